This design comes from an exercise in tuning for small area, a short achievable clock period and few clock cycles on the open sky130 flow, not from production work. Where RTL was checked, it was by simulation tests only, not by an equivalence proof against the original. The runs stand in the order in which they began. Some may have run side by side, so a run need not build on the results above it, and the first need not be the original design. Not every run is shown, and edits may drop behaviour that the tests do not exercise. No functional check of the RTL was part of run 2. No activity file was given, so power comes from the tool's default toggle rates.

<file path="flow/design.v">
`timescale 1ns / 1ps
module myCPU (
    input  wire         cpu_rst,
    input  wire         cpu_clk,
    output wire [13:0]  inst_addr,
    input  wire [31:0]  inst,
    output wire [31:0]  Bus_addr,
    input  wire [31:0]  Bus_rdata,
    output wire         Bus_wen,
    output wire [31:0]  Bus_wdata
);
    reg  [31:0] e_pc;
    reg  [31:0] e_base;      
    reg  [31:0] e_imm;
    reg  [31:0] e_a;         
    reg  [31:0] e_b;         
    reg  [4:0]  e_rd;
    reg  [2:0]  e_f3;
    reg         e_alt;       
    reg  [1:0]  e_rsel;      
    reg         e_we;        
    reg         e_st;
    reg         e_br;
    reg         e_jmp;
    wire [31:0] agu = e_base + e_imm;
    wire [31:0] pc4 = e_pc + 32'd4;
    wire eq  = (e_a == e_b);
    wire lo  = (e_a[30:0] < e_b[30:0]);
    wire sd  = e_a[31] ^ e_b[31];
    wire ltu = sd ? e_b[31] : lo;
    wire lt  = sd ? e_a[31] : lo;
    wire cmp = e_f3[2] ? (e_f3[1] ? ltu : lt) : eq;
    wire taken = e_jmp | (e_br & (cmp ^ e_f3[0]));
    wire [31:0] npc = taken ? {agu[31:1], 1'b0} : pc4;
    wire [31:0] sum = e_alt ? (e_a - e_b) : (e_a + e_b);
    wire        sleft = ~e_f3[2];
    wire [31:0] a_rev;
    genvar gi;
    generate
        for (gi = 0; gi < 32; gi = gi + 1) begin : g_rev
            assign a_rev[gi] = e_a[31 - gi];
        end
    endgenerate
    wire [31:0] sh_in = sleft ? a_rev : e_a;
    wire signed [32:0] sh_ext = {e_alt & ~sleft & e_a[31], sh_in};
    wire signed [32:0] sh_out = sh_ext >>> e_b[4:0];
    wire [31:0] sh_r = sh_out[31:0];
    wire [31:0] sh_l;
    generate
        for (gi = 0; gi < 32; gi = gi + 1) begin : g_rev2
            assign sh_l[gi] = sh_r[31 - gi];
        end
    endgenerate
    reg [31:0] alu;
    always @(*) begin
        case (e_f3)
            3'b000: alu = sum;
            3'b001: alu = sh_l;
            3'b010: alu = {31'b0, lt};
            3'b011: alu = {31'b0, ltu};
            3'b100: alu = e_a ^ e_b;
            3'b101: alu = sh_r;
            3'b110: alu = e_a | e_b;
            default: alu = e_a & e_b;
        endcase
    end
    wire [31:0] rsh = Bus_rdata >> {agu[1:0], 3'b000};
    wire [31:0] ld = e_f3[1] ? Bus_rdata :
                     e_f3[0] ? {{16{~e_f3[2] & rsh[15]}}, rsh[15:0]} :
                               {{24{~e_f3[2] & rsh[7]}}, rsh[7:0]};
    reg [31:0] res;
    always @(*) begin
        case (e_rsel)
            2'd0: res = alu;
            2'd1: res = ld;
            2'd2: res = pc4;
            default: res = agu;
        endcase
    end
    wire [3:0] wm = e_f3[1] ? 4'b1111 :
                    e_f3[0] ? (agu[1] ? 4'b1100 : 4'b0011) :
                              (4'b0001 << agu[1:0]);
    assign inst_addr = npc[15:2];
    assign Bus_addr  = agu;
    assign Bus_wen   = e_st;
    assign Bus_wdata = {wm[3] ? e_b[31:24] : Bus_rdata[31:24],
                        wm[2] ? e_b[23:16] : Bus_rdata[23:16],
                        wm[1] ? e_b[15:8]  : Bus_rdata[15:8],
                        wm[0] ? e_b[7:0]   : Bus_rdata[7:0]};
    reg [31:0] rf [1:31];
    always @(posedge cpu_clk) begin
        if (e_we)
            rf[e_rd] <= res;
    end
    wire [4:0] op  = inst[6:2];
    wire [2:0] f3  = inst[14:12];
    wire [4:0] rs1 = inst[19:15];
    wire [4:0] rs2 = inst[24:20];
    wire [4:0] rd  = inst[11:7];
    wire is_lui   = (op == 5'b01101);
    wire is_auipc = (op == 5'b00101);
    wire is_jal   = (op == 5'b11011);
    wire is_jalr  = (op == 5'b11001);
    wire is_br    = (op == 5'b11000);
    wire is_ld    = (op == 5'b00000);
    wire is_st    = (op == 5'b01000);
    wire is_opi   = (op == 5'b00100);
    wire is_op    = (op == 5'b01100);
    wire [31:0] r1 = (rs1 == 5'd0) ? 32'd0 :
                     (e_we && e_rd == rs1) ? res : rf[rs1];
    wire [31:0] r2 = (rs2 == 5'd0) ? 32'd0 :
                     (e_we && e_rd == rs2) ? res : rf[rs2];
    wire [31:0] imm_i = {{21{inst[31]}}, inst[30:20]};
    wire [31:0] imm_s = {{21{inst[31]}}, inst[30:25], inst[11:7]};
    wire [31:0] imm_b = {{20{inst[31]}}, inst[7], inst[30:25], inst[11:8], 1'b0};
    wire [31:0] imm_u = {inst[31:12], 12'b0};
    wire [31:0] imm_j = {{12{inst[31]}}, inst[19:12], inst[20], inst[30:21], 1'b0};
    reg [31:0] imm;
    always @(*) begin
        if (is_st)
            imm = imm_s;
        else if (is_br)
            imm = imm_b;
        else if (is_lui | is_auipc)
            imm = imm_u;
        else if (is_jal)
            imm = imm_j;
        else
            imm = imm_i;
    end
    wire [31:0] st_data = f3[1] ? r2 :
                          f3[0] ? {2{r2[15:0]}} : {4{r2[7:0]}};
    always @(posedge cpu_clk) begin
        e_imm  <= imm;
        e_base <= (is_jalr | is_ld | is_st) ? r1 : (is_lui ? 32'd0 : npc);
        e_a    <= r1;
        e_b    <= is_st ? st_data : (is_opi ? imm_i : r2);
        e_rd   <= rd;
        e_f3   <= f3;
        e_alt  <= inst[30] & (is_op | f3 == 3'b101);
        e_rsel <= (is_op | is_opi) ? 2'd0 :
                  is_ld ? 2'd1 :
                  (is_jal | is_jalr) ? 2'd2 : 2'd3;
    end
    always @(posedge cpu_clk or posedge cpu_rst) begin
        if (cpu_rst) begin
            e_pc  <= 32'hFFFF_FFFC;
            e_we  <= 1'b0;
            e_st  <= 1'b0;
            e_br  <= 1'b0;
            e_jmp <= 1'b0;
        end else begin
            e_pc  <= npc;
            e_we  <= (is_lui | is_auipc | is_jal | is_jalr | is_ld | is_opi | is_op) & (rd != 5'd0);
            e_st  <= is_st;
            e_br  <= is_br;
            e_jmp <= is_jal | is_jalr;
        end
    end
endmodule
</file>
<file path="flow/config.mk">
export PLATFORM = sky130hd
export DESIGN_NAME = myCPU
export DESIGN_NICKNAME = myCPU
export VERILOG_FILES = /design/flow/design.v
export SDC_FILE = /design/flow/constraint.sdc
export NUM_CORES = 4
export LEC_CHECK = 0
export CAP_MARGIN = 20
export CORE_MARGIN = 2
export CORE_UTILIZATION = 30
export SLEW_MARGIN = 20
</file>
<file path="flow/constraint.sdc">
create_clock -name core_clock -period 10.0 [get_ports {cpu_clk}]
set_input_delay 2.0000 -clock core_clock [delete_from_list [all_inputs] [get_ports {cpu_clk}]]
set_output_delay 2.0000 -clock core_clock [all_outputs]
set_load 0.01 [all_outputs]
</file>
<file path="flow/run.sh">
#!/bin/bash
# synth_recipe.tcl (not shown) runs the flow's synth.tcl, then flattens the netlist and writes it again
# the make line also repeats each setting of config.mk as NAME=value (left out here)
make -C /OpenROAD-flow-scripts/flow DESIGN_CONFIG=/design/flow/config.mk WORK_HOME=/design/flow/orfs CLKGATE_MAP_FILE= SYNTH_SCRIPT=/design/flow/synth_recipe.tcl finish
</file>
==> impl_metrics.py, run 1 <==
metrics = {
    "status": {
        "status": "no timing/DRC/antenna violations",
    },
    "clock_network": {
        "clockRootBuffer": "clkbuf_16",
        "clkTransAtPathRegs_ps": 60,
        "clock_latency_ps": 810,
        "cts-resized-gates": 0,
        "numCtsBuffers": 132,
        "cts.sinks": 1167,
        "cts_max_level": 4,
        "cts_buffer_depth": 3,
        "cts_tree": "built",
        "cts_setup_buffers": 0,
        "ctsHoldBuffers": 0,
    },
    "setup_path": {
        "crit_arrival_ps": 6370,
        "rrSetupSlack_ps": 3390,
        "reg2reg_to": "e_base[26]$_DFF_P_",
        "cp-start-kind": "register",
        "r2r-start": "e_base[0]$_DFF_P_",
        "cp.required_ps": 8000,
        "ff2ff_path_depth": 14,
        "critPathCapture": "inst_addr[3]",
        "worstSetupPathType": "register to output port",
        "cp_max_fo": 14,
        "cp-end-kind": "output port",
        "crit_start": "e_a[1]$_DFF_P_",
    },
    "final_layout": {
        "fillCellCount": 20500,
        "finalNetCount": 4890,
        "layout-drive-gt1-share": 0.231,
        "final_cell_count_no_fill": 7638,
        "utilization": 0.345,
        "synthToLayoutAreaGrowth_pct": 14.4,
        "stdcell_area_mm2": 0.0741,
    },
    "placed_design": {
        "placed_area_mm2": 0.0697,
        "dp.cells": 7390,
        "place_congestion": 0.987,
        "hpwl_um": 166000,
        "numPortBuffers": 142,
    },
    "logic_synthesis": {
        "ys_ff_latch": 1167,
        "synth_nets": 4825,
        "avgSynthCellArea_um2": 14.0,
        "synth_edf_count": 992,
        "synth_cells": 4623,
        "post-synth-top-count-cell": "edfxtp_1",
        "synth.cells.most_frequent": "992 x edfxtp_1, 605 x mux4_2, 330 x nor2_1",
        "yosys.cell_types.count": 94,
        "synth.top_cell.area_share": 0.460,
        "yosysTopAreaCell": "edfxtp_1",
        "synthFlopType": "edfxtp_1",
        "synthArstFlopShare": 0.0308,
        "yosys_warnings": 1,
        "yosysSeqAreaShare": 0.517,
        "synth_area_leaders": "edfxtp_1 46%, mux4_2 21%, dfxtp_1 4.3%",
        "synth_area_mm2": 0.0648,
    },
    "min_path": {
        "hold_path.class": "register to register",
    },
    "drt": {
        "vias": 45900,
        "final_antenna_net_count": 0,
        "route.detailed.drc": 0,
        "wl_um": 252000,
        "dr.pass1.iters": 6,
        "wl_per_cell_um": 33.0,
        "drt_iter0_drc": 6201,
        "vias_per_cell": 6.01,
    },
    "global_routing": {
        "grt_pass1_vias": 44700,
        "grt_pass1_wl_um": 350000,
        "grt_max_degree": 116,
        "antenna_found_initial": 23,
        "grt-ovfl-total": 0,
        "track_usage": 0.225,
    },
    "timing": {
        "maxSlewHeadroom": 0.135,
        "clock_skew_ps": 57.6,
        "post-route-min-period_ps": 8370,
        "hold_viol_final": 0,
        "slew_violations": 0,
        "fin_crit_sh": 0.837,
        "worst_pin_slew_ps": 1290,
        "rsz0062_at_grt": "false",
        "fmax_mhz": 119,
        "setup_tns_ps": 0,
        "finalSetupViolCount": 0,
    },
    "power": {
        "finalPower_mw": 17.8,
        "ir_drop_mv": 0.174,
        "power.density_mw_per_mm2": 240,
        "power_leakage_nw": 24.8,
    },
    "floorplanning": {
        "die_width_um": 469,
        "start_util": 0.302,
        "core_area_mm2": 0.215,
        "ios": 145,
        "rows": 170,
        "die-area_mm2": 0.220,
        "die_h_um": 469,
    },
    "flow_run": {
        "cap_viol_max_count": 0,
    },
}
## critical path, cell delays in order (launching register included)
cell and delay, ps:
dfxtp_1 650, inv_1 160, ha_1 390, or2_2 300, a221oi_1 420, o21a_1 380, a211oi_2 180, o21ai_1 510
a21o_1 280, o31ai_4 80, xnor2_2 160, a21oi_4 580, buf_4 400, mux2i_1 440, clkdlybuf4s50_1 620
## stage by stage
stage                     hold slack, ps  setup slack, ps
after global routing                 564             1410
after global placement               511             2640
final                                531             1630
after CTS                            533             1730
after detailed placement             522             2610
after floorplan                      478             3820
## kinds of logic (layout without fill, tap and decap cells)
group	after synthesis	after routing	synth area share
multiplexers	840	840	0.248
XOR/XNOR	82	82	0.0112
AND/OR/NAND/NOR	928	928	0.0651
other	0	3	0
AO/OA/AOI/OAI	978	978	0.101
flip-flops	1167	1167	0.517
adder cells (fa/ha/maj)	136	136	0.0266
buffers and inverters	492	666	0.0317
## worst min-delay path by stage
stage | startpoint | end | slack, ps | cells after the start
5_1_grt | e_pc[1]$_DFF_PP0_ | e_pc[1]$_DFF_PP0_ | 560 | 1
2_1_floorplan | e_pc[0]$_DFF_PP0_ | e_pc[0]$_DFF_PP0_ | 480 | 1
6_report | e_pc[1]$_DFF_PP0_ | e_pc[1]$_DFF_PP0_ | 530 | 1
4_1_cts | e_pc[1]$_DFF_PP0_ | e_pc[1]$_DFF_PP0_ | 530 | 1
3_5_place_dp | e_pc[1]$_DFF_PP0_ | e_pc[1]$_DFF_PP0_ | 520 | 1
3_3_place_gp | e_pc[1]$_DFF_PP0_ | e_pc[1]$_DFF_PP0_ | 510 | 1
## final cells by class
cell class              count  area [um2]  area share
flip-flops and latches   1167       33500       0.452
multi-input cells        2964       29600       0.399
well taps                2838        3550      0.0479
clock buffers             169        3510      0.0474
repair buffers            287        2620      0.0354
clock inverters            74         853      0.0115
inverters                 136         510     0.00688
diodes                      3        7.51    0.000101
## metal layers
metal  track usage  routed length [um]
met1         0.301               99200
met4        0.0914               11500
met5             0                  56
met2         0.356              117000
met3        0.0469               24700
## cells in the final DEF, fill, tap and decap left out, types with 24 or more instances in the layout
| cell type | instances |
|---|---|
| xor2_1 | 35 |
| xnor2_1 | 46 |
| clkdlybuf4s50_1 | 132 |
| o22ai_1 | 28 |
| dfxtp_1 | 136 |
| mux2_2 | 27 |
| clkbuf_1 | 30 |
| ha_1 | 133 |
| nand3_1 | 58 |
| a21oi_1 | 251 |
| buf_4 | 137 |
| nor3_1 | 51 |
| mux4_2 | 605 |
| inv_1 | 130 |
| mux2i_1 | 195 |
| edfxtp_1 | 992 |
| clkbuf_16 | 132 |
| dfstp_2 | 30 |
| clkinv_2 | 25 |
| nand2_1 | 279 |
| o221ai_1 | 24 |
| a21o_1 | 37 |
| nor2_1 | 296 |
| o211ai_1 | 32 |
| o21ai_0 | 195 |
| and2_1 | 33 |
| o21a_1 | 31 |
| a211oi_1 | 94 |
| nor2_4 | 32 |
## where the power goes
| group | total, mW | leakage [nW] | switching (mW) | internal (mW) |
|---|---|---|---|---|
| Combinational | 5.99 | 12.2 | 4.14 | 1.85 |
| Sequential | 6.90 | 10.5 | 0.212 | 6.68 |
| Clock | 4.90 | 2.12 | 2.15 | 2.75 |
| Total | 17.8 | 24.8 | 6.50 | 11.3 |
## sequential cells by signal, summed over array words and instances, names as in the netlist
register and count:
e_b 32, rf 992, e_br 1, e_base 32, e_a 32, e_f3 3, e_rsel 2, e_jmp 1
e_rd 5, e_st 1, e_alt 1, e_imm 32, e_pc 32, e_we 1
Testbench counts, summed over its fixed seeds: cycles 176,016.
==> run 2: changes to the inputs <==
--- a/flow/design.v
+++ b/flow/design.v
@@ -10,7 +10,6 @@
     output wire [31:0]  Bus_wdata
 );
-    reg  [31:0] e_pc;
-    reg  [31:0] e_base;      
-    reg  [31:0] e_imm;
+    reg  [31:0] e_pc4;       
+    reg  [31:0] e_ag;        
     reg  [31:0] e_a;         
     reg  [31:0] e_b;         
@@ -21,16 +20,11 @@
     reg         e_we;        
     reg         e_st;
-    reg         e_br;
-    reg         e_jmp;
-    wire [31:0] agu = e_base + e_imm;
-    wire [31:0] pc4 = e_pc + 32'd4;
-    wire eq  = (e_a == e_b);
-    wire lo  = (e_a[30:0] < e_b[30:0]);
-    wire sd  = e_a[31] ^ e_b[31];
-    wire ltu = sd ? e_b[31] : lo;
-    wire lt  = sd ? e_a[31] : lo;
-    wire cmp = e_f3[2] ? (e_f3[1] ? ltu : lt) : eq;
-    wire taken = e_jmp | (e_br & (cmp ^ e_f3[0]));
-    wire [31:0] npc = taken ? {agu[31:1], 1'b0} : pc4;
+    reg         e_taken;
+    reg         e_rmw;       
+    wire [31:0] npc = e_taken ? {e_ag[31:1], 1'b0} : e_pc4;
+    wire        lo  = (e_a[30:0] < e_b[30:0]);
+    wire        sd  = e_a[31] ^ e_b[31];
+    wire        ltu = sd ? e_b[31] : lo;
+    wire        lt  = sd ? e_a[31] : lo;
     wire [31:0] sum = e_alt ? (e_a - e_b) : (e_a + e_b);
     wire        sleft = ~e_f3[2];
@@ -65,5 +59,5 @@
         endcase
     end
-    wire [31:0] rsh = Bus_rdata >> {agu[1:0], 3'b000};
+    wire [31:0] rsh = Bus_rdata >> {e_ag[1:0], 3'b000};
     wire [31:0] ld = e_f3[1] ? Bus_rdata :
                      e_f3[0] ? {{16{~e_f3[2] & rsh[15]}}, rsh[15:0]} :
@@ -74,18 +68,19 @@
             2'd0: res = alu;
             2'd1: res = ld;
-            2'd2: res = pc4;
-            default: res = agu;
+            2'd2: res = e_pc4;
+            default: res = e_ag;
         endcase
     end
     wire [3:0] wm = e_f3[1] ? 4'b1111 :
-                    e_f3[0] ? (agu[1] ? 4'b1100 : 4'b0011) :
-                              (4'b0001 << agu[1:0]);
+                    e_f3[0] ? (e_ag[1] ? 4'b1100 : 4'b0011) :
+                              (4'b0001 << e_ag[1:0]);
     assign inst_addr = npc[15:2];
-    assign Bus_addr  = agu;
+    assign Bus_addr  = e_ag;
     assign Bus_wen   = e_st;
-    assign Bus_wdata = {wm[3] ? e_b[31:24] : Bus_rdata[31:24],
-                        wm[2] ? e_b[23:16] : Bus_rdata[23:16],
-                        wm[1] ? e_b[15:8]  : Bus_rdata[15:8],
-                        wm[0] ? e_b[7:0]   : Bus_rdata[7:0]};
+    assign Bus_wdata = e_b;
+    wire [31:0] merged = {wm[3] ? e_b[31:24] : Bus_rdata[31:24],
+                          wm[2] ? e_b[23:16] : Bus_rdata[23:16],
+                          wm[1] ? e_b[15:8]  : Bus_rdata[15:8],
+                          wm[0] ? e_b[7:0]   : Bus_rdata[7:0]};
     reg [31:0] rf [1:31];
     always @(posedge cpu_clk) begin
@@ -129,11 +124,20 @@
             imm = imm_i;
     end
+    wire [31:0] base = (is_jalr | is_ld | is_st) ? r1 : (is_lui ? 32'd0 : npc);
+    wire d_lo  = (r1[30:0] < r2[30:0]);
+    wire d_sd  = r1[31] ^ r2[31];
+    wire d_ltu = d_sd ? r2[31] : d_lo;
+    wire d_lt  = d_sd ? r1[31] : d_lo;
+    wire d_eq  = (r1 == r2);
+    wire d_cmp = f3[2] ? (f3[1] ? d_ltu : d_lt) : d_eq;
+    wire d_taken = is_jal | is_jalr | (is_br & (d_cmp ^ f3[0]));
+    wire rmw1 = is_st & ~f3[1] & ~e_rmw;     
+    wire rmw2 = e_rmw;                       
     wire [31:0] st_data = f3[1] ? r2 :
                           f3[0] ? {2{r2[15:0]}} : {4{r2[7:0]}};
     always @(posedge cpu_clk) begin
-        e_imm  <= imm;
-        e_base <= (is_jalr | is_ld | is_st) ? r1 : (is_lui ? 32'd0 : npc);
+        e_ag   <= base + imm;
         e_a    <= r1;
-        e_b    <= is_st ? st_data : (is_opi ? imm_i : r2);
+        e_b    <= rmw2 ? merged : is_st ? st_data : (is_opi ? imm_i : r2);
         e_rd   <= rd;
         e_f3   <= f3;
@@ -145,15 +149,15 @@
     always @(posedge cpu_clk or posedge cpu_rst) begin
         if (cpu_rst) begin
-            e_pc  <= 32'hFFFF_FFFC;
-            e_we  <= 1'b0;
-            e_st  <= 1'b0;
-            e_br  <= 1'b0;
-            e_jmp <= 1'b0;
+            e_pc4   <= 32'd0;
+            e_we    <= 1'b0;
+            e_st    <= 1'b0;
+            e_taken <= 1'b0;
+            e_rmw   <= 1'b0;
         end else begin
-            e_pc  <= npc;
-            e_we  <= (is_lui | is_auipc | is_jal | is_jalr | is_ld | is_opi | is_op) & (rd != 5'd0);
-            e_st  <= is_st;
-            e_br  <= is_br;
-            e_jmp <= is_jal | is_jalr;
+            e_pc4   <= rmw1 ? npc : npc + 32'd4;
+            e_rmw   <= rmw1;
+            e_we    <= (is_lui | is_auipc | is_jal | is_jalr | is_ld | is_opi | is_op) & (rd != 5'd0);
+            e_st    <= is_st & ~rmw1;
+            e_taken <= d_taken;
         end
     end
--- a/flow/config.mk
+++ b/flow/config.mk
@@ -6,6 +6,8 @@
 export NUM_CORES = 4
 export LEC_CHECK = 0
+export ABC_CLOCK_PERIOD_IN_PS = 3000
 export CAP_MARGIN = 20
 export CORE_MARGIN = 2
-export CORE_UTILIZATION = 30
+export CORE_UTILIZATION = 40
+export SETUP_SLACK_MARGIN = 5
 export SLEW_MARGIN = 20
==> impl_metrics.py, run 2 <==
metrics = {
    "timing": {
        "post-route-min-period_ps": 6640,
        "worst_pin_slew_ps": 1160,
        "fin_crit_sh": 0.664,
        "slew_violations": 0,
        "setup_ws_ps": 3360,
        "fmax_mhz": 151,
        "clock_skew_ps": 51.0,
        "setup_tns_ps": 0,
        "finalSetupViolCount": 0,
        "timing.hold.ws_ps": 573,
        "maxSlewHeadroom": 0.203,
        "hold_viol_final": 0,
        "rsz0062_at_grt": "true",
    },
    "drt": {
        "wl_um": 262000,
        "final_antenna_net_count": 0,
        "vias": 47400,
        "route.detailed.drc": 0,
        "vias_per_cell": 6.58,
        "dr.pass1.iters": 6,
        "wl_per_cell_um": 36.3,
        "drt_iter0_drc": 5998,
    },
    "placed_design": {
        "pre_cts_ws_ps": 1390,
        "dp.cells": 6757,
        "place_congestion": 1.03,
        "numPortBuffers": 142,
        "hpwl_um": 163000,
    },
    "logic_synthesis": {
        "synth_area_leaders": "edfxtp_1 48%, mux4_2 20%, ha_1 3.7%",
        "synthArstFlopShare": 0.0317,
        "ys_ff_latch": 1135,
        "synth_cells": 4622,
        "synth_nets": 4879,
        "synth.cells.most_frequent": "1024 x edfxtp_1, 584 x mux4_2, 356 x nor2_1",
        "yosys.cell_types.count": 89,
        "yosys_warnings": 1,
        "yosysTopAreaCell": "edfxtp_1",
        "avgSynthCellArea_um2": 14.0,
        "synth_area_mm2": 0.0647,
        "synth.top_cell.area_share": 0.475,
        "post-synth-top-count-cell": "edfxtp_1",
        "synth_edf_count": 1024,
        "synthFlopType": "edfxtp_1",
        "yosysSeqAreaShare": 0.513,
    },
    "global_routing": {
        "track_usage": 0.312,
        "antenna_found_initial": 18,
        "grt-ovfl-total": 0,
        "grt_max_degree": 86,
        "grt_pass1_vias": 46200,
        "grt_pass1_wl_um": 360000,
    },
    "setup_path": {
        "r2r-start": "e_b[4]$_DFFE_PP_",
        "worst-path-buf-inv": 3,
        "cp.required_ps": 10660,
        "cp_max_fo": 5,
        "crit_arrival_ps": 7300,
        "ff2ff_path_depth": 32,
        "reg2reg_to": "e_taken$_DFF_PP0_",
        "cp-end-kind": "register",
        "max_stage_delay_ps": 510,
        "cp_common_cell": "nor2_4",
        "slowest_stage": "edfxtp_1",
        "worstSetupPathType": "register to register",
        "cp-start-kind": "register",
        "cp_top_family": "simple AND/OR/NAND/NOR gates",
        "rrSetupSlack_ps": 3360,
    },
    "power": {
        "pwr-share-seq": 0.384,
        "ir_drop_mv": 0.166,
        "power.density_mw_per_mm2": 211,
        "switchingPower_mw": 5.70,
        "clkPwrFrac": 0.269,
        "finalPower_mw": 16.4,
        "power_switching_share": 0.347,
        "p_int_mw": 10.7,
        "comb_power_share": 0.346,
        "power_leakage_nw": 26.9,
    },
    "final_layout": {
        "finalNetCount": 5191,
        "fillCellCount": 13800,
        "mostFrequentLayoutCell": "edfxtp_1",
        "synthToLayoutAreaGrowth_pct": 20.6,
        "final_cell_count_no_fill": 7202,
        "layout-drive-gt1-share": 0.323,
        "regMostFlops": "rf",
        "largest_reg_flops": 992,
        "final_cell_mix": "1024 x edfxtp_1, 584 x mux4_2, 291 x nor2_1",
    },
    "floorplanning": {
        "die_h_um": 406,
        "die_width_um": 406,
        "core_area_mm2": 0.161,
        "die-area_mm2": 0.165,
        "rows": 147,
        "ios": 145,
        "start_util": 0.403,
    },
    "min_path": {
        "hold_path.class": "register to register",
        "min_to": "e_pc4[0]$_DFF_PP0_",
        "min-delay-start": "e_pc4[0]$_DFF_PP0_",
        "hold_depth": 2,
    },
    "clock_network": {
        "cts_tree": "built",
        "clockRootBuffer": "clkbuf_16",
        "cts_buffer_depth": 3,
        "clock_latency_ps": 770,
        "cts_max_level": 3,
        "clkTransAtPathRegs_ps": 60,
        "cts.sinks": 1135,
        "numCtsBuffers": 120,
        "ctsHoldBuffers": 0,
    },
    "flow_run": {
        "cap_viol_max_count": 0,
    },
    "status": {
        "status": "no timing/DRC/antenna violations",
    },
}
-- run 2: layer usage --
| layer | wire, um | GRT usage |
|---|---|---|
| met2 | 121000 | 0.490 |
| met4 | 18800 | 0.191 |
| met1 | 94400 | 0.395 |
| met3 | 27300 | 0.0716 |
| met5 | 63 | 0 |
-- run 2: stage by stage --
stage	util	area (um2)
2_1_floorplan	-	65200
3_3_place_gp	0.431	69200
3_5_place_dp	0.431	69200
4_1_cts	0.475	76300
5_1_grt	0.485	77900
6_report	0.486	78000
-- run 2: area by class of cell --
type,count,area [um2],area share
clock inverters,69,637,0.00817
clock buffers,150,3200,0.0410
diodes,11,27.5,0.000353
flip-flops and latches,1135,33200,0.426
multi-input cells,3027,32100,0.412
inverters,128,548,0.00703
repair buffers,518,5550,0.0712
repair inverters,4,31.3,0.000401
well taps,2160,2700,0.0347
-- run 2: tightest hold or removal path: cells and delay by family (launching register included) --
| family | cells | cell delay, ps |
|---|---|---|
| flip-flops | 1 | 410 |
| buffers and inverters | 1 | 80 |
| AND/OR/NAND/NOR | 1 | 40 |
-- run 2: timing repair --
item | 4_1_cts | 5_1_grt
resized for setup | 431 | 235
endpoints found under the setup margin | 687 | 144
setup buffers | 116 | 64
gates cloned | 25 | 9
pin swaps | 108 | 97
-- run 2: cell families (layout without fill, tap and decap cells) --
group | after synthesis | count (layout) | share of synthesized area
flip-flops | 1135 | 1135 | 0.513
AND/OR/NAND/NOR | 910 | 912 | 0.0628
AO/OA/AOI/OAI | 951 | 956 | 0.0942
XOR/XNOR | 126 | 126 | 0.0171
other | 0 | 11 | 0
buffers and inverters | 467 | 869 | 0.0309
adder cells (fa/ha/maj) | 191 | 191 | 0.0372
multiplexers | 842 | 842 | 0.245
-- run 2: how the worst max path moves through the flow --
stage                          start                end  slack [ps]  cells after the start
global route        e_b[7]$_DFFE_PP_  e_taken$_DFF_PP0_        3210                     30
floorplan                   inst[15]   e_ag[30]$_DFF_P_        3630                     26
detailed placement  e_b[3]$_DFFE_PP_  e_taken$_DFF_PP0_        1390                     32
finish              e_b[4]$_DFFE_PP_  e_taken$_DFF_PP0_        3360                     32
CTS                 e_b[7]$_DFFE_PP_  e_taken$_DFF_PP0_        3460                     30
global placement    e_b[3]$_DFFE_PP_  e_taken$_DFF_PP0_        1330                     32
-- run 2: power groups by stage --
| stage | combinational [mW] | sequential [mW] | clock, mW |
|---|---|---|---|
| detailed placement | 4.30 | 6.40 | 0 |
| floorplan | 2.64 | 6.20 | 0 |
| global route | 5.94 | 6.31 | 4.65 |
| CTS | 5.11 | 6.30 | 4.47 |
| global placement | 4.28 | 6.39 | 0 |
| finish | 5.69 | 6.32 | 4.43 |
==> run 3: changes to the inputs <==
==> flow/design.v: back to that of run 1 <==
==> impl_metrics.py, run 3 <==
metrics = {
    "drt": {
        "vias": 46900,
        "vias_per_cell": 6.55,
        "dr.pass1.iters": 5,
        "drt_iter0_drc": 6481,
        "wl_met3_um": 24800,
        "final_antenna_net_count": 0,
        "wl_met1_um": 93400,
        "top_layer_used": "met5",
        "route.detailed.drc": 0,
        "dr_wl_met2_um": 117000,
        "wl_um": 253000,
        "wl_per_cell_um": 35.4,
    },
    "global_routing": {
        "grt_max_degree": 121,
        "antenna_found_initial": 17,
        "grt_pass1_vias": 45800,
        "grt-ovfl-total": 0,
        "grt_pass1_wl_um": 348000,
        "track_usage": 0.301,
    },
    "setup_path": {
        "cp-start-kind": "register",
        "max_stage_delay_ps": 510,
        "worst-path-buf-inv": 5,
        "crit_arrival_ps": 4220,
        "slowest_stage": "or4_4",
        "ff2ff_path_depth": 18,
        "critPathCapture": "inst_addr[10]",
        "cp_cell_sequence": "buf_12 -> inv_16 -> ha_4 -> or4_4 -> o21a_4 -> a211oi_4 -> o21ai_4 -> a21o_1 -> o31ai_4 -> xnor2_2 -> a21oi_4 -> buf_6 -> buf_16 -> mux2_4 -> buf_6",
        "cp_common_cell": "buf_6",
        "reg2reg_to": "e_a[24]$_DFF_P_",
        "worstSetupPathType": "register to output port",
        "crit_start": "e_b[3]$_DFF_P_",
        "r2r-start": "e_imm[0]$_DFF_P_",
        "cp.depth": 15,
        "cp_top_family": "compound AO/OA/AOI/OAI gates",
        "cp-end-kind": "output port",
        "cp_max_fo": 6,
        "cp.required_ps": 8000,
        "rrSetupSlack_ps": 4950,
    },
    "floorplanning": {
        "core_area_mm2": 0.161,
        "die_h_um": 407,
        "die-area_mm2": 0.165,
        "die_width_um": 407,
        "start_util": 0.403,
        "rows": 147,
        "ios": 145,
    },
    "timing": {
        "fin_crit_sh": 0.622,
        "rsz0062_at_grt": "true",
        "fmax_mhz": 161,
        "worst_pin_slew_ps": 1220,
        "slew_violations": 0,
        "maxSlewHeadroom": 0.176,
        "post-route-min-period_ps": 6220,
        "clock_skew_ps": 37.9,
        "hold_viol_final": 0,
        "finalSetupViolCount": 0,
        "setup_tns_ps": 0,
        "timing.hold.ws_ps": 542,
    },
    "min_path": {
        "hold_path.class": "register to register",
        "hold_depth": 1,
    },
    "final_layout": {
        "multi_input_area_mm2": 0.0313,
        "synthToLayoutAreaGrowth_pct": 18.6,
        "regMostFlops": "rf",
        "layout-drive-gt1-share": 0.327,
        "fillCellCount": 13900,
        "mostFrequentLayoutCell": "edfxtp_1",
        "final_cell_mix": "992 x edfxtp_1, 605 x mux4_2, 290 x nor2_1",
        "largest_reg_flops": 992,
        "final_cell_count_no_fill": 7160,
        "finalNetCount": 5094,
        "seq_area_mm2": 0.0336,
    },
    "logic_synthesis": {
        "synth.cells.most_frequent": "992 x edfxtp_1, 605 x mux4_2, 330 x nor2_1",
        "synth_area_mm2": 0.0648,
        "yosysTopAreaCell": "edfxtp_1",
        "synth_area_leaders": "edfxtp_1 46%, mux4_2 21%, dfxtp_1 4.3%",
        "yosys.cell_types.count": 94,
        "yosys_warnings": 1,
        "yosysSeqAreaShare": 0.517,
        "synth_nets": 4825,
        "post-synth-top-count-cell": "edfxtp_1",
        "synth.top_cell.area_share": 0.460,
        "synthFlopType": "edfxtp_1",
        "synth_edf_count": 992,
        "ys_ff_latch": 1167,
        "synthArstFlopShare": 0.0308,
        "synth_cells": 4623,
        "avgSynthCellArea_um2": 14.0,
    },
    "clock_network": {
        "cts_tree": "built",
        "clock_latency_ps": 770,
        "cts.sinks": 1167,
        "clockRootBuffer": "clkbuf_16",
        "numCtsBuffers": 120,
        "cts_buffer_depth": 3,
        "cts_max_level": 3,
        "clkTransAtPathRegs_ps": 60,
        "ctsHoldBuffers": 0,
    },
    "power": {
        "comb_power_share": 0.395,
        "power.density_mw_per_mm2": 246,
        "power_leakage_nw": 26.2,
        "power_switching_share": 0.365,
        "p_int_mw": 12.0,
        "pwr-share-seq": 0.365,
        "clkPwrFrac": 0.239,
        "switchingPower_mw": 6.89,
        "ir_drop_mv": 0.207,
    },
    "flow_run": {
        "cap_viol_max_count": 0,
    },
    "placed_design": {
        "place_congestion": 1.04,
        "numPortBuffers": 142,
        "hpwl_um": 167000,
        "dp.cells": 6711,
    },
    "status": {
        "status": "no timing/DRC/antenna violations",
    },
}
==> run 3: layout make-up <==
class | count | area share
inverter | 136 | 0.00765
sequential | 1167 | 0.437
timing repair inverter | 7 | 0.000700
clock buffer | 150 | 0.0408
antenna | 1 | 0.0000326
clock inverter | 79 | 0.0105
tap | 2160 | 0.0352
multi-input combinational | 2967 | 0.407
timing repair buffer | 493 | 0.0609
==> run 3: worst min-delay path by stage <==
| stage | slack, ps | start | endpoint |
|---|---|---|---|
| after floorplan | 480 | e_pc[0]$_DFF_PP0_ | e_pc[0]$_DFF_PP0_ |
| after global placement | 530 | e_pc[1]$_DFF_PP0_ | e_pc[1]$_DFF_PP0_ |
| after detailed placement | 520 | e_pc[1]$_DFF_PP0_ | e_pc[1]$_DFF_PP0_ |
| after CTS | 540 | e_pc[1]$_DFF_PP0_ | e_pc[1]$_DFF_PP0_ |
| after global routing | 570 | e_pc[1]$_DFF_PP0_ | e_pc[1]$_DFF_PP0_ |
| final | 540 | e_pc[1]$_DFF_PP0_ | e_pc[1]$_DFF_PP0_ |
==> run 3: through the flow <==
step / cell area (um2) / power (mW) / util / setup slack (ps)
after floorplan: 65000 / 10.1 / - / 4460
after global placement: 68900 / 12.7 / 0.428 / 2700
after detailed placement: 68900 / 12.8 / 0.429 / 2720
after CTS: 75900 / 18.4 / 0.472 / 3760
after global routing: 76900 / 19.4 / 0.478 / 3710
final: 76900 / 18.9 / 0.478 / 3780
==> run 3: metal layers <==
layer,GRT usage,vias to the layer above
li1,-,19200
met4,0.178,20
met5,0,-
met2,0.479,2847
met3,0.0595,712
met1,0.382,24100
==> run 3: power groups by stage <==
stage / registers (mW) / logic (mW) / clock network [mW]
2_1_floorplan: 6.90 / 3.20 / 0
3_3_place_gp: 6.98 / 5.72 / 0
3_5_place_dp: 7.00 / 5.76 / 0
4_1_cts: 6.89 / 6.92 / 4.58
5_1_grt: 6.92 / 7.73 / 4.76
6_report: 6.90 / 7.46 / 4.52
==> run 3: cell families after synthesis <==
kind of cell / synth area share
AOI/OAI and AO/OA: 0.101
xor gates and xnor gates: 0.0112
adders and majority gates: 0.0266
buffers and inverters: 0.0317
DFF: 0.517
muxes: 0.248
and+or+nand+nor: 0.0651
==> run 3: timing repair <==
item | 4_1_cts | 5_1_grt
endpoints found under the setup margin | 735 | 166
pin swaps | 72 | 51
cloned | 17 | 2
setup buffers | 145 | 54
gates resized for setup | 667 | 195
Testbench counts for the RTL of run 3, summed over its fixed seeds: cycles 176,016.
==> run 4: changes to the inputs <==
==> flow/design.v (replaced) <==
`timescale 1ns / 1ps
module myCPU (
    input  wire         cpu_rst,
    input  wire         cpu_clk,
    output wire [13:0]  inst_addr,
    input  wire [31:0]  inst,
    output wire [31:0]  Bus_addr,
    input  wire [31:0]  Bus_rdata,
    output wire         Bus_wen,
    output wire [31:0]  Bus_wdata
);
    genvar gi, gl;
    localparam WA = 4;           
    localparam NA = 32 / WA;
    localparam WC = 8;           
    localparam NC = 32 / WC;
    reg  [31:0]   e_pc4;     
    reg  [31:0]   e_tgt;     
    reg  [WA-1:0] e_s0;      
    reg  [31:WA]  e_sa;      
    reg  [31:WA]  e_sb;      
    reg  [NA-1:0] e_g;       
    reg  [NA-1:1] e_p;       
    reg  [NC-1:0] e_eq;      
    reg  [NC-1:0] e_lt;      
    reg  [31:0]   e_a;       
    reg  [31:0]   e_b;       
    reg  [4:0]    e_sh;      
    reg           e_sra;
    reg  [4:0]    e_rd;
    reg  [2:0]    e_f3;
    reg           s_add, s_slt, s_xor, s_or, s_and, s_sr, s_sl;
    reg           s_ld, s_pc4, s_tgt;
    reg           e_we;      
    reg           e_st;
    reg           e_rmw;     
    reg           e_jal;
    reg           e_jalr;
    reg           e_br;
    reg           e_beqt;    
    reg           e_binv;    
    wire [NA-1:0] cg [0:3];
    wire [NA-1:0] cp [0:3];
    assign cg[0] = e_g;
    assign cp[0] = {e_p, 1'b0};
    generate
        for (gl = 0; gl < 3; gl = gl + 1) begin : g_lvl
            for (gi = 0; gi < NA; gi = gi + 1) begin : g_el
                if (gi >= (1 << gl)) begin : g_c
                    assign cg[gl+1][gi] = cg[gl][gi] | cp[gl][gi] & cg[gl][gi - (1 << gl)];
                    assign cp[gl+1][gi] = cp[gl][gi] & cp[gl][gi - (1 << gl)];
                end else begin : g_p
                    assign cg[gl+1][gi] = cg[gl][gi];
                    assign cp[gl+1][gi] = cp[gl][gi];
                end
            end
        end
    endgenerate
    wire [NA-1:0] cin_k = {cg[3][NA-2:0], 1'b0};
    wire [31:0] ag;
    assign ag[WA-1:0] = e_s0;
    generate
        for (gi = 1; gi < NA; gi = gi + 1) begin : g_sel
            assign ag[WA*gi +: WA] = cin_k[gi] ? e_sb[WA*gi +: WA] : e_sa[WA*gi +: WA];
        end
    endgenerate
    wire c_eq = &e_eq;
    wire c_lt = e_lt[3] | e_eq[3] & (e_lt[2] | e_eq[2] & (e_lt[1] | e_eq[1] & e_lt[0]));
    wire taken = e_jal | e_br & (e_binv ^ (e_beqt ? c_eq : c_lt));
    wire [31:0] jt  = {ag[31:1], 1'b0};
    wire [31:0] npc = e_jalr ? jt : taken ? e_tgt : e_pc4;
    wire signed [32:0] sh_ext = {e_sra & e_a[31], e_a};
    wire signed [32:0] sh_out = sh_ext >>> e_sh;
    wire [31:0] sh_r = sh_out[31:0];
    wire [31:0] sh_l;
    generate
        for (gi = 0; gi < 32; gi = gi + 1) begin : g_rev2
            assign sh_l[gi] = sh_r[31 - gi];
        end
    endgenerate
    wire [31:0] rsh = Bus_rdata >> {e_s0[1:0], 3'b000};
    wire [31:0] ld = e_f3[1] ? Bus_rdata :
                     e_f3[0] ? {{16{~e_f3[2] & rsh[15]}}, rsh[15:0]} :
                               {{24{~e_f3[2] & rsh[7]}}, rsh[7:0]};
    wire [31:0] res = ({32{s_add}}  & ag) |
                      ({32{s_slt}}  & {31'b0, c_lt}) |
                      ({32{s_xor}}  & (e_a ^ e_b)) |
                      ({32{s_or}}   & (e_a | e_b)) |
                      ({32{s_and}}  & (e_a & e_b)) |
                      ({32{s_sr}}   & sh_r) |
                      ({32{s_sl}}   & sh_l) |
                      ({32{s_ld}}   & ld) |
                      ({32{s_pc4}}  & e_pc4) |
                      ({32{s_tgt}}  & e_tgt);
    wire [3:0] wm = e_f3[0] ? (e_s0[1] ? 4'b1100 : 4'b0011) :
                              (4'b0001 << e_s0[1:0]);
    wire [31:0] merged = {wm[3] ? e_b[31:24] : Bus_rdata[31:24],
                          wm[2] ? e_b[23:16] : Bus_rdata[23:16],
                          wm[1] ? e_b[15:8]  : Bus_rdata[15:8],
                          wm[0] ? e_b[7:0]   : Bus_rdata[7:0]};
    assign inst_addr = npc[15:2];
    assign Bus_addr  = ag;
    assign Bus_wen   = e_st;
    assign Bus_wdata = e_b;
    reg [31:0] rf [1:31];
    always @(posedge cpu_clk) begin
        if (e_we)
            rf[e_rd] <= res;
    end
    wire [4:0] op  = inst[6:2];
    wire [2:0] f3  = inst[14:12];
    wire [4:0] rs1 = inst[19:15];
    wire [4:0] rs2 = inst[24:20];
    wire [4:0] rd  = inst[11:7];
    wire is_lui   = (op == 5'b01101);
    wire is_auipc = (op == 5'b00101);
    wire is_jal   = (op == 5'b11011);
    wire is_jalr  = (op == 5'b11001);
    wire is_br    = (op == 5'b11000);
    wire is_ld    = (op == 5'b00000);
    wire is_st    = (op == 5'b01000);
    wire is_opi   = (op == 5'b00100);
    wire is_op    = (op == 5'b01100);
    wire is_alu   = is_op | is_opi;
    reg [31:0] rf1, rf2;
    integer ri;
    always @(*) begin
        rf1 = 32'd0;
        rf2 = 32'd0;
        for (ri = 1; ri < 32; ri = ri + 1) begin
            rf1 = rf1 | ({32{rs1 == ri[4:0]}} & rf[ri]);
            rf2 = rf2 | ({32{rs2 == ri[4:0]}} & rf[ri]);
        end
    end
    wire [31:0] r1 = (e_we && e_rd == rs1) ? res : rf1;
    wire [31:0] r2 = (e_we && e_rd == rs2) ? res : rf2;
    wire [31:0] imm_i = {{21{inst[31]}}, inst[30:20]};
    wire [31:0] imm_s = {{21{inst[31]}}, inst[30:25], inst[11:7]};
    wire [31:0] imm_b = {{20{inst[31]}}, inst[7], inst[30:25], inst[11:8], 1'b0};
    wire [31:0] imm_u = {inst[31:12], 12'b0};
    wire [31:0] imm_j = {{12{inst[31]}}, inst[19:12], inst[20], inst[30:21], 1'b0};
    wire        use_r2 = is_op | is_br;
    wire [31:0] imm_a  = is_st ? imm_s : imm_i;
    wire [31:0] opb    = use_r2 ? r2 : imm_a;
    wire        sub   = is_op & inst[30] & (f3 == 3'b000);
    wire [31:0] addb  = sub ? ~r2 : opb;
    wire [WA+1:0] d_s0c = {1'b0, r1[WA-1:0], sub} + {1'b0, addb[WA-1:0], sub};
    wire [31:WA]  d_sa, d_sb;
    wire [NA-1:1] d_g, d_p;
    generate
        for (gi = 1; gi < NA; gi = gi + 1) begin : g_add
            wire [WA:0]   t0 = {1'b0, r1[WA*gi +: WA]} + {1'b0, addb[WA*gi +: WA]};
            wire [WA+1:0] t1 = {1'b0, r1[WA*gi +: WA], 1'b1} + {1'b0, addb[WA*gi +: WA], 1'b1};
            assign d_sa[WA*gi +: WA] = t0[WA-1:0];
            assign d_g[gi]           = t0[WA];
            assign d_sb[WA*gi +: WA] = t1[WA:1];
            assign d_p[gi]           = t1[WA+1];
        end
    endgenerate
    wire sgn = is_br ? ~f3[1] : ~f3[0];
    wire [NC-1:0] d_eq, d_ltu;
    generate
        for (gi = 0; gi < NC; gi = gi + 1) begin : g_cmp
            assign d_eq[gi]  = (r1[WC*gi +: WC] == opb[WC*gi +: WC]);
            assign d_ltu[gi] = (r1[WC*gi +: WC] <  opb[WC*gi +: WC]);
        end
    endgenerate
    wire d_ltt = (sgn & (r1[31] ^ opb[31])) ? r1[31] : d_ltu[NC-1];
    wire [31:0] imm_t = is_br ? imm_b : is_jal ? imm_j : imm_u;
    wire [31:0] t_j = jt + imm_t;
    wire [31:0] t_t = e_tgt + imm_t;
    wire [31:0] t_p = e_pc4 + imm_t;
    wire [31:0] d_tgt = is_lui ? imm_u : e_jalr ? t_j : taken ? t_t : t_p;
    wire        shl = is_alu & (f3 == 3'b001);
    wire [31:0] r1_rev;
    generate
        for (gi = 0; gi < 32; gi = gi + 1) begin : g_rev
            assign r1_rev[gi] = r1[31 - gi];
        end
    endgenerate
    wire rmw1 = is_st & ~f3[1] & ~e_rmw;     
    wire rmw2 = e_rmw;                       
    wire [31:0] st_data = f3[1] ? r2 :
                          f3[0] ? {2{r2[15:0]}} : {4{r2[7:0]}};
    always @(posedge cpu_clk) begin
        e_tgt  <= d_tgt;
        e_s0   <= d_s0c[WA:1];
        e_sa   <= d_sa;
        e_sb   <= d_sb;
        e_g    <= {d_g, d_s0c[WA+1]};
        e_p    <= d_p;
        e_eq   <= d_eq;
        e_lt   <= {d_ltt, d_ltu[NC-2:0]};
        e_a    <= shl ? r1_rev : r1;
        e_b    <= rmw2 ? merged : is_st ? st_data : opb;
        e_sh   <= opb[4:0];
        e_sra  <= inst[30] & (f3 == 3'b101);
        e_rd   <= rd;
        e_f3   <= f3;
        s_add  <= is_alu & (f3 == 3'b000);
        s_slt  <= is_alu & (f3[2:1] == 2'b01);
        s_xor  <= is_alu & (f3 == 3'b100);
        s_or   <= is_alu & (f3 == 3'b110);
        s_and  <= is_alu & (f3 == 3'b111);
        s_sr   <= is_alu & (f3 == 3'b101);
        s_sl   <= shl;
        s_ld   <= is_ld;
        s_pc4  <= is_jal | is_jalr;
        s_tgt  <= is_lui | is_auipc;
        e_beqt <= ~f3[2];
        e_binv <= f3[0];
    end
    always @(posedge cpu_clk or posedge cpu_rst) begin
        if (cpu_rst) begin
            e_pc4  <= 32'd0;
            e_we   <= 1'b0;
            e_st   <= 1'b0;
            e_rmw  <= 1'b0;
            e_jal  <= 1'b0;
            e_jalr <= 1'b0;
            e_br   <= 1'b0;
        end else begin
            e_pc4  <= rmw1 ? npc : npc + 32'd4;
            e_we   <= (is_lui | is_auipc | is_jal | is_jalr | is_ld | is_alu) & (rd != 5'd0);
            e_st   <= is_st & ~rmw1;
            e_rmw  <= rmw1;
            e_jal  <= is_jal;
            e_jalr <= is_jalr;
            e_br   <= is_br;
        end
    end
endmodule
--- a/flow/config.mk
+++ b/flow/config.mk
@@ -6,8 +6,7 @@
 export NUM_CORES = 4
 export LEC_CHECK = 0
-export ABC_CLOCK_PERIOD_IN_PS = 3000
 export CAP_MARGIN = 20
 export CORE_MARGIN = 2
-export CORE_UTILIZATION = 40
+export CORE_UTILIZATION = 30
 export SETUP_SLACK_MARGIN = 5
 export SLEW_MARGIN = 20
==> impl_metrics.py, run 4 <==
metrics = {
    "drt": {
        "drt_iter0_drc": 14100,
        "route.detailed.drc": 0,
        "vias_per_cell": 6.80,
        "vias": 57600,
        "dr.pass1.iters": 14,
        "wl_um": 339000,
        "final_antenna_net_count": 0,
        "wl_per_cell_um": 40.0,
    },
    "floorplanning": {
        "ios": 145,
        "core_area_mm2": 0.205,
        "rows": 166,
        "start_util": 0.302,
        "die-area_mm2": 0.209,
        "die_width_um": 458,
        "die_h_um": 458,
    },
    "final_layout": {
        "synthToLayoutAreaGrowth_pct": 24.3,
        "utilization": 0.375,
        "layout-drive-gt1-share": 0.214,
        "largest_reg_flops": 992,
        "regMostFlops": "rf",
        "final_cell_mix": "1024 x edfxtp_1, 876 x a22oi_1, 389 x nand2_1",
        "mostFrequentLayoutCell": "edfxtp_1",
        "finalNetCount": 5910,
    },
    "logic_synthesis": {
        "synth_cells": 5244,
        "yosys_warnings": 1,
        "synth_nets": 5491,
        "yosys.cell_types.count": 96,
        "ys_ff_latch": 1232,
        "yosysSeqAreaShare": 0.569,
        "synth_area_leaders": "edfxtp_1 50%, a22oi_1 11%, dfxtp_1 5.5%",
        "post-synth-top-count-cell": "edfxtp_1",
        "synthFlopType": "edfxtp_1",
        "synthArstFlopShare": 0.0308,
        "synth_area_mm2": 0.0617,
        "synth.cells.most_frequent": "1024 x edfxtp_1, 879 x a22oi_1, 401 x nand2_1",
        "synth_edf_count": 1024,
        "avgSynthCellArea_um2": 11.8,
        "synth.top_cell.area_share": 0.498,
        "yosysTopAreaCell": "edfxtp_1",
    },
    "clock_network": {
        "clkTransAtPathRegs_ps": 60,
        "clock_latency_ps": 820,
        "numCtsBuffers": 132,
        "clockRootBuffer": "clkbuf_16",
        "ctsHoldBuffers": 0,
        "cts.sinks": 1232,
        "cts_max_level": 4,
        "cts_buffer_depth": 3,
        "cts_tree": "built",
    },
    "global_routing": {
        "track_usage": 0.307,
        "antenna_found_initial": 16,
        "grt_max_degree": 50,
        "grt_pass1_wl_um": 446000,
        "grtUsageMet2": 0.429,
        "grt-ovfl-total": 0,
        "top_usage_layer": "met2",
        "met3_usage": 0.139,
        "grt_pass1_vias": 52800,
        "use_met1": 0.365,
    },
    "setup_path": {
        "cp-start-kind": "input pin",
        "cp.required_ps": 10670,
        "cp_max_fo": 24,
        "slowest_stage": "nand4_1",
        "cp_cell_sequence": "buf_6 -> buf_6 -> nor2b_4 -> and2_4 -> buf_12 -> a22oi_1 -> nand2_1 -> nor4_2 -> nand4_1 -> o21ai_4 -> o21ai_4 -> mux2_4 -> ha_4 -> fa_2 -> a21o_1 -> a21o_1",
        "r2r-start": "e_lt[2]$_DFF_P_",
        "ff2ff_path_depth": 36,
        "worstSetupPathType": "input pin to register",
        "crit_arrival_ps": 5740,
        "max_stage_delay_ps": 390,
        "reg2reg_to": "e_pc4[19]$_DFF_PP0_",
        "rrSetupSlack_ps": 5030,
        "cp-end-kind": "register",
    },
    "timing": {
        "finalSetupViolCount": 0,
        "setup_tns_ps": 0,
        "hold_viol_final": 0,
        "maxSlewHeadroom": 0.142,
        "post-route-min-period_ps": 5080,
        "timing.hold.ws_ps": 551,
        "fmax_mhz": 197,
        "fin_crit_sh": 0.508,
        "worst_pin_slew_ps": 1280,
        "slew_violations": 0,
        "rsz0062_at_grt": "true",
        "clock_skew_ps": 51.0,
    },
    "status": {
        "status": "no timing/DRC/antenna violations",
    },
    "placed_design": {
        "place_congestion": 0.992,
        "hpwl_um": 195000,
        "numPortBuffers": 142,
    },
    "min_path": {
        "min_to": "e_pc4[0]$_DFF_PP0_",
        "min-delay-start": "e_tgt[0]$_SDFF_PP0_",
        "hold_depth": 2,
        "hold_path.class": "register to register",
    },
    "flow_run": {
        "cap_viol_max_count": 0,
    },
    "power": {
        "finalPower_mw": 14.6,
        "ir_drop_mv": 0.169,
        "power_leakage_nw": 28.4,
        "power.density_mw_per_mm2": 190,
    },
}
## run 4: cell count changes in the layout (fill, tap and decap cells not counted), moves of 101 or more
cell and delta:
a22oi_1 +867, mux4_2 -554, nand2_1 +130, a21oi_1 -114, mux2i_1 -112, nand3_1 +105
buf_4 +101
## run 4: worst max-delay path by stage
| stage | startpoint | to | slack, ps | cells past startpoint |
|---|---|---|---|---|
| after floorplan | inst[2] | e_tgt[28]$_DFF_P_ | 4560 | 18 |
| after global routing | inst[21] | cg[0][1]$_DFF_P_ | 4960 | 20 |
| after detailed placement | inst[20] | e_p[4]$_DFF_P_ | 2290 | 15 |
| after CTS | cg[0][0]$_DFF_P_ | inst_addr[6] | 4860 | 6 |
| final | inst[20] | cg[0][2]$_DFF_P_ | 4920 | 16 |
| after global placement | inst[20] | e_p[4]$_DFF_P_ | 2360 | 15 |
## run 4: per-stage QoR
stage	setup slack, ps	cells	cell area, um2
after floorplan	4560	5244	62200
after global placement	2360	7919	67700
after detailed placement	2290	7919	67700
after CTS	4860	8359	75100
after global routing	4960	8461	76700
final	4920	8472	76700
## run 4: cell type report
type,instances,area [um2]
Antenna cell,14,35.0
Clock buffer,159,3500
Clock inverter,82,910
Fill cell,19500,128000
Inverter,209,806
Multi-Input combinational cell,3444,26800
Sequential cell,1232,35100
Tap cell,2688,3360
Timing Repair Buffer,642,6200
Timing Repair inverter,2,10.0
## run 4: metal layers
metal	wire length (um)	vias to the layer above
met4	34100	25
met1	113000	27700
met2	133000	6417
li1	-	21600
met5	476	-
met3	57800	1939
## run 4: timing repair
action	in CTS	in global routing
hold endpoints to repair	0	0
setup buffers	187	94
resized for setup	356	220
pin swaps	73	56
cloned	12	3
endpoints found under the setup margin	201	98
## run 4: logic make-up (layout without fill, tap and decap cells)
group           Yosys count  after routing  share of synthesized area
buf+inv                 578           1094                     0.0376
mux                     194            194                     0.0433
flops                  1232           1232                      0.569
simple gates           1341           1345                      0.106
compound gates         1623           1629                      0.193
fa+ha+maj               181            181                     0.0386
other cells               0             14                          0
xor+xnor                 95             95                     0.0135
## run 4: power by group
group          total (mW)  switching (mW)  internal, mW
clock                5.11            2.26          2.85
combinational        3.24            2.02          1.23
sequential           6.21           0.338          5.87
total                14.6            4.61          9.95
## run 4: critical path: cells and delay by family
family | cells | cell delay (ps)
and+or+nand+nor | 5 | 1090
AOI/OAI and AO/OA | 5 | 1000
buffers and inverters | 3 | 670
adders and majority gates | 2 | 530
muxes | 1 | 290
Testbench counts for the RTL of run 4, summed over its fixed seeds: cycles 179,035.
==> run 5: changes to the inputs <==
--- a/flow/design.v
+++ b/flow/design.v
@@ -34,5 +34,4 @@
     reg           e_we;      
     reg           e_st;
-    reg           e_rmw;     
     reg           e_jal;
     reg           e_jalr;
@@ -93,14 +92,14 @@
                       ({32{s_pc4}}  & e_pc4) |
                       ({32{s_tgt}}  & e_tgt);
-    wire [3:0] wm = e_f3[0] ? (e_s0[1] ? 4'b1100 : 4'b0011) :
+    wire [3:0] wm = e_f3[1] ? 4'b1111 :
+                    e_f3[0] ? (e_s0[1] ? 4'b1100 : 4'b0011) :
                               (4'b0001 << e_s0[1:0]);
-    wire [31:0] merged = {wm[3] ? e_b[31:24] : Bus_rdata[31:24],
-                          wm[2] ? e_b[23:16] : Bus_rdata[23:16],
-                          wm[1] ? e_b[15:8]  : Bus_rdata[15:8],
-                          wm[0] ? e_b[7:0]   : Bus_rdata[7:0]};
     assign inst_addr = npc[15:2];
     assign Bus_addr  = ag;
     assign Bus_wen   = e_st;
-    assign Bus_wdata = e_b;
+    assign Bus_wdata = {wm[3] ? e_b[31:24] : Bus_rdata[31:24],
+                        wm[2] ? e_b[23:16] : Bus_rdata[23:16],
+                        wm[1] ? e_b[15:8]  : Bus_rdata[15:8],
+                        wm[0] ? e_b[7:0]   : Bus_rdata[7:0]};
     reg [31:0] rf [1:31];
     always @(posedge cpu_clk) begin
@@ -141,8 +140,9 @@
     wire [31:0] imm_j = {{12{inst[31]}}, inst[19:12], inst[20], inst[30:21], 1'b0};
     wire        use_r2 = is_op | is_br;
+    wire        sub    = is_op & inst[30] & (f3 == 3'b000);
     wire [31:0] imm_a  = is_st ? imm_s : imm_i;
-    wire [31:0] opb    = use_r2 ? r2 : imm_a;
-    wire        sub   = is_op & inst[30] & (f3 == 3'b000);
-    wire [31:0] addb  = sub ? ~r2 : opb;
+    wire [31:0] opb    = ({32{use_r2}} & r2) | ({32{~use_r2}} & imm_a);
+    wire [31:0] addb   = ({32{use_r2 & ~sub}} & r2) | ({32{sub}} & ~r2) |
+                         ({32{~use_r2}} & imm_a);
     wire [WA+1:0] d_s0c = {1'b0, r1[WA-1:0], sub} + {1'b0, addb[WA-1:0], sub};
     wire [31:WA]  d_sa, d_sb;
@@ -179,6 +179,4 @@
         end
     endgenerate
-    wire rmw1 = is_st & ~f3[1] & ~e_rmw;     
-    wire rmw2 = e_rmw;                       
     wire [31:0] st_data = f3[1] ? r2 :
                           f3[0] ? {2{r2[15:0]}} : {4{r2[7:0]}};
@@ -193,5 +191,5 @@
         e_lt   <= {d_ltt, d_ltu[NC-2:0]};
         e_a    <= shl ? r1_rev : r1;
-        e_b    <= rmw2 ? merged : is_st ? st_data : opb;
+        e_b    <= is_st ? st_data : opb;
         e_sh   <= opb[4:0];
         e_sra  <= inst[30] & (f3 == 3'b101);
@@ -208,6 +206,6 @@
         s_pc4  <= is_jal | is_jalr;
         s_tgt  <= is_lui | is_auipc;
-        e_beqt <= ~f3[2];
-        e_binv <= f3[0];
+        e_beqt <= is_br & ~f3[2];
+        e_binv <= is_br & f3[0];
     end
     always @(posedge cpu_clk or posedge cpu_rst) begin
@@ -216,13 +214,11 @@
             e_we   <= 1'b0;
             e_st   <= 1'b0;
-            e_rmw  <= 1'b0;
             e_jal  <= 1'b0;
             e_jalr <= 1'b0;
             e_br   <= 1'b0;
         end else begin
-            e_pc4  <= rmw1 ? npc : npc + 32'd4;
+            e_pc4  <= npc + 32'd4;
             e_we   <= (is_lui | is_auipc | is_jal | is_jalr | is_ld | is_alu) & (rd != 5'd0);
-            e_st   <= is_st & ~rmw1;
-            e_rmw  <= rmw1;
+            e_st   <= is_st;
             e_jal  <= is_jal;
             e_jalr <= is_jalr;
==> flow/flow/run.sh (new file) <==
#!/bin/bash
# The standard layout (standard.sh, with config.mk's settings), with one
# change to how it is made: the port buffers are plain sky130_fd_sc_hd__buf_4
# cells. make's full output goes to flow_make.log; ORFS keeps each step's log
# under orfs/logs/.
set -euo pipefail
bash standard.sh "BUFFER_PORTS_ARGS=-buffer_cell sky130_fd_sc_hd__buf_4" finish > flow_make.log 2>&1
==> flow/standard.sh (new file) <==
#!/bin/bash
# synth_recipe.tcl (not shown) runs the flow's synth.tcl, then flattens the netlist and writes it again
# the make line also repeats each setting of config.mk as NAME=value (left out here)
make -C /OpenROAD-flow-scripts/flow DESIGN_CONFIG=/design/flow/config.mk WORK_HOME=/design/flow/orfs CLKGATE_MAP_FILE= SYNTH_SCRIPT=/design/flow/synth_recipe.tcl "${@:-finish}"
removed: flow/run.sh
==> impl_metrics.py, run 5 <==
metrics = {
    "drt": {
        "final_antenna_net_count": 0,
        "vias_per_cell": 6.81,
        "route.detailed.drc": 0,
        "wl_um": 320000,
        "vias": 56100,
        "drt_iter0_drc": 13500,
        "dr.pass1.iters": 13,
        "wl_per_cell_um": 38.9,
    },
    "clock_network": {
        "ctsHoldBuffers": 0,
        "cts.sinks": 1232,
        "clockRootBuffer": "clkbuf_16",
        "cts_max_level": 3,
        "clock_latency_ps": 830,
        "cts_buffer_depth": 3,
        "clkTransAtPathRegs_ps": 70,
        "cts_tree": "built",
        "numCtsBuffers": 119,
    },
    "global_routing": {
        "grt_max_degree": 53,
        "grt_pass1_wl_um": 421000,
        "antenna_found_initial": 15,
        "grt_pass1_vias": 50800,
        "grt-ovfl-total": 0,
        "track_usage": 0.289,
    },
    "final_layout": {
        "layout-drive-gt1-share": 0.189,
        "mostFrequentLayoutCell": "edfxtp_1",
        "stdcell_area_mm2": 0.0730,
        "utilization": 0.361,
        "synthToLayoutAreaGrowth_pct": 19.4,
        "regMostFlops": "rf",
        "largest_reg_flops": 992,
        "final_cell_mix": "992 x edfxtp_1, 905 x a22oi_1, 415 x nand2_1",
        "finalNetCount": 5708,
    },
    "logic_synthesis": {
        "synth_cells": 5212,
        "post-synth-top-count-cell": "edfxtp_1",
        "synth_nets": 5459,
        "synth_area_mm2": 0.0612,
        "avgSynthCellArea_um2": 11.7,
        "yosys.cell_types.count": 87,
        "yosysSeqAreaShare": 0.569,
        "synthArstFlopShare": 0.0300,
        "yosys_warnings": 1,
        "ys_ff_latch": 1232,
        "synth.top_cell.area_share": 0.487,
        "synthFlopType": "edfxtp_1",
        "synth.cells.most_frequent": "992 x edfxtp_1, 906 x a22oi_1, 419 x nand2_1",
        "synth_area_leaders": "edfxtp_1 49%, a22oi_1 11%, dfxtp_1 6.6%",
        "synth_edf_count": 992,
        "yosysTopAreaCell": "edfxtp_1",
    },
    "setup_path": {
        "rrSetupSlack_ps": 5120,
        "cp.depth": 15,
        "max_stage_delay_ps": 570,
        "cp-end-kind": "register",
        "cp-start-kind": "input pin",
        "cp_top_family": "simple AND/OR/NAND/NOR gates",
        "ff2ff_path_depth": 13,
        "r2r-start": "e_sh[0]$_DFF_P_",
        "reg2reg_to": "e_sa[23]$_DFF_P_",
        "cp.required_ps": 10670,
        "cp_cell_sequence": "buf_4 -> or3_1 -> nor2_4 -> buf_6 -> a222oi_1 -> nand3_1 -> nor3_1 -> nand3_2 -> o21ai_4 -> and2_1 -> or3_1 -> ha_1 -> fa_1 -> a21o_1 -> a21o_1",
        "worstSetupPathType": "input pin to register",
        "cp_max_fo": 18,
        "crit_arrival_ps": 5760,
        "slowest_stage": "or3_1",
        "worst-path-buf-inv": 2,
    },
    "timing": {
        "slew_violations": 0,
        "worst_pin_slew_ps": 1270,
        "post-route-min-period_ps": 5090,
        "clock_skew_ps": 83.4,
        "rsz0062_at_grt": "true",
        "fmax_mhz": 196,
        "setup_tns_ps": 0,
        "timing.hold.ws_ps": 614,
        "maxSlewHeadroom": 0.152,
        "hold_viol_final": 0,
        "finalSetupViolCount": 0,
        "fin_crit_sh": 0.509,
    },
    "power": {
        "ir_drop_mv": 0.152,
        "power_leakage_nw": 26.6,
        "power.density_mw_per_mm2": 196,
    },
    "min_path": {
        "min_to": "e_pc4[0]$_DFFE_PP0P_",
        "hold_depth": 2,
        "hold_path.class": "register to register",
        "min-delay-start": "e_tgt[0]$_SDFF_PP0_",
    },
    "floorplanning": {
        "ios": 145,
        "die-area_mm2": 0.208,
        "die_h_um": 456,
        "start_util": 0.302,
        "die_width_um": 456,
        "core_area_mm2": 0.202,
        "rows": 165,
    },
    "placed_design": {
        "hpwl_um": 183000,
        "place_congestion": 1.00,
        "numPortBuffers": 142,
        "placed_area_mm2": 0.0665,
    },
    "status": {
        "status": "no timing/DRC/antenna violations",
    },
    "flow_run": {
        "cap_viol_max_count": 0,
    },
}
## run 5: cell types whose count changed after synthesis, sizes merged, moves of 21 or more
cell	previous run	this run
dfxtp	170	203
inv	208	174
nor2	280	313
a22oi	879	906
nand2b	43	22
edfxtp	1024	992
o211ai	14	40
o21ai	170	191
## run 5: where the power goes
| part | switching [mW] | internal [mW] |
|---|---|---|
| Sequential | 0.365 | 5.90 |
| Combinational | 2.12 | 1.14 |
| Clock | 2.13 | 2.68 |
| Total | 4.61 | 9.72 |
## run 5: worst max-delay path by stage
stage | start | endpoint
2_1_floorplan | inst[23] | cg[0][3]$_DFF_P_
3_3_place_gp | inst[20] | cg[0][1]$_DFF_P_
3_5_place_dp | inst[20] | cg[0][1]$_DFF_P_
4_1_cts | inst[22] | cg[0][1]$_DFF_P_
5_1_grt | e_s0[1]$_DFF_P_ | Bus_wdata[7]
6_report | inst[22] | cg[0][1]$_DFF_P_
## run 5: logic make-up after synthesis
| family | count (synthesis) | synth area share |
|---|---|---|
| fa+ha+maj | 181 | 0.0390 |
| compound gates | 1644 | 0.196 |
| simple gates | 1316 | 0.102 |
| mux | 213 | 0.0465 |
| flops | 1232 | 0.569 |
| xor+xnor | 93 | 0.0133 |
| buf+inv | 533 | 0.0345 |
## run 5: per-layer routing
layer  track usage  routed length, um  up-vias
li1              -                  -    21100
met2         0.403             126000     6377
met4         0.167              24900       27
met5       0.00390                300        -
met1         0.354             108000    26900
met3         0.149              61300     1661
## run 5: per-stage QoR
step           instances  total power, mW  setup WS [ps]
2_1_floorplan       5212             7.87           4910
6_report            8241             14.3           4910
3_5_place_dp        7852             9.28           3170
3_3_place_gp        7852             9.24           3170
5_1_grt             8233             14.6           4880
4_1_cts             8176             14.1           4870
## run 5: worst min-delay path: stages (launching register included)
cell and delay [ps]:
dfxtp_1 370, mux2i_1 110, nor2_1 100
## run 5: layout make-up
class                   instances  area [um2]
multi-input cells            3454       26000
repair buffers                476        4110
fillers                     19500      129000
flip-flops and latches       1232       34800
inverters                     178         681
clock buffers                 151        3280
clock inverters                70         797
diodes                          8        20.0
well taps                    2672        3340
## run 5: repair_timing
| action | CTS | global route |
|---|---|---|
| buffers inserted | 100 | 50 |
| cloned | 3 | 7 |
| gates resized for setup | 135 | 115 |
| setup endpoints to repair | 130 | 92 |
| pin swaps | 46 | 21 |
Testbench counts for the RTL of run 5, summed over its fixed seeds: cycles 176,016.
==> run 6: changes to the inputs <==
--- a/flow/config.mk
+++ b/flow/config.mk
@@ -9,4 +9,5 @@
 export CORE_MARGIN = 2
 export CORE_UTILIZATION = 30
+export CTS_BUF_LIST = sky130_fd_sc_hd__clkbuf_8
 export SETUP_SLACK_MARGIN = 5
 export SLEW_MARGIN = 20
==> impl_metrics.py, run 6 <==
metrics = {
    "drt": {
        "drt_iter0_drc": 13200,
        "dr.pass1.iters": 12,
        "wl_um": 316000,
        "route.detailed.drc": 0,
        "wl_met1_um": 109000,
        "vias_per_cell": 6.72,
        "dr_wl_met2_um": 125000,
        "vias": 56100,
        "final_antenna_net_count": 0,
        "wl_per_cell_um": 37.8,
        "wl_met3_um": 56700,
        "top_layer_used": "met5",
    },
    "placed_design": {
        "place_congestion": 1.00,
        "hpwl_um": 183000,
        "dp.cells": 7852,
        "numPortBuffers": 142,
    },
    "floorplanning": {
        "core_area_mm2": 0.202,
        "rows": 165,
        "die_width_um": 456,
        "die_h_um": 456,
        "start_util": 0.302,
        "die-area_mm2": 0.208,
        "ios": 145,
    },
    "setup_path": {
        "slowest_stage": "a21oi_1",
        "cp.required_ps": 10800,
        "max_stage_delay_ps": 610,
        "worst-path-buf-inv": 3,
        "cp-end-kind": "register",
        "cp_cell_sequence": "buf_4 -> or3_1 -> nor2_4 -> buf_4 -> buf_6 -> a22oi_1 -> nand3_1 -> nor2_1 -> and3_1 -> a21oi_1 -> ha_1 -> nor2b_1 -> o21ai_0 -> nand2b_1",
        "reg2reg_to": "e_p[1]$_DFF_P_",
        "cp-start-kind": "input pin",
        "crit_arrival_ps": 5880,
        "worstSetupPathType": "input pin to register",
        "ff2ff_path_depth": 14,
        "rrSetupSlack_ps": 5080,
        "cp_top_family": "simple AND/OR/NAND/NOR gates",
        "cp_common_cell": "buf_4",
        "r2r-start": "e_sh[0]$_DFF_P_",
        "cp_max_fo": 19,
    },
    "power": {
        "power.density_mw_per_mm2": 192,
        "power_leakage_nw": 26.6,
        "finalPower_mw": 13.9,
        "ir_drop_mv": 0.146,
    },
    "logic_synthesis": {
        "synth_xor_xnor_area_share": 0.0133,
        "synth_area_leaders": "edfxtp_1 49%, a22oi_1 11%, dfxtp_1 6.6%",
        "synthSimpleGateAreaFrac": 0.102,
        "avgSynthCellArea_um2": 11.7,
        "synth_mux_area_frac": 0.0465,
        "yosys_warnings": 1,
        "synth.top_cell.area_share": 0.487,
        "yosys.cell_types.count": 87,
        "post-synth-top-count-cell": "edfxtp_1",
        "synthAdderAreaFrac": 0.0390,
        "synth_edf_count": 992,
        "yosysTopAreaCell": "edfxtp_1",
        "synth_nets": 5459,
        "synth_compound_area_frac": 0.196,
        "synthArstFlopShare": 0.0300,
        "synth_cells": 5212,
        "synth.cells.most_frequent": "992 x edfxtp_1, 906 x a22oi_1, 419 x nand2_1",
        "ys_ff_latch": 1232,
        "yosysSeqAreaShare": 0.569,
        "synthFlopType": "edfxtp_1",
        "synth_top_family_by_area": "compound AO/OA/AOI/OAI gates",
        "synth_area_mm2": 0.0612,
    },
    "timing": {
        "post-route-min-period_ps": 5080,
        "timing.hold.ws_ps": 591,
        "rsz0062_at_grt": "true",
        "worst_pin_slew_ps": 1210,
        "maxSlewHeadroom": 0.192,
        "setup_tns_ps": 0,
        "fmax_mhz": 197,
        "finalSetupViolCount": 0,
        "hold_viol_final": 0,
        "slew_violations": 0,
        "fin_crit_sh": 0.508,
        "clock_skew_ps": 100,
    },
    "final_layout": {
        "utilization": 0.358,
        "layout-drive-gt1-share": 0.195,
        "final_cell_mix": "992 x edfxtp_1, 906 x a22oi_1, 420 x buf_4",
        "synthToLayoutAreaGrowth_pct": 18.5,
        "finalNetCount": 5770,
        "regMostFlops": "rf",
        "largest_reg_flops": 992,
        "final_cell_count_no_fill": 8359,
        "mostFrequentLayoutCell": "edfxtp_1",
    },
    "global_routing": {
        "grt_pass1_vias": 51200,
        "grt_pass1_wl_um": 418000,
        "grt_max_degree": 53,
        "grt-ovfl-total": 0,
        "antenna_found_initial": 11,
        "track_usage": 0.287,
    },
    "min_path": {
        "hold_path.class": "register to register",
        "min-delay-start": "e_tgt[0]$_SDFF_PP0_",
        "min_to": "e_pc4[0]$_DFFE_PP0P_",
        "hold_depth": 2,
    },
    "clock_network": {
        "cts_tree": "built",
        "clock_latency_ps": 1010,
        "clkTransAtPathRegs_ps": 70,
        "clockRootBuffer": "clkbuf_8",
        "ctsHoldBuffers": 0,
        "cts.sinks": 1232,
        "cts_max_level": 4,
        "cts_buffer_depth": 3,
        "numCtsBuffers": 190,
    },
    "status": {
        "status": "no timing/DRC/antenna violations",
    },
    "flow_run": {
        "cap_viol_max_count": 0,
    },
}
[run 6: cell types whose count changed in the layout (fill, tap and decap cells not counted), sizes merged, moves of 2 or more]
cell and delta:
buf -3, clkbuf +44, inv +57, a221o -2, clkinv +28, bufinv -4, diode -2
[run 6: layout make-up]
cell class	count	area [um2]
well taps	2672	3340
diodes	6	15.0
clock buffers	198	2730
flip-flops and latches	1232	34800
multi-input cells	3451	25900
repair buffers	470	3950
clock inverters	152	1060
fillers	19600	130000
inverters	178	682
[run 6: what timing repair did]
item	CTS	global route
pin swaps	44	19
cloned	0	4
setup buffers	97	50
setup endpoints to repair	130	89
gates resized for setup	127	113
[run 6: power by group]
group          switching, mW  internal (mW)
logic                   2.11           1.18
clock network           2.23           2.13
registers              0.369           5.90
total                   4.71           9.21
[run 6: stage by stage]
step	cell area [um2]	setup slack, ps
3_3_place_gp	66500	3170
6_report	72500	4920
4_1_cts	71600	4910
2_1_floorplan	61500	4910
5_1_grt	72500	4960
3_5_place_dp	66500	3170
[run 6: cells by family (layout without fill, tap and decap cells)]
family | count (synthesis) | count (layout)
compound gates | 1644 | 1646
xor+xnor | 93 | 93
fa+ha+maj | 181 | 181
buf+inv | 533 | 998
flops | 1232 | 1232
mux | 213 | 213
other cells | 0 | 6
simple gates | 1316 | 1318
[run 6: routing by layer]
metal  track usage  vias up
met5      0.000918        -
met4         0.174       20
met3         0.133     1620
met2         0.399     6205
met1         0.358    27100
li1              -    21300
[run 6: worst max path at each step]
stage                      from  cells after the start  slack (ps)          endpoint
5_1_grt                inst[21]                     16        4960  e_sb[31]$_DFF_P_
4_1_cts        e_jalr$_DFF_PP0_                      5        4910      inst_addr[7]
2_1_floorplan          inst[23]                     17        4910  cg[0][3]$_DFF_P_
3_5_place_dp           inst[20]                     15        3170  cg[0][1]$_DFF_P_
6_report               inst[19]                     14        4920    e_p[0]$_DFF_P_
3_3_place_gp           inst[20]                     15        3170  cg[0][1]$_DFF_P_
[run 6: worst reg2reg max path: stages, from the launching register on]
cell and delay [ps]:
dfxtp_2 330, buf_6 360, mux4_2 730, nand2_1 120, nand2_1 150, mux4_2 560, a221o_2 730, o21ai_4 400
mux2i_1 130, and2_1 180, ha_1 230, fa_1 460, nor2b_1 150, o21ai_0 90, nand2b_1 200
==> run 7: changes to the inputs <==
--- a/flow/config.mk
+++ b/flow/config.mk
@@ -10,4 +10,5 @@
 export CORE_UTILIZATION = 30
 export CTS_BUF_LIST = sky130_fd_sc_hd__clkbuf_8
+export PLACE_DENSITY = 0.5
 export SETUP_SLACK_MARGIN = 5
 export SLEW_MARGIN = 20
==> impl_metrics.py, run 7 <==
metrics = {
    "setup_path": {
        "max_stage_delay_ps": 570,
        "cp_cell_sequence": "buf_4 -> or3_1 -> nor2_4 -> clkbuf_8 -> a22oi_1 -> nand2_1 -> nor3_1 -> nand3_1 -> o21ai_2 -> and2_1 -> or3_1 -> ha_1 -> fa_1 -> a21o_1 -> a21o_1",
        "crit_arrival_ps": 5910,
        "r2r-start": "e_sh[1]$_DFF_P_",
        "cp-start-kind": "input pin",
        "cp_max_fo": 22,
        "worstSetupPathType": "input pin to register",
        "cp.required_ps": 10830,
        "cp-end-kind": "register",
        "rrSetupSlack_ps": 5150,
        "slowest_stage": "or3_1",
        "crit_start": "inst[22]",
    },
    "floorplanning": {
        "die_width_um": 456,
        "start_util": 0.302,
        "core_area_mm2": 0.202,
        "die-area_mm2": 0.208,
        "ios": 145,
        "rows": 165,
        "die_h_um": 456,
    },
    "logic_synthesis": {
        "synth_edf_count": 992,
        "synth_area_leaders": "edfxtp_1 49%, a22oi_1 11%, dfxtp_1 6.6%",
        "synth_nets": 5459,
        "yosys.cell_types.count": 87,
        "synthFlopType": "edfxtp_1",
        "synth_cells": 5212,
        "post-synth-top-count-cell": "edfxtp_1",
        "yosys_warnings": 1,
        "synth.top_cell.area_share": 0.487,
        "avgSynthCellArea_um2": 11.7,
        "synthArstFlopShare": 0.0300,
        "synth_area_mm2": 0.0612,
        "yosysSeqAreaShare": 0.569,
        "ys_ff_latch": 1232,
        "synth.cells.most_frequent": "992 x edfxtp_1, 906 x a22oi_1, 419 x nand2_1",
        "yosysTopAreaCell": "edfxtp_1",
    },
    "clock_network": {
        "cts.sinks": 1232,
        "cts_max_level": 4,
        "clkTransAtPathRegs_ps": 70,
        "cts_tree": "built",
        "clock_latency_ps": 980,
        "numCtsBuffers": 199,
        "cts_buffer_depth": 3,
        "clockRootBuffer": "clkbuf_8",
        "ctsHoldBuffers": 0,
    },
    "final_layout": {
        "stdcell_area_mm2": 0.0725,
        "synthToLayoutAreaGrowth_pct": 18.5,
        "regMostFlops": "rf",
        "finalNetCount": 5747,
        "final_cell_count_no_fill": 8346,
        "utilization": 0.358,
        "fillCellCount": 19900,
        "final_cell_mix": "992 x edfxtp_1, 905 x a22oi_1, 416 x nand2_1",
        "largest_reg_flops": 992,
        "seq_area_mm2": 0.0348,
        "layout-drive-gt1-share": 0.194,
        "multi_input_area_mm2": 0.0260,
        "mostFrequentLayoutCell": "edfxtp_1",
    },
    "global_routing": {
        "grt_pass1_wl_um": 436000,
        "grt-ovfl-total": 0,
        "grt_pass1_vias": 51300,
        "track_usage": 0.302,
        "grt_max_degree": 52,
        "antenna_found_initial": 20,
    },
    "placed_design": {
        "place_congestion": 0.963,
        "numPortBuffers": 142,
        "hpwl_um": 192000,
        "dp.cells": 7842,
        "placed_area_mm2": 0.0663,
    },
    "timing": {
        "fin_crit_sh": 0.508,
        "worst_pin_slew_ps": 1170,
        "clock_skew_ps": 83.0,
        "slew_violations": 0,
        "rsz0062_at_grt": "true",
        "finalSetupViolCount": 0,
        "setup_tns_ps": 0,
        "fmax_mhz": 197,
        "post-route-min-period_ps": 5080,
        "maxSlewHeadroom": 0.220,
        "hold_viol_final": 0,
    },
    "power": {
        "power.density_mw_per_mm2": 194,
        "power_leakage_nw": 26.6,
        "ir_drop_mv": 0.179,
    },
    "min_path": {
        "min-delay-start": "e_tgt[0]$_SDFF_PP0_",
        "hold_path.class": "register to register",
    },
    "drt": {
        "dr.pass1.iters": 10,
        "wl_um": 331000,
        "wl_per_cell_um": 39.7,
        "final_antenna_net_count": 0,
        "route.detailed.drc": 0,
        "drt_iter0_drc": 11800,
        "vias_per_cell": 6.60,
        "vias": 55100,
    },
    "flow_run": {
        "cap_viol_max_count": 0,
    },
    "status": {
        "status": "no timing/DRC/antenna violations",
    },
}
[run 7: cell types whose count changed in the layout (fill, tap and decap cells not counted), moves of 6 or more]
cell,delta
buf_12,-9
clkbuf_8,+15
buf_6,+9
clkinv_2,+11
buf_4,-37
diode_2,+6
[run 7: worst paths after layout]
kind | to | cells after the start
worst min-delay path | e_pc4[0]$_DFFE_PP0P_ | 2
worst min register to register | e_pc4[0]$_DFFE_PP0P_ | 2
worst max register to register | e_p[5]$_DFF_P_ | 13
min in group asynchronous | e_pc4[15]$_DFF_PP0_ | 3
worst max-delay path | cg[0][1]$_DFF_P_ | 15
max in group asynchronous | e_jal$_DFF_PP0_ | 3
[run 7: final cells by class]
class	instances	share of cell area
sequential	1232	0.480
multi-input combinational	3452	0.359
timing repair buffer	437	0.0506
tap	2672	0.0461
clock buffer	212	0.0403
clock inverter	151	0.0144
inverter	178	0.00941
antenna	12	0.000414
[run 7: repair_timing]
| action | in CTS | in global routing |
|---|---|---|
| pin swaps | 56 | 17 |
| setup buffers | 88 | 35 |
| setup endpoints to repair | 140 | 57 |
| gates resized for setup | 159 | 86 |
| gates cloned | 2 | 3 |
[run 7: worst max-delay path: cells and delay by family]
family                   cells  cell delay (ps)
AND/OR/NAND/NOR              7             1740
adder cells (fa/ha/maj)      2              710
buffers and inverters        2              670
AO/OA/AOI/OAI                4              720
[run 7: cell families after synthesis]
group | synth area share
adder cells (fa/ha/maj) | 0.0390
flip-flops | 0.569
AO/OA/AOI/OAI | 0.196
XOR/XNOR | 0.0133
AND/OR/NAND/NOR | 0.102
buffers and inverters | 0.0345
multiplexers | 0.0465
[run 7: where the power goes]
group	total, mW	internal (mW)	switching, mW
Sequential	6.28	5.90	0.377
Clock	4.50	2.25	2.25
Combinational	3.30	1.17	2.13
[run 7: metrics by stage]
step | hold WS [ps] | power [mW] | worst slack, ps
4_1_cts | 559 | 13.9 | 4890
2_1_floorplan | 490 | 7.87 | 4910
3_5_place_dp | 543 | 9.34 | 3170
6_report | 560 | 14.1 | 4920
3_3_place_gp | 546 | 9.31 | 3180
5_1_grt | 607 | 14.4 | 4880
[run 7: per-layer routing]
| metal | share of wire | wire, um | global-route usage | vias up |
|---|---|---|---|---|
| met5 | 0.00090 | 299 | 0.00574 | - |
| li1 | - | - | - | 21200 |
| met4 | 0.072 | 23800 | 0.176 | 22 |
| met1 | 0.36 | 119000 | 0.381 | 27200 |
| met3 | 0.15 | 51400 | 0.114 | 1337 |
| met2 | 0.41 | 137000 | 0.440 | 5378 |
==> run 8: changes to the inputs <==
==> flow/flow/run.sh (replaced) <==
#!/bin/bash
# The standard layout (standard.sh, with config.mk's settings), with two
# changes to how it is made:
#  - the setup repair aims at a slack of 5.5 ns instead of config.mk's 5 (the
#    clock period and constraints are unchanged; config.mk's TNS_END_PERCENT
#    keeps the repair to the worst endpoints);
#  - the port buffers are plain sky130_fd_sc_hd__buf_4 cells.
# make's full output goes to flow_make.log; ORFS keeps each step's log under
# orfs/logs/.
set -euo pipefail
bash standard.sh SETUP_SLACK_MARGIN=5.5 "BUFFER_PORTS_ARGS=-buffer_cell sky130_fd_sc_hd__buf_4" finish > flow_make.log 2>&1
--- a/flow/config.mk
+++ b/flow/config.mk
@@ -10,5 +10,5 @@
 export CORE_UTILIZATION = 30
 export CTS_BUF_LIST = sky130_fd_sc_hd__clkbuf_8
-export PLACE_DENSITY = 0.5
 export SETUP_SLACK_MARGIN = 5
 export SLEW_MARGIN = 20
+export TNS_END_PERCENT = 10
==> impl_metrics.py, run 8 <==
metrics = {
    "floorplanning": {
        "core_area_mm2": 0.202,
        "die_width_um": 456,
        "start_util": 0.302,
        "die-area_mm2": 0.208,
        "ios": 145,
        "rows": 165,
        "die_h_um": 456,
    },
    "timing": {
        "hold_viol_final": 0,
        "rsz0062_at_grt": "true",
        "fmax_mhz": 205,
        "worst_pin_slew_ps": 1210,
        "slew_violations": 0,
        "fin_crit_sh": 0.489,
        "timing.hold.ws_ps": 585,
        "post-route-min-period_ps": 4890,
        "setup_ws_ps": 5110,
        "finalSetupViolCount": 0,
        "clock_skew_ps": 98.1,
        "setup_tns_ps": 0,
        "maxSlewHeadroom": 0.186,
    },
    "clock_network": {
        "cts_max_level": 4,
        "cts.sinks": 1232,
        "numCtsBuffers": 190,
        "clkTransAtPathRegs_ps": 70,
        "clock_latency_ps": 1000,
        "clockRootBuffer": "clkbuf_8",
        "cts_buffer_depth": 3,
        "cts_tree": "built",
    },
    "logic_synthesis": {
        "yosys_warnings": 1,
        "yosys.cell_types.count": 87,
        "synth.cells.most_frequent": "992 x edfxtp_1, 906 x a22oi_1, 419 x nand2_1",
        "synthFlopType": "edfxtp_1",
        "synth.top_cell.area_share": 0.487,
        "post-synth-top-count-cell": "edfxtp_1",
        "synth_edf_count": 992,
        "avgSynthCellArea_um2": 11.7,
        "yosysSeqAreaShare": 0.569,
        "synth_cells": 5212,
        "yosysTopAreaCell": "edfxtp_1",
        "synth_area_mm2": 0.0612,
        "synth_nets": 5459,
        "ys_ff_latch": 1232,
        "synth_area_leaders": "edfxtp_1 49%, a22oi_1 11%, dfxtp_1 6.6%",
        "synthArstFlopShare": 0.0300,
    },
    "drt": {
        "vias": 57500,
        "wl_per_cell_um": 38.5,
        "dr.pass1.iters": 13,
        "final_antenna_net_count": 0,
        "wl_um": 325000,
        "drt_iter0_drc": 13400,
        "vias_per_cell": 6.83,
        "route.detailed.drc": 0,
    },
    "power": {
        "power_leakage_nw": 27.1,
        "finalPower_mw": 14.1,
        "ir_drop_mv": 0.148,
        "power.density_mw_per_mm2": 191,
    },
    "final_layout": {
        "regMostFlops": "rf",
        "largest_reg_flops": 992,
        "final_cell_count_no_fill": 8430,
        "synthToLayoutAreaGrowth_pct": 20.8,
        "final_cell_mix": "992 x edfxtp_1, 902 x a22oi_1, 445 x buf_4",
        "stdcell_area_mm2": 0.0739,
        "finalNetCount": 5829,
        "utilization": 0.365,
        "fillCellCount": 19500,
        "layout-drive-gt1-share": 0.221,
        "mostFrequentLayoutCell": "edfxtp_1",
        "multi_input_area_mm2": 0.0267,
        "seq_area_mm2": 0.0348,
    },
    "min_path": {
        "hold_path.class": "register to register",
        "min_to": "e_pc4[0]$_DFFE_PP0P_",
        "hold_depth": 2,
        "min-delay-start": "e_tgt[0]$_SDFF_PP0_",
    },
    "setup_path": {
        "ff2ff_path_depth": 13,
        "cp-end-kind": "register",
        "rrSetupSlack_ps": 5110,
        "cp.required_ps": 10780,
        "cp_max_fo": 33,
        "r2r-start": "e_a[23]$_DFF_P_",
        "reg2reg_to": "cg[0][3]$_DFF_P_",
        "max_stage_delay_ps": 790,
        "crit_start": "e_a[23]$_DFF_P_",
        "crit_arrival_ps": 5660,
        "cp_cell_sequence": "inv_1 -> mux4_2 -> mux4_2 -> nor2_1 -> a21oi_1 -> o221ai_4 -> o21ai_2 -> mux2i_1 -> nand2_1 -> ha_2 -> fa_2 -> a21o_1 -> a21o_1",
        "worstSetupPathType": "register to register",
        "cp-start-kind": "register",
        "slowest_stage": "o221ai_4",
    },
    "placed_design": {
        "place_congestion": 0.978,
        "numPortBuffers": 142,
        "hpwl_um": 188000,
        "placed_area_mm2": 0.0667,
        "dp.cells": 7858,
        "pre_cts_ws_ps": 3050,
    },
    "global_routing": {
        "antenna_found_initial": 25,
        "grt_pass1_wl_um": 427000,
        "grt_pass1_vias": 52900,
        "track_usage": 0.293,
        "grt_max_degree": 53,
        "grt-ovfl-total": 0,
    },
    "flow_run": {
        "cap_viol_max_count": 0,
    },
    "status": {
        "status": "no timing/DRC/antenna violations",
    },
}
## run 8: worst max-delay path by stage
| stage | endpoint | slack (ps) | depth (start not counted) |
|---|---|---|---|
| after global routing | inst_addr[12] | 5050 | 8 |
| after floorplan | e_p[3]$_DFF_P_ | 4940 | 14 |
| after global placement | cg[0][0]$_DFF_P_ | 3020 | 17 |
| after detailed placement | cg[0][0]$_DFF_P_ | 3050 | 17 |
| final | cg[0][3]$_DFF_P_ | 5110 | 13 |
| after CTS | inst_addr[6] | 5130 | 7 |
## run 8: cell families after synthesis
| family | Yosys count | synth area share |
|---|---|---|
| xor gates and xnor gates | 93 | 0.0133 |
| DFF | 1232 | 0.569 |
| AOI/OAI and AO/OA | 1644 | 0.196 |
| adders and majority gates | 181 | 0.0390 |
| and+or+nand+nor | 1316 | 0.102 |
| muxes | 213 | 0.0465 |
| buffers and inverters | 533 | 0.0345 |
## run 8: area by class of cell
type	instances	area share
Clock inverter	153	0.0149
Multi-Input combinational cell	3458	0.361
Sequential cell	1232	0.471
Clock buffer	199	0.0371
Tap cell	2672	0.0452
Antenna cell	16	0.000542
Inverter	178	0.00945
Timing Repair Buffer	522	0.0609
## run 8: what timing repair did
| item | in CTS | in global routing |
|---|---|---|
| gates resized for setup | 283 | 89 |
| setup endpoints to repair | 214 | 148 |
| pin swaps | 73 | 24 |
| setup buffers | 149 | 44 |
| hold buffers | 0 | 0 |
| gates cloned | 4 | 7 |
## run 8: per-layer routing
metal  GRT usage  share of wire  up-vias
li1            -              -    21400
met1       0.352           0.33    27500
met2       0.409           0.39     6572
met3       0.142           0.18     2028
met4       0.195          0.093       34
met5      0.0250         0.0028        -
## run 8: report_power, final
group          internal (mW)  switching [mW]  total [mW]
Combinational           1.28            2.16        3.44
Sequential              5.90           0.382        6.28
Clock                   2.21            2.20        4.42
## run 8: critical path: cells and delay by family, from the launching register on
| family | cells | cell delay, ps |
|---|---|---|
| AOI/OAI and AO/OA | 5 | 1590 |
| DFF | 1 | 720 |
| adders and majority gates | 2 | 630 |
| muxes | 3 | 1370 |
| buffers and inverters | 1 | 180 |
| and+or+nand+nor | 2 | 210 |
==> run 9: changes to the inputs <==
--- a/flow/config.mk
+++ b/flow/config.mk
@@ -9,5 +9,4 @@
 export CORE_MARGIN = 2
 export CORE_UTILIZATION = 30
-export CTS_BUF_LIST = sky130_fd_sc_hd__clkbuf_8
 export SETUP_SLACK_MARGIN = 5
 export SLEW_MARGIN = 20
==> impl_metrics.py, run 9 <==
metrics = {
    "logic_synthesis": {
        "synth_edf_count": 992,
        "synthArstFlopShare": 0.0300,
        "synth_area_leaders": "edfxtp_1 49%, a22oi_1 11%, dfxtp_1 6.6%",
        "synthFlopType": "edfxtp_1",
        "synth.cells.most_frequent": "992 x edfxtp_1, 906 x a22oi_1, 419 x nand2_1",
        "synth_area_mm2": 0.0612,
        "post-synth-top-count-cell": "edfxtp_1",
        "yosysTopAreaCell": "edfxtp_1",
        "yosys.cell_types.count": 87,
        "synth_nets": 5459,
        "synth_cells": 5212,
        "ys_ff_latch": 1232,
        "yosys_warnings": 1,
        "yosysSeqAreaShare": 0.569,
        "avgSynthCellArea_um2": 11.7,
        "synth.top_cell.area_share": 0.487,
    },
    "clock_network": {
        "cts.sinks": 1232,
        "clock_latency_ps": 820,
        "cts_tree": "built",
        "clockRootBuffer": "clkbuf_16",
        "clkTransAtPathRegs_ps": 60,
        "cts_buffer_depth": 3,
        "numCtsBuffers": 121,
        "cts_max_level": 3,
    },
    "drt": {
        "dr.pass1.iters": 14,
        "wl_per_cell_um": 39.1,
        "drt_iter0_drc": 13400,
        "vias_per_cell": 6.84,
        "route.detailed.drc": 0,
        "vias": 57400,
        "wl_um": 328000,
        "final_antenna_net_count": 0,
    },
    "timing": {
        "fin_crit_sh": 0.479,
        "hold_viol_final": 0,
        "rsz0062_at_grt": "true",
        "maxSlewHeadroom": 0.187,
        "post-route-min-period_ps": 4790,
        "clock_skew_ps": 80.5,
        "setup_tns_ps": 0,
        "worst_pin_slew_ps": 1210,
        "fmax_mhz": 209,
        "finalSetupViolCount": 0,
        "slew_violations": 0,
    },
    "global_routing": {
        "grt_pass1_wl_um": 435000,
        "grt_max_degree": 53,
        "grt-ovfl-total": 0,
        "grtUsageMet2": 0.413,
        "track_usage": 0.299,
        "met3_usage": 0.158,
        "grt_pass1_vias": 53000,
        "antenna_found_initial": 24,
        "top_usage_layer": "met2",
        "use_met1": 0.356,
    },
    "floorplanning": {
        "rows": 165,
        "core_area_mm2": 0.202,
        "start_util": 0.302,
        "die-area_mm2": 0.208,
        "die_h_um": 456,
        "ios": 145,
        "die_width_um": 456,
    },
    "setup_path": {
        "cp.required_ps": 10670,
        "worstSetupPathType": "input pin to register",
        "crit_arrival_ps": 5470,
        "cp-start-kind": "input pin",
        "cp-end-kind": "register",
        "cp_max_fo": 24,
    },
    "power": {
        "power_switching_share": 0.322,
        "finalPower_mw": 14.7,
        "switchingPower_mw": 4.74,
        "pwr-share-seq": 0.427,
        "power.density_mw_per_mm2": 194,
        "p_int_mw": 9.98,
        "power_leakage_nw": 27.7,
        "comb_power_share": 0.241,
        "ir_drop_mv": 0.172,
        "clkPwrFrac": 0.332,
    },
    "final_layout": {
        "stdcell_area_mm2": 0.0760,
        "finalNetCount": 5842,
        "layout-drive-gt1-share": 0.240,
        "synthToLayoutAreaGrowth_pct": 24.2,
        "largest_reg_flops": 992,
        "regMostFlops": "rf",
        "final_cell_count_no_fill": 8390,
        "fillCellCount": 19300,
        "mostFrequentLayoutCell": "edfxtp_1",
        "final_cell_mix": "992 x edfxtp_1, 896 x a22oi_1, 486 x buf_4",
    },
    "placed_design": {
        "place_congestion": 0.978,
        "dp.cells": 7858,
        "hpwl_um": 188000,
        "placed_area_mm2": 0.0667,
        "numPortBuffers": 142,
    },
    "status": {
        "status": "no timing/DRC/antenna violations",
    },
    "flow_run": {
        "cap_viol_max_count": 0,
    },
    "min_path": {
        "hold_path.class": "register to register",
    },
}
==> run 9: cell counts after synthesis <==
No cell type changed its count.
==> run 9: layout make-up <==
type | instances | area (um2) | share of cell area
sequential | 1232 | 34800 | 0.458
inverter | 178 | 703 | 0.00926
clock inverter | 76 | 895 | 0.0118
antenna | 20 | 50.0 | 0.000659
timing repair buffer | 605 | 5600 | 0.0737
clock buffer | 150 | 3320 | 0.0437
tap | 2672 | 3340 | 0.0440
multi-input combinational | 3457 | 27300 | 0.359
==> run 9: power groups by stage <==
stage               registers (mW)  logic, mW  clock network, mW
finish                        6.29       3.55               4.89
global route                  6.28       3.66               5.08
CTS                           6.26       3.28               4.86
detailed placement            6.35       2.90                  0
global placement              6.35       2.87                  0
floorplan                     6.13       1.77                  0
==> run 9: timing repair <==
action | CTS | global route
hold buffers | 0 | 0
cloned | 14 | 2
setup buffers | 205 | 65
resized for setup | 409 | 169
endpoints found under the setup margin | 235 | 135
pin swaps | 103 | 72
==> run 9: critical path, cell delays in order <==
cell and delay, ps:
buf_6 190, nand2b_4 280, buf_12 130, nor2_4 40, clkbuf_8 320, a222oi_1 450
nand3_1 110, nor3_1 260, nand3_2 340, o21ai_4 180, inv_2 120, ha_1 300
nor2b_1 140, o21ai_1 110, nand2b_1 90, a21oi_2 150, o211ai_1 90, o21ai_1 100
==> run 9: stage by stage <==
stage	worst slack, ps	util	hold slack, ps
after CTS	5290	0.369	569
final	5210	0.375	571
after global routing	5160	0.375	604
after global placement	3020	0.330	546
after floorplan	4940	-	490
after detailed placement	3050	0.330	556
==> run 9: kinds of logic after synthesis <==
| logic type | after synthesis | synth area share |
|---|---|---|
| xor+xnor | 93 | 0.0133 |
| mux | 213 | 0.0465 |
| simple gates | 1316 | 0.102 |
| flops | 1232 | 0.569 |
| fa+ha+maj | 181 | 0.0390 |
| compound gates | 1644 | 0.196 |
| buf+inv | 533 | 0.0345 |
==> run 9: worst paths after layout <==
check / start / endpoint / slack, ps / cells after the start
setup reg to reg: e_a[23]$_DFF_P_ / cg[0][3]$_DFF_P_ / 5310 / 13
setup / recovery: inst[15] / e_lt[3]$_DFF_P_ / 5210 / 18
min in group asynchronous: cpu_rst / e_pc4[2]$_DFF_PP0_ / 1350 / 3
hold reg to reg: e_tgt[0]$_SDFF_PP0_ / e_pc4[0]$_DFFE_PP0P_ / 570 / 2
hold / removal: e_tgt[0]$_SDFF_PP0_ / e_pc4[0]$_DFFE_PP0P_ / 570 / 2
max in group asynchronous: cpu_rst / e_br$_DFF_PP0_ / 8190 / 3
==> run 9: per-layer routing <==
| layer | wire length [um] | up-vias |
|---|---|---|
| met4 | 30500 | 32 |
| met2 | 128000 | 6443 |
| met3 | 59700 | 1943 |
| met1 | 110000 | 27600 |
| li1 | - | 21400 |
| met5 | 798 | - |

afterwards: timing with drivers on the ports:
In the flow no input, the clock included, has a driving cell. The finished layouts below were timed again as built, in two steps.
Step 1 assumes that a clkbuf_16 drives the clock port and a buf_2 every other input.
Step 2 adds t to the input delays and takes it off the output delays; t is the mean of the earliest and latest rising clock arrival at the registers after step 1. Input paths then give back, and output paths get back, about the clock's delay inside the block.
Three values: ideal, step 1, step 2; two values: the first two.
| run | t, ns | setup slack, ns | slew at the worst register clock pin (ns) | worst data-port slew with drivers (ns) |
|---|---|---|---|---|
| run 1 | 0.863 | 1.631 / 1.545 / 2.408 | 0.07 / 0.07 | 0.15 |
| run 2 | 0.818 | 3.363 / 3.363 / 2.729 | 0.07 / 0.07 | 0.42 |
| run 3 | 0.835 | 3.784 / 3.701 / 4.184 | 0.07 / 0.07 | 0.25 |
| run 4 | 0.885 | 4.923 / 4.897 / 4.091 | 0.07 / 0.07 | 0.08 |
| run 5 | 0.872 | 4.909 / 4.919 / 4.094 | 0.08 / 0.08 | 0.06 |
| run 6 | 1.039 | 4.923 / 4.906 / 3.946 | 0.09 / 0.09 | 0.06 |
| run 7 | 1.024 | 4.917 / 4.930 / 3.955 | 0.09 / 0.09 | 0.06 |
| run 8 | 1.030 | 5.115 / 5.040 / 4.035 | 0.08 / 0.08 | 0.22 |
| run 9 | 0.863 | 5.206 / 5.136 / 4.273 | 0.07 / 0.07 | 0.22 |
After both steps every run listed still meets setup and hold. The setup slack of run 8, which loses most, moves by -0.075 ns with the drivers and by -1.080 ns with both steps.
